Background: an optimization exercise with open tools, aiming at small area. Do not read the settings as production practice. Where RTL was checked, it was by simulation tests only, not by an equivalence proof against the original. Runs are listed by start time; runs that overlapped did not see each other's results, and the first one shown may already differ from the original design. Not every run is shown, and edits may drop behaviour that the tests do not exercise. Function not checked in run 3: the RTL went through the layout flow alone.

==> flow/design.v <==
module axi_timer #(
  parameter AXI_ADDR_BW_p = 12     
) (
  input logic  clk,
  input logic  rst_n,
  input logic [AXI_ADDR_BW_p-1:0] i_axi_awaddr,
  input logic  i_axi_awvalid,
  input logic [31:0] i_axi_wdata,
  input logic i_axi_wvalid,
  input logic i_axi_bready,
  input logic [AXI_ADDR_BW_p-1:0] i_axi_araddr,
  input logic i_axi_arvalid,
  input logic i_axi_rready,
  output logic o_axi_awready,
  output logic o_axi_wready,
  output logic [1:0] o_axi_bresp,
  output logic o_axi_bvalid,
  output logic o_axi_arready,
  output logic [31:0] o_axi_rdata,
  output logic [1:0] o_axi_rresp,
  output logic o_axi_rvalid,
  output logic o_cnt0_en,
  output logic o_cnt0_reload,
  output logic o_cnt0_count_up,
  output logic [31:0] o_cnt0_load_value,
  output logic [31:0] o_cnt0_compare_value,
  input  logic [31:0] i_cnt0_value,
  output logic o_cnt1_en,
  output logic o_cnt1_reload,
  output logic o_cnt1_count_up,
  output logic o_cnt1_src,
  output logic [31:0] o_cnt1_load_value,
  output logic [31:0] o_cnt1_compare_value,
  input  logic [31:0] i_cnt1_value
);
  localparam logic [1:0] RESP_OKAY   = 2'b00;
  localparam logic [1:0] RESP_EXOKAY = 2'b01;
  localparam logic [1:0] RESP_SLVERR = 2'b10;
  localparam logic [1:0] RESP_DECERR = 2'b11;
  logic s_cnt0_en;
  logic s_cnt0_reload;
  logic s_cnt0_count_up;
  logic [31:0] s_cnt0_load_value;
  logic [31:0] s_cnt0_compare_value;
  logic s_cnt1_en;
  logic s_cnt1_reload;
  logic s_cnt1_count_up;
  logic s_cnt1_src;
  logic [31:0] s_cnt1_load_value;
  logic [31:0] s_cnt1_compare_value;
  assign o_cnt0_en = s_cnt0_en;
  assign o_cnt0_reload = s_cnt0_reload;
  assign o_cnt0_count_up = s_cnt0_count_up;
  assign o_cnt0_load_value = s_cnt0_load_value;
  assign o_cnt0_compare_value = s_cnt0_compare_value;
  assign o_cnt1_en = s_cnt1_en;
  assign o_cnt1_reload = s_cnt1_reload;
  assign o_cnt1_count_up = s_cnt1_count_up;
  assign o_cnt1_src = s_cnt1_src;
  assign o_cnt1_load_value = s_cnt1_load_value;
  assign o_cnt1_compare_value = s_cnt1_compare_value;
  logic [1:0]  c_axi_wresp;
  logic [3:0]  c_axi_wstrb;
  logic [31:0] c_axi_wdata;
  logic s_axi_wdata_buf_used;
  logic [31:0] s_axi_wdata_buf;
  logic [3:0]  s_axi_wstrb_buf;
  logic [1:0]  s_axi_bresp;
  logic [AXI_ADDR_BW_p-1:0] s_axi_awaddr_buf;
  logic [AXI_ADDR_BW_p-1:0] c_axi_awaddr;
  logic s_axi_awaddr_buf_used;
  logic s_axi_awvalid;
  logic s_axi_wvalid;
  logic s_axi_bvalid;
  logic s_axi_awready;
  logic s_axi_wready;
  logic s_awaddr_done;
  logic [AXI_ADDR_BW_p-1:0] s_axi_awaddr;
  assign o_axi_awready = !s_axi_awaddr_buf_used & s_axi_awvalid;
  assign o_axi_wready  = !s_axi_wdata_buf_used & s_axi_wvalid;
  logic write_response_stalled;
  logic valid_write_address;
  logic valid_write_data;
  assign write_response_stalled = o_axi_bvalid & ~i_axi_bready;
  assign valid_write_address = s_axi_awaddr_buf_used | (i_axi_awvalid & o_axi_awready);
  assign valid_write_data = s_axi_wdata_buf_used | (i_axi_wvalid & o_axi_wready);
  always_ff @(posedge clk) begin
    if (!rst_n) begin
      s_axi_awvalid <= 1'b0;
      s_axi_awaddr_buf_used <= 1'b0;
    end else begin
      s_axi_awvalid <= 1'b1;
      if (i_axi_awvalid && o_axi_awready && (write_response_stalled || !valid_write_data)) begin
        s_axi_awaddr_buf <= i_axi_awaddr;
        s_axi_awaddr_buf_used <= 1'b1;
      end else if (s_axi_awaddr_buf_used && valid_write_data && (!o_axi_bvalid || i_axi_bready)) begin
        s_axi_awaddr_buf_used <= 1'b0;
      end
    end
  end
  always_ff @(posedge clk) begin
    if (!rst_n) begin
      s_axi_wdata_buf_used <= 1'b0;
      s_axi_wvalid <= 1'b0;
    end else begin
      s_axi_wvalid <= 1'b1;
      if (i_axi_wvalid && o_axi_wready && (write_response_stalled || !valid_write_address)) begin
        s_axi_wdata_buf <= i_axi_wdata;
        s_axi_wdata_buf_used <= 1'b1;
      end else if (s_axi_wdata_buf_used && valid_write_address && (!o_axi_bvalid || i_axi_bready)) begin
        s_axi_wdata_buf_used <= 1'b0;
      end
    end
  end
  assign c_axi_awaddr = s_axi_awaddr_buf_used ? s_axi_awaddr_buf : i_axi_awaddr;
  assign c_axi_wdata  = s_axi_wdata_buf_used  ? s_axi_wdata_buf : i_axi_wdata;
  always_ff @(posedge clk) begin
    if (!rst_n) begin
      s_axi_bvalid <= 1'b0;
      s_cnt0_en <= 1'b0;
      s_cnt0_reload <= 1'b0;
      s_cnt0_count_up <= 1'b0;
      s_cnt0_load_value <= '0;
      s_cnt0_compare_value <= '0;
      s_cnt1_en <= 1'b0;
      s_cnt1_reload <= 1'b0;
      s_cnt1_count_up <= 1'b0;
      s_cnt1_src <= 1'b0;
      s_cnt1_load_value <= '0;
      s_cnt1_compare_value <= '0;
    end else begin
      if (valid_write_address && valid_write_data && (!o_axi_bvalid || i_axi_bready)) begin
        s_axi_bresp <= RESP_OKAY;
        s_axi_bvalid <= 1'b1;
        case (c_axi_awaddr[AXI_ADDR_BW_p-1:2])
          'd0 : begin
            s_cnt0_en <= c_axi_wdata[0];
            s_cnt0_reload <= c_axi_wdata[1];
            s_cnt0_count_up <= c_axi_wdata[2];
          end
          'd1 : begin
            s_cnt0_load_value <= c_axi_wdata;
          end
          'd2 : begin
            s_cnt0_compare_value <= c_axi_wdata;
          end
          'd4 : begin
            s_cnt1_en <= c_axi_wdata[0];
            s_cnt1_reload <= c_axi_wdata[1];
            s_cnt1_count_up <= c_axi_wdata[2];
            s_cnt1_src <= c_axi_wdata[3]; 
          end
          'd5 : begin
            s_cnt1_load_value <= c_axi_wdata;
          end
          'd6 : begin
            s_cnt1_compare_value <= c_axi_wdata;
          end
          default: begin
            s_axi_bresp <= RESP_SLVERR;
          end
        endcase
      end else if (o_axi_bvalid && i_axi_bready && !(valid_write_address && valid_write_data)) begin
        s_axi_bvalid <= 1'b0;
      end
    end
  end
  assign o_axi_bresp = s_axi_bresp;
  assign o_axi_bvalid = s_axi_bvalid;
  logic s_axi_rvalid;
  logic [31:0] s_axi_rdata;
  logic [1:0] s_axi_rresp;
  logic s_axi_arready;
  logic [AXI_ADDR_BW_p-1:0] s_araddr_buf;
  logic s_araddr_buf_used;
  logic [AXI_ADDR_BW_p-1:0] c_axi_araddr;
  always_ff @(posedge clk) begin
    if (!rst_n) begin
      s_araddr_buf_used <= 1'b0;
      s_axi_arready <= 1'b0;
    end else begin
      s_axi_arready <= 1'b1;
      if (i_axi_arvalid && o_axi_arready && o_axi_rvalid && !i_axi_rready) begin
        s_araddr_buf <= i_axi_araddr;
        s_araddr_buf_used <= 1'b1;
      end 
      else if (s_araddr_buf_used && (!o_axi_rvalid || i_axi_rready)) begin
        s_araddr_buf_used <= 1'b0;
      end
    end
  end
  assign c_axi_araddr = s_araddr_buf_used ? s_araddr_buf : i_axi_araddr;
  assign o_axi_arready = !s_araddr_buf_used & s_axi_arready;
  always_ff @(posedge clk) begin
    if (!rst_n) begin
      s_axi_rvalid <= 1'b0;
    end else begin
      if ((s_araddr_buf_used || (i_axi_arvalid && o_axi_arready)) && (!o_axi_rvalid || i_axi_rready)) begin
        s_axi_rresp <= RESP_OKAY;
        s_axi_rvalid <= 1'b1;
        s_axi_rdata <= '0;
        case (c_axi_araddr[AXI_ADDR_BW_p-1:2])
          'd0 : begin
            s_axi_rdata[0] <= s_cnt0_en;
            s_axi_rdata[1] <= s_cnt0_reload;
            s_axi_rdata[2] <= s_cnt0_count_up;
          end
          'd1 : begin
            s_axi_rdata <= s_cnt0_load_value;
          end
          'd2 : begin
            s_axi_rdata <= s_cnt0_compare_value;
          end
          'd3 : begin
            s_axi_rdata <= i_cnt0_value;
          end
          'd4 : begin
            s_axi_rdata[0] <= s_cnt1_en;
            s_axi_rdata[1] <= s_cnt1_reload; 
            s_axi_rdata[2] <= s_cnt1_count_up;
            s_axi_rdata[3] <= s_cnt1_src; 
          end
          'd5 : begin
            s_axi_rdata <= s_cnt1_load_value;
          end
          'd6 : begin
            s_axi_rdata <= s_cnt1_compare_value;
          end
          'd7 : begin
            s_axi_rdata <= i_cnt1_value;
          end
          default: begin
            s_axi_rdata <= 32'hdeaddead;
            s_axi_rresp <= RESP_SLVERR;
          end
        endcase
      end else if (o_axi_rvalid && i_axi_rready && !s_araddr_buf_used && !(i_axi_arvalid && o_axi_arready)) begin
        s_axi_rvalid <= 1'b0;
      end
    end
  end
  assign o_axi_rdata = s_axi_rdata;
  assign o_axi_rresp = s_axi_rresp;
  assign o_axi_rvalid = s_axi_rvalid;
endmodule
module timer_counter (
  input logic clk,
  input logic rst_n,
  input logic i_cnt0_en,
  input logic i_cnt0_reload,
  input logic i_cnt0_count_up,
  input logic [31:0] i_cnt0_load_value,
  input logic [31:0] i_cnt0_compare_value,
  input logic i_cnt1_en,
  input logic i_cnt1_reload,
  input logic i_cnt1_count_up,
  input logic i_cnt1_src,
  input logic [31:0] i_cnt1_load_value,
  input logic [31:0] i_cnt1_compare_value,
  output logic [31:0] o_cnt0_value,
  output logic [31:0] o_cnt1_value,
  output logic o_cnt0_done,
  output logic o_cnt1_done
);
  logic [31:0] s_cnt0_value;
  logic s_cnt0_done;
  logic [31:0] s_cnt1_value;
  logic s_cnt1_done;
  assign o_cnt0_done = s_cnt0_done & i_cnt0_en;
  assign o_cnt1_done = s_cnt1_done & i_cnt1_en; 
  assign o_cnt0_value = s_cnt0_value;
  assign o_cnt1_value = s_cnt1_value;
  always_ff @(posedge clk) begin
    if (!rst_n) begin
      s_cnt0_done <= 1'b0;
      s_cnt0_value <= '0;
    end else begin
      s_cnt0_done <= 1'b0;
      if (i_cnt0_en) begin
        if (i_cnt0_count_up) begin
          s_cnt0_value <= s_cnt0_value + 1;
        end else begin
          s_cnt0_value <= s_cnt0_value - 1;
        end
        if (s_cnt0_value == i_cnt0_compare_value) begin
          s_cnt0_done <= 1'b1;
          if (i_cnt0_reload) begin
            s_cnt0_value <= i_cnt0_load_value;
          end
        end
      end else begin
        s_cnt0_value <= i_cnt0_load_value;
      end
    end
  end
  always_ff @(posedge clk) begin
    if (!rst_n) begin
      s_cnt1_done <= 1'b0;
      s_cnt1_value <= '0;
    end else begin
      s_cnt1_done <= 1'b0;
      if (i_cnt1_en) begin
        if (!i_cnt1_src || (i_cnt1_src && s_cnt0_done)) begin
          if (i_cnt1_count_up) begin
            s_cnt1_value <= s_cnt1_value + 1;
          end else begin
            s_cnt1_value <= s_cnt1_value - 1;
          end
        end
        if (s_cnt1_value == i_cnt1_compare_value) begin
          s_cnt1_done <= 1'b1;
          if (i_cnt1_reload) begin
            s_cnt1_value <= i_cnt1_load_value;
          end
        end
      end else begin
        s_cnt1_value <= i_cnt1_load_value;
      end
    end
  end
endmodule
module axi_timer_counter_top #(
  parameter AXI_ADDR_BW_p = 12     
) (
  input logic  clk,
  input logic  rst_n,
  input logic [AXI_ADDR_BW_p-1:0] i_axi_awaddr,
  input logic  i_axi_awvalid,
  input logic [31:0] i_axi_wdata,
  input logic i_axi_wvalid,
  input logic i_axi_bready,
  input logic [AXI_ADDR_BW_p-1:0] i_axi_araddr,
  input logic i_axi_arvalid,
  input logic i_axi_rready,
  output logic o_axi_awready,
  output logic o_axi_wready,
  output logic [1:0] o_axi_bresp,
  output logic o_axi_bvalid,
  output logic o_axi_arready,
  output logic [31:0] o_axi_rdata,
  output logic [1:0] o_axi_rresp,
  output logic o_axi_rvalid,
  output logic o_cnt0_done,
  output logic o_cnt1_done
);
  logic s_cnt0_en;
  logic s_cnt0_reload;
  logic s_cnt0_count_up;
  logic [31:0] s_cnt0_load_value;
  logic [31:0] s_cnt0_compare_value;
  logic [31:0] s_cnt0_value;
  logic s_cnt1_en;
  logic s_cnt1_reload;
  logic s_cnt1_count_up;
  logic s_cnt1_src;
  logic [31:0] s_cnt1_load_value;
  logic [31:0] s_cnt1_compare_value;
  logic [31:0] s_cnt1_value;
  axi_timer #(
    .AXI_ADDR_BW_p ( AXI_ADDR_BW_p )
  ) axi_timer_inst (
    .clk                  ( clk                   ),
    .rst_n                ( rst_n                 ),
    .i_axi_awaddr         ( i_axi_awaddr          ),
    .i_axi_awvalid        ( i_axi_awvalid         ),
    .i_axi_wdata          ( i_axi_wdata           ),
    .i_axi_wvalid         ( i_axi_wvalid          ),
    .i_axi_bready         ( i_axi_bready          ),
    .i_axi_araddr         ( i_axi_araddr          ),
    .i_axi_arvalid        ( i_axi_arvalid         ),
    .i_axi_rready         ( i_axi_rready          ),
    .o_axi_awready        ( o_axi_awready         ),
    .o_axi_wready         ( o_axi_wready          ),
    .o_axi_bresp          ( o_axi_bresp           ),
    .o_axi_bvalid         ( o_axi_bvalid          ),
    .o_axi_arready        ( o_axi_arready         ),
    .o_axi_rdata          ( o_axi_rdata           ),
    .o_axi_rresp          ( o_axi_rresp           ),
    .o_axi_rvalid         ( o_axi_rvalid          ),
    .o_cnt0_en            ( s_cnt0_en             ),
    .o_cnt0_reload        ( s_cnt0_reload         ),
    .o_cnt0_count_up      ( s_cnt0_count_up       ),
    .o_cnt0_load_value    ( s_cnt0_load_value     ),
    .o_cnt0_compare_value ( s_cnt0_compare_value  ),
    .i_cnt0_value         ( s_cnt0_value          ),
    .o_cnt1_en            ( s_cnt1_en             ),
    .o_cnt1_reload        ( s_cnt1_reload         ),
    .o_cnt1_count_up      ( s_cnt1_count_up       ),
    .o_cnt1_src           ( s_cnt1_src            ),
    .o_cnt1_load_value    ( s_cnt1_load_value     ),
    .o_cnt1_compare_value ( s_cnt1_compare_value  ),
    .i_cnt1_value         ( s_cnt1_value          )
  );
  timer_counter timer_counter_inst (
    .clk                  ( clk                   ),
    .rst_n                ( rst_n                 ),
    .i_cnt0_en            ( s_cnt0_en             ),
    .i_cnt0_reload        ( s_cnt0_reload         ),
    .i_cnt0_count_up      ( s_cnt0_count_up       ),
    .i_cnt0_load_value    ( s_cnt0_load_value     ),
    .i_cnt0_compare_value ( s_cnt0_compare_value  ),
    .o_cnt0_value         ( s_cnt0_value          ),
    .i_cnt1_en            ( s_cnt1_en             ),
    .i_cnt1_reload        ( s_cnt1_reload         ),
    .i_cnt1_count_up      ( s_cnt1_count_up       ),
    .i_cnt1_src           ( s_cnt1_src            ),
    .i_cnt1_load_value    ( s_cnt1_load_value     ),
    .i_cnt1_compare_value ( s_cnt1_compare_value  ),
    .o_cnt1_value         ( s_cnt1_value          ),
    .o_cnt0_done          ( o_cnt0_done           ),
    .o_cnt1_done          ( o_cnt1_done           )
  );
endmodule
==> flow/run.sh <==
#!/bin/bash
# synth_recipe.tcl (not shown) runs the flow's synth.tcl, then flattens the netlist and writes it again
# the make line also repeats each setting of config.mk as NAME=value (left out here)
make -C /OpenROAD-flow-scripts/flow DESIGN_CONFIG=/design/flow/config.mk WORK_HOME=/design/flow/orfs CLKGATE_MAP_FILE= SYNTH_SCRIPT=/design/flow/synth_recipe.tcl finish
==> flow/config.mk <==
export PLATFORM = sky130hd
export DESIGN_NAME = axi_timer_counter_top
export DESIGN_NICKNAME = axi_timer_counter_top
export VERILOG_FILES = /design/flow/design.v
export SDC_FILE = /design/flow/constraint.sdc
export NUM_CORES = 4
export LEC_CHECK = 0
export CAP_MARGIN = 20
export CORE_MARGIN = 2
export CORE_UTILIZATION = 40
export SLEW_MARGIN = 20
==> flow/constraint.sdc <==
create_clock -name core_clock -period 5.0 [get_ports {clk}]
set_input_delay 1.0000 -clock core_clock [delete_from_list [all_inputs] [get_ports {clk}]]
set_output_delay 1.0000 -clock core_clock [all_outputs]
set_load 0.01 [all_outputs]
==> results of run 1 <==
-- metrics by stage --
| step | utilization, % | cells | hold slack, ns | setup WS [ns] |
|---|---|---|---|---|
| after floorplan | - | 1628 | 0.448 | 0.807 |
| after detailed placement | 44.7 | 2161 | 0.490 | 0.956 |
| after global placement | 44.7 | 2161 | 0.483 | 1.02 |
| after CTS | 47.6 | 2219 | 0.499 | 0.914 |
| after global routing | 47.6 | 2219 | 0.534 | 0.714 |
| final | 47.6 | 2219 | 0.493 | 0.787 |
-- worst register-to-register path, cell delays in order, from the launching register on --
cell	delay, ns
dfxtp_1	0.39
inv_1	0.64
ha_1	0.41
nor2b_1	0.17
o31a_1	0.31
o31ai_1	0.46
o211ai_1	0.21
a211oi_1	0.60
o31ai_1	0.23
o21ai_0	0.32
mux2i_1	0.25
o211ai_1	0.10
-- how the worst min path moves through the flow --
stage	start	end	slack [ns]	cells past startpoint
final	axi_timer_inst.s_cnt0_load_value[26]	timer_counter_inst.s_cnt0_value[26]	0.49	2
after CTS	axi_timer_inst.s_cnt0_load_value[26]	timer_counter_inst.s_cnt0_value[26]	0.50	2
after floorplan	axi_timer_inst.s_cnt0_load_value[21]	timer_counter_inst.s_cnt0_value[21]	0.45	2
after global routing	axi_timer_inst.s_cnt1_load_value[1]	axi_timer_inst.s_cnt1_load_value[1]	0.53	2
after detailed placement	axi_timer_inst.s_cnt0_load_value[26]	timer_counter_inst.s_cnt0_value[26]	0.49	2
after global placement	axi_timer_inst.s_cnt0_load_value[26]	timer_counter_inst.s_cnt0_value[26]	0.48	2
-- area by class of cell --
cell class / count / area [um^2] / area share (%)
Clock buffer: 42 / 877 / 4.88
Clock inverter: 16 / 188 / 1.04
Inverter: 21 / 81.3 / 0.453
Multi-Input combinational cell: 1211 / 8260 / 46.0
Sequential cell: 293 / 6730 / 37.4
Tap cell: 511 / 639 / 3.56
Timing Repair Buffer: 125 / 1200 / 6.67
-- routing by layer --
layer / track usage (%) / part of all wire, %
met2: 37.9 / 44
met1: 34.4 / 46
met5: 0 / 0
met3: 3.09 / 6.1
met4: 8.92 / 3.7
-- cell usage after synthesis, types with 15 or more instances --
library cell | n | area (um^2)
a211oi_1 | 142 | 1070
a21o_1 | 38 | 285
a21oi_1 | 86 | 430
a222oi_1 | 21 | 210
a22oi_1 | 50 | 375
a31oi_1 | 20 | 125
clkbuf_1 | 81 | 304
dfxtp_1 | 207 | 4140
edfxtp_1 | 86 | 2580
ha_1 | 60 | 751
inv_1 | 20 | 75.1
mux2i_1 | 58 | 581
nand2_1 | 77 | 289
nand3_1 | 46 | 230
nor2_1 | 219 | 822
nor3_1 | 21 | 105
nor4_1 | 20 | 125
o21a_1 | 15 | 113
o21ai_0 | 52 | 260
xnor2_1 | 30 | 263
xor2_1 | 79 | 692
-- registers in the layout, indices dropped and copies added (netlist names), 10 cells and up --
signal	cells
axi_timer_inst.s_araddr_buf	10
axi_timer_inst.s_axi_awaddr_buf	10
axi_timer_inst.s_axi_rdata	32
axi_timer_inst.s_axi_wdata_buf	32
axi_timer_inst.s_cnt0_compare_value	32
axi_timer_inst.s_cnt0_load_value	32
axi_timer_inst.s_cnt1_compare_value	32
axi_timer_inst.s_cnt1_load_value	32
timer_counter_inst.s_cnt0_value	32
timer_counter_inst.s_cnt1_value	32
-- cell families (layout without fill, tap and decap cells) --
group           Yosys count  count (layout)  synth area share (%)
mux                      61              61                  4.00
fa+ha+maj                62              62                  5.15
flops                   293             293                  43.8
simple gates            465             465                  13.7
compound gates          512             512                  23.9
xor+xnor                109             109                  6.21
buf+inv                 124             204                  3.19
other cells               1               2                0.0244
-- placed cells by master (no fill, tap or decap), types with 7 or more instances in the layout --
cell / Yosys / layout
nor2b_1: 12 / 11
inv_1: 20 / 20
mux2i_1: 58 / 58
nor3_1: 21 / 17
xor2_1: 79 / 79
a21oi_1: 86 / 86
nand2b_1: 14 / 14
nor4_1: 20 / 19
o21bai_1: 9 / 9
nand4_1: 14 / 14
a21o_1: 38 / 38
a211oi_1: 142 / 142
ha_1: 60 / 60
o211ai_1: 9 / 9
nand2_1: 77 / 77
o21ai_0: 52 / 52
buf_4: 2 / 25
o31a_1: 7 / 7
edfxtp_1: 86 / 86
nand3_1: 46 / 46
a22oi_1: 50 / 50
a222oi_1: 21 / 21
and3_1: 10 / 10
clkbuf_16: 0 / 31
clkdlybuf4s50_1: 0 / 99
a31oi_1: 20 / 20
nor2_1: 219 / 217
xnor2_1: 30 / 30
dfxtp_1: 207 / 206
o21a_1: 15 / 15
==> impl_metrics.env, run 1 <==
export IMPL_status="finished clean"
export IMPL_h_tree_depth=1
export IMPL_syn_area_um2=15400
export IMPL_tns_ns=0
export IMPL_clock_sinks=293
export IMPL_cp_end_kind="flip-flop"
export IMPL_grt_setup_unrepaired="false"
export IMPL_crit_slowest_cell="inv_1"
export IMPL_final_layout_size_suffix_gt1_share_pct=6.62
export IMPL_drc=0
export IMPL_nFillCells=3542
export IMPL_synthArstFlopShare_pct=0
export IMPL_ctsResizeCount=0
export IMPL_tritoncts="built"
export IMPL_post_route_min_period_ns=4.21
export IMPL_cap_violations=0
export IMPL_rows=71
export IMPL_critPathBufInv=1
export IMPL_finalSetupViolations=0
export IMPL_grt_max_degree=68
export IMPL_final_cell_area_um2=18000
export IMPL_cp_startpoint="axi_timer_inst.s_cnt0_count_up"
export IMPL_portBuffers=99
export IMPL_numCtsBuffers=31
export IMPL_yosysUniqueCellTypes=78
export IMPL_ys_flop_type="dfxtp_1"
export IMPL_r2r_cells=11
export IMPL_hold_path_class="reg -> reg"
export IMPL_drt_iter0_drc=1202
export IMPL_tightest_slew_ns=1.02
export IMPL_dieArea_um2=40000
export IMPL_overflow=0
export IMPL_dr_total_vias=13100
export IMPL_core_area_um2=37800
export IMPL_dp_hpwl_mm=33.7
export IMPL_dieWidth_um=200
export IMPL_hold_viol=0
export IMPL_cts_path_max_buffers=3
export IMPL_grt_pass1_wl_mm=74.5
export IMPL_crit_family="compound AO/OA/AOI/OAI gates"
export IMPL_detail_route_antenna_nets=0
export IMPL_wire_per_inst_um=21.7
export IMPL_crit_type="reg -> reg"
export IMPL_max_freq_ghz=0.237
export IMPL_dr_pass1_iters=6
export IMPL_finClkSkew_ns=0.0177
export IMPL_relSlewSlack_pct=31.2
export IMPL_critical_path_max_stage_delay_ns=0.64
export IMPL_via_per_inst=5.91
export IMPL_reg2reg_to="timer_counter_inst.s_cnt0_value[30]"
export IMPL_cp_arrival_ns=4.68
export IMPL_yosys_warnings=2
export IMPL_required_ns=5.47
export IMPL_clkSlewWorstSetupHoldPaths_ns=0.06
export IMPL_wl_mm=48.1
export IMPL_grt_antenna_before_repair=1
export IMPL_drv_slew=0
export IMPL_postPlaceCellArea_um2=16900
export IMPL_grt_pass1_vias=12600
export IMPL_rrSetupSlack_ns=0.79
export IMPL_yosysSeqAreaShare_pct=43.8
export IMPL_reg2reg_from="axi_timer_inst.s_cnt0_count_up"
export IMPL_postCtsSetupRepairBufs=0
export IMPL_synth_edff_count=86
export IMPL_worstPathCellList="inv_1 > ha_1 > nor2b_1 > o31a_1 > o31ai_1 > o211ai_1 > a211oi_1 > o31ai_1 > o21ai_0 > mux2i_1 > o211ai_1"
export IMPL_postCtsHoldBufs=0
export IMPL_synth_seq_cells=293
export IMPL_dieHeight_um=200
export IMPL_gr_usage_all_layers_pct=24.3
export IMPL_min_period_over_period_pct=84.3
export IMPL_nets=1808
export IMPL_worstSetupEndpoint="timer_counter_inst.s_cnt0_value[30]"
export IMPL_clock_latency_ns=0.59
export IMPL_synth_avg_cell_area_um2=9.44
export IMPL_start_util_pct=40.7
export IMPL_antennaDiodeCount=0
export IMPL_syn_inst=1627
export IMPL_gp_congestion=0.906
export IMPL_critPathMaxFanout=19
export IMPL_boundaryPins=106
export IMPL_area_delta_synth_final_pct=16.9
export IMPL_cp_start_kind="flip-flop"
export IMPL_path_depth=11
export IMPL_root_buffer="clkbuf_16"
Power of run 1 is not shown: the default activity estimate is doubtful for this run.
==> inputs of run 2 (changes only) <==
==> flow/design.v (replaced) <==
module axi_timer (
  input  logic [3:0]  i_cls,
  input  logic [2:0]  i_ctrl0,
  input  logic [3:0]  i_ctrl1,
  input  logic [31:0] i_load0,
  input  logic [31:0] i_cmp0,
  input  logic [31:0] i_cnt0,
  input  logic [31:0] i_load1,
  input  logic [31:0] i_cmp1,
  input  logic [31:0] i_cnt1,
  output logic [31:0] o_rdata
);
  logic err;
  logic [7:0] sel;
  assign err = i_cls[3];
  always_comb begin
    for (int k = 0; k < 8; k++) sel[k] = !err && (i_cls[2:0] == k[2:0]);
  end
  assign o_rdata = ({32{sel[0]}} & {29'd0, i_ctrl0})
                 | ({32{sel[1]}} & i_load0)
                 | ({32{sel[2]}} & i_cmp0)
                 | ({32{sel[3]}} & i_cnt0)
                 | ({32{sel[4]}} & {28'd0, i_ctrl1})
                 | ({32{sel[5]}} & i_load1)
                 | ({32{sel[6]}} & i_cmp1)
                 | ({32{sel[7]}} & i_cnt1)
                 | ({32{err}}    & 32'hdeaddead);
endmodule
module timer_counter (
  input  logic        clk,
  input  logic        i_en,
  input  logic        i_reload,
  input  logic        i_up,
  input  logic        i_step,
  input  logic [31:0] i_load,
  input  logic [31:0] i_cmp,
  output logic [31:0] o_value,
  output logic        o_match
);
  logic [31:0] cnt;
  logic [31:0] tgl;
  logic        eq;
  assign eq = (cnt == i_cmp);
  always_comb begin
    tgl[0] = i_step;
    for (int i = 1; i < 32; i++) tgl[i] = tgl[i-1] & (cnt[i-1] ~^ i_up);
  end
  always_ff @(posedge clk) begin
    if (!i_en || (eq && i_reload)) cnt <= i_load;
    else                           cnt <= cnt ^ tgl;
    o_match <= i_en & eq;
  end
  assign o_value = cnt;
endmodule
module axi_timer_counter_top #(
  parameter AXI_ADDR_BW_p = 12     
) (
  input logic  clk,
  input logic  rst_n,
  input logic [AXI_ADDR_BW_p-1:0] i_axi_awaddr,
  input logic  i_axi_awvalid,
  input logic [31:0] i_axi_wdata,
  input logic i_axi_wvalid,
  input logic i_axi_bready,
  input logic [AXI_ADDR_BW_p-1:0] i_axi_araddr,
  input logic i_axi_arvalid,
  input logic i_axi_rready,
  output logic o_axi_awready,
  output logic o_axi_wready,
  output logic [1:0] o_axi_bresp,
  output logic o_axi_bvalid,
  output logic o_axi_arready,
  output logic [31:0] o_axi_rdata,
  output logic [1:0] o_axi_rresp,
  output logic o_axi_rvalid,
  output logic o_cnt0_done,
  output logic o_cnt1_done
);
  logic s_rdy;                    
  logic aw_used, w_used, ar_used;
  logic bvalid, rvalid;
  logic bresp_err, rresp_err;
  always_ff @(posedge clk) s_rdy <= rst_n;
  logic       aw_hi;
  logic [2:0] aw_cls_in, aw_buf, aw_cls;
  logic [31:0] w_buf, wdata, gdata;
  assign aw_hi     = |i_axi_awaddr[AXI_ADDR_BW_p-1:5];
  assign aw_cls_in = {i_axi_awaddr[4], i_axi_awaddr[3] | aw_hi, i_axi_awaddr[2] | aw_hi};
  logic hs_aw, hs_w, vwa, vwd, go;
  assign o_axi_awready = s_rdy & !aw_used;
  assign o_axi_wready  = s_rdy & !w_used;
  assign hs_aw = i_axi_awvalid & o_axi_awready;
  assign hs_w  = i_axi_wvalid & o_axi_wready;
  assign vwa   = aw_used | hs_aw;
  assign vwd   = w_used | hs_w;
  assign go    = vwa & vwd & (!bvalid | i_axi_bready);
  always_ff @(posedge clk) begin
    if (!aw_used) aw_buf <= aw_cls_in;
    if (!w_used)  w_buf  <= i_axi_wdata;
  end
  assign aw_cls = aw_used ? aw_buf : aw_cls_in;
  assign wdata  = w_used ? w_buf : i_axi_wdata;
  assign gdata  = wdata & {32{rst_n}};
  always_ff @(posedge clk) begin
    aw_used <= rst_n & vwa & !go;
    w_used  <= rst_n & vwd & !go;
    bvalid  <= rst_n & (go | (bvalid & !i_axi_bready));
    if (go) bresp_err <= aw_cls[1] & aw_cls[0];
  end
  assign o_axi_bvalid = bvalid;
  assign o_axi_bresp  = {bresp_err, 1'b0};
  logic [2:0]  ctrl0;             
  logic [3:0]  ctrl1;             
  logic [31:0] load0, cmp0, load1, cmp1;
  logic [7:0]  we;
  always_comb begin
    for (int k = 0; k < 8; k++) we[k] = !rst_n || (go && aw_cls == k[2:0]);
  end
  always_ff @(posedge clk) begin
    if (we[0]) ctrl0 <= gdata[2:0];
    if (we[1]) load0 <= gdata;
    if (we[2]) cmp0  <= gdata;
    if (we[4]) ctrl1 <= gdata[3:0];
    if (we[5]) load1 <= gdata;
    if (we[6]) cmp1  <= gdata;
  end
  logic [31:0] cnt0, cnt1;
  logic        m0, m1;
  timer_counter t0 (
    .clk      ( clk ),
    .i_en     ( ctrl0[0] ),
    .i_reload ( ctrl0[1] ),
    .i_up     ( ctrl0[2] ),
    .i_step   ( 1'b1 ),
    .i_load   ( load0 ),
    .i_cmp    ( cmp0 ),
    .o_value  ( cnt0 ),
    .o_match  ( m0 )
  );
  timer_counter t1 (
    .clk      ( clk ),
    .i_en     ( ctrl1[0] ),
    .i_reload ( ctrl1[1] ),
    .i_up     ( ctrl1[2] ),
    .i_step   ( !ctrl1[3] | m0 ),
    .i_load   ( load1 ),
    .i_cmp    ( cmp1 ),
    .o_value  ( cnt1 ),
    .o_match  ( m1 )
  );
  assign o_cnt0_done = m0 & ctrl0[0];
  assign o_cnt1_done = m1 & ctrl1[0];
  logic [3:0]  ar_cls_in, ar_buf, ar_cls;
  logic [31:0] rsel, rdata;
  logic        hs_ar, var_, cap;
  assign ar_cls_in = {|i_axi_araddr[AXI_ADDR_BW_p-1:5], i_axi_araddr[4:2]};
  assign o_axi_arready = s_rdy & !ar_used;
  assign hs_ar = i_axi_arvalid & o_axi_arready;
  assign var_  = ar_used | hs_ar;
  assign cap   = var_ & (!rvalid | i_axi_rready);
  always_ff @(posedge clk) begin
    if (!ar_used) ar_buf <= ar_cls_in;
  end
  assign ar_cls = ar_used ? ar_buf : ar_cls_in;
  axi_timer rmux (
    .i_cls   ( ar_cls ),
    .i_ctrl0 ( ctrl0 ),
    .i_ctrl1 ( ctrl1 ),
    .i_load0 ( load0 ),
    .i_cmp0  ( cmp0 ),
    .i_cnt0  ( cnt0 ),
    .i_load1 ( load1 ),
    .i_cmp1  ( cmp1 ),
    .i_cnt1  ( cnt1 ),
    .o_rdata ( rsel )
  );
  always_ff @(posedge clk) begin
    ar_used <= rst_n & var_ & !cap;
    rvalid  <= rst_n & (cap | (rvalid & !i_axi_rready));
    if (cap) begin
      rdata     <= rsel;
      rresp_err <= ar_cls[3];
    end
  end
  assign o_axi_rvalid = rvalid;
  assign o_axi_rdata  = rdata;
  assign o_axi_rresp  = {rresp_err, 1'b0};
endmodule
==> run 2 against run 1 <==
Global-route usage down 3.7 points. Critical endpoint is now rdata[17]. Sequential cell count down 13. Critical path depth down 4. First-iteration DRC count down 28%. Die area down 15%. Clock skew down 0.0089 ns.
==> impl_metrics.env, run 2 <==
export IMPL_cts_path_max_buffers=3
export IMPL_synth_top_area_share_pct=38.9
export IMPL_via_per_inst=5.45
export IMPL_dr_total_vias=8977
export IMPL_boundaryPins=106
export IMPL_drt_iter0_drc=870
export IMPL_layout_common_cells="edfxtp_1, dfxtp_1, xor2_1"
export IMPL_post_route_min_period_ns=3.23
export IMPL_postCtsHoldBufs=0
export IMPL_met3_usage_pct=3.04
export IMPL_synth_edff_count=169
export IMPL_wl_mm=34.8
export IMPL_overflow=0
export IMPL_cp_start_kind="primary input"
export IMPL_reg2reg_from="ctrl1[2]"
export IMPL_clock_latency_ns=0.56
export IMPL_gr_usage_all_layers_pct=20.5
export IMPL_tightest_slew_ns=0.926
export IMPL_busiest_layer="met2"
export IMPL_tritoncts="built"
export IMPL_yosysMostFrequentCell="edfxtp_1"
export IMPL_critPathMaxFanout=11
export IMPL_dr_pass1_iters=5
export IMPL_worstSetupEndpoint="rdata[17]"
export IMPL_hold_path_class="reg -> reg"
export IMPL_grt_max_degree=60
export IMPL_critical_path_max_stage_delay_ns=0.72
export IMPL_postPlaceCellArea_um2=14500
export IMPL_cp_end_kind="flip-flop"
export IMPL_finClkSkew_ns=0.00880
export IMPL_r2r_cells=7
export IMPL_rows=66
export IMPL_dieWidth_um=185
export IMPL_area_delta_synth_final_pct=19.4
export IMPL_drc=0
export IMPL_portBuffers=99
export IMPL_gr_usage_met2_pct=31.2
export IMPL_syn_inst=1112
export IMPL_cp_arrival_ns=3.54
export IMPL_wire_per_inst_um=21.2
export IMPL_hold_viol=0
export IMPL_path_depth=7
export IMPL_critPathBufInv=2
export IMPL_finalNonFillerCells=1646
export IMPL_numCtsBuffers=30
export IMPL_core_area_um2=32400
export IMPL_drv_slew=0
export IMPL_cp_startpoint="i_axi_araddr[2]"
export IMPL_synth_avg_cell_area_um2=11.7
export IMPL_max_freq_ghz=0.310
export IMPL_final_layout_size_suffix_gt1_share_pct=14.6
export IMPL_grt_setup_unrepaired="false"
export IMPL_rrSetupSlack_ns=1.90
export IMPL_min_period_over_period_pct=64.5
export IMPL_root_buffer="clkbuf_16"
export IMPL_yosys_warnings=3
export IMPL_clock_sinks=280
export IMPL_dp_hpwl_mm=24.5
export IMPL_yosys_top_cells_count="edfxtp_1, dfxtp_1, xor2_1"
export IMPL_ys_flop_type="edfxtp_1"
export IMPL_worstPathCellList="clkdlybuf4s50_1 > or3b_2 > nand2_1 > buf_4 > nor3b_2 > a22oi_1 > o21ai_0"
export IMPL_final_common_cell="edfxtp_1"
export IMPL_grt_util_met1_pct=31.0
export IMPL_crit_slowest_cell="nor3b_2"
export IMPL_crit_family="simple AND/OR/NAND/NOR gates"
export IMPL_nets=1241
export IMPL_dieArea_um2=34100
export IMPL_relSlewSlack_pct=38.3
export IMPL_postCtsSetupRepairBufs=0
export IMPL_h_tree_depth=1
export IMPL_clkSlewWorstSetupHoldPaths_ns=0.06
export IMPL_placedCellCount=1587
export IMPL_dieHeight_um=185
export IMPL_synthArstFlopShare_pct=0
export IMPL_status="finished clean"
export IMPL_required_ns=5.31
export IMPL_grt_antenna_before_repair=0
export IMPL_synthTopCellsByArea="edfxtp_1, dfxtp_1, xor2_1"
export IMPL_start_util_pct=40.3
export IMPL_synth_largest_area_cell="edfxtp_1"
export IMPL_syn_area_um2=13100
export IMPL_grt_pass1_wl_mm=52.5
export IMPL_yosysUniqueCellTypes=68
export IMPL_reg2reg_to="t1.cnt[29]"
export IMPL_tns_ns=0
export IMPL_ctsResizeCount=0
export IMPL_gp_congestion=0.861
export IMPL_grt_pass1_vias=8457
export IMPL_crit_type="in -> reg"
export IMPL_detail_route_antenna_nets=0
export IMPL_cap_violations=0
export IMPL_final_cell_area_um2=15600
export IMPL_finalSetupViolations=0
export IMPL_synth_seq_cells=280
export IMPL_yosysSeqAreaShare_pct=55.9
-- run 2: cell families (layout without fill, tap and decap cells) --
family / after synthesis / in the layout / share of synthesized area [%]
AO/OA/AOI/OAI: 196 / 196 / 11.1
XOR/XNOR: 150 / 150 / 10.1
buffers and inverters: 106 / 195 / 3.47
flip-flops: 280 / 280 / 55.9
multiplexers: 78 / 78 / 6.74
other: 1 / 4 / 0.0287
AND/OR/NAND/NOR: 301 / 301 / 12.7
-- run 2: through the flow --
stage	setup WS, ns	hold slack [ns]	utilization, %
global placement	1.26	0.451	44.8
finish	1.77	0.468	48.2
floorplan	0.437	0.444	-
detailed placement	1.23	0.454	44.8
global route	1.68	0.483	48.1
CTS	1.80	0.470	48.1
-- run 2: how the worst min path moves through the flow --
| stage | startpoint | to | slack, ns | cells past startpoint |
|---|---|---|---|---|
| 2_1_floorplan | w_buf[0] | w_buf[0] | 0.44 | 1 |
| 3_3_place_gp | w_buf[3] | w_buf[3] | 0.45 | 1 |
| 3_5_place_dp | w_buf[8] | w_buf[8] | 0.45 | 1 |
| 4_1_cts | w_buf[3] | w_buf[3] | 0.47 | 1 |
| 5_1_grt | w_buf[23] | w_buf[23] | 0.48 | 1 |
| 6_report | w_buf[30] | w_buf[30] | 0.47 | 1 |
-- run 2: per-layer routing --
metal	part of all wire [%]	vias to the layer above	wire (um)
met5	0	-	0
met4	1.7	0	584
met3	7.6	47	2640
met2	44	344	15200
met1	47	4373	16300
li1	-	4213	-
-- run 2: area by class of cell --
cell class	instances	area [um^2]
fillers	2961	16800
repair buffers	126	1210
inverters	13	48.8
diodes	2	5.00
well taps	442	553
flip-flops and latches	280	7300
clock inverters	12	161
multi-input cells	727	5420
clock buffers	44	885
Power of run 2 is not shown: the default activity estimate is doubtful for this run.
==> inputs of run 3 (changes only) <==
--- a/flow/design.v
+++ b/flow/design.v
@@ -85,3 +85,3 @@
   logic [2:0] aw_cls_in, aw_buf, aw_cls;
-  logic [31:0] w_buf, wdata, gdata;
+  logic [31:0] w_buf, gdata;
   assign aw_hi     = |i_axi_awaddr[AXI_ADDR_BW_p-1:5];
@@ -96,9 +96,11 @@
   assign go    = vwa & vwd & (!bvalid | i_axi_bready);
+  logic wsel_buf, wsel_bus;
+  assign wsel_buf = rst_n & w_used;
+  assign wsel_bus = rst_n & !w_used;
+  assign gdata  = ({32{wsel_buf}} & w_buf) | ({32{wsel_bus}} & i_axi_wdata);
   always_ff @(posedge clk) begin
     if (!aw_used) aw_buf <= aw_cls_in;
-    if (!w_used)  w_buf  <= i_axi_wdata;
+    w_buf <= gdata;
   end
   assign aw_cls = aw_used ? aw_buf : aw_cls_in;
-  assign wdata  = w_used ? w_buf : i_axi_wdata;
-  assign gdata  = wdata & {32{rst_n}};
   always_ff @(posedge clk) begin
--- a/flow/config.mk
+++ b/flow/config.mk
@@ -9,3 +9,6 @@
 export CORE_MARGIN = 2
-export CORE_UTILIZATION = 40
+export CORE_UTILIZATION = 60
+export CTS_BUF_LIST = sky130_fd_sc_hd__clkbuf_8
+export CTS_CLUSTER_DIAMETER = 60
+export CTS_CLUSTER_SIZE = 18
 export SLEW_MARGIN = 20
==> run 3 against run 2 <==
Critical path type is now reg -> reg. Still clean on timing, DRC and antenna. Register-to-register slack lost 0.43 ns. Worst hold slack gained 0.023 ns. Maximum frequency shrank 8.5%. Sequential cell count is the same. Setup slack lost 0.30 ns. Cell count shrank 11%. Die area shrank 34%. Synthesized cell count grew 0.63%.
==> impl_metrics.env, run 3 <==
export IMPL_status="finished clean"
export IMPL_hold_path_class="reg -> reg"
export IMPL_synth_largest_area_cell="edfxtp_1"
export IMPL_drv_slew=0
export IMPL_grt_pass1_wl_mm=47.0
export IMPL_synth_avg_cell_area_um2=11.4
export IMPL_final_common_cell="edfxtp_1"
export IMPL_postPlaceCellArea_um2=14000
export IMPL_hold_viol=0
export IMPL_dp_hpwl_mm=20.2
export IMPL_syn_inst=1119
export IMPL_dieWidth_um=150
export IMPL_postCtsHoldBufs=0
export IMPL_dieArea_um2=22500
export IMPL_overflow=0
export IMPL_antennaDiodeCount=0
export IMPL_fin_hold_ws_ns=0.492
export IMPL_cp_start_kind="flip-flop"
export IMPL_root_buffer="clkbuf_8"
export IMPL_cts_path_max_buffers=3
export IMPL_synth_seq_cells=280
export IMPL_nets=1230
export IMPL_rrSetupSlack_ns=1.47
export IMPL_tritoncts="built"
export IMPL_gp_congestion=0.845
export IMPL_ctsResizeCount=0
export IMPL_syn_area_um2=12800
export IMPL_wl_mm=30.7
export IMPL_cp_startpoint="ctrl1[2]"
export IMPL_final_layout_size_suffix_gt1_share_pct=8.12
export IMPL_synth_edff_count=169
export IMPL_finalSetupViolations=0
export IMPL_start_util_pct=60.9
export IMPL_finClkSkew_ns=0.0321
export IMPL_postLayoutCoreUtil_pct=68.6
export IMPL_yosysUniqueCellTypes=53
export IMPL_clkSlewWorstSetupHoldPaths_ns=0.11
export IMPL_yosysSeqAreaShare_pct=57.0
export IMPL_worstSetupEndpoint="t1.cnt[31]"
export IMPL_cp_end_kind="flip-flop"
export IMPL_boundaryPins=106
export IMPL_max_freq_ghz=0.283
export IMPL_grt_setup_unrepaired="false"
export IMPL_synth_compound_area_share_pct=9.37
export IMPL_post_route_min_period_ns=3.53
export IMPL_crit_type="reg -> reg"
export IMPL_synthTopCellsByArea="edfxtp_1, dfxtp_1, xor2_1"
export IMPL_gr_usage_all_layers_pct=27.4
export IMPL_portBuffers=99
export IMPL_tightest_slew_ns=0.960
export IMPL_drc=0
export IMPL_yosys_top_cells_count="edfxtp_1, dfxtp_1, xor2_1"
export IMPL_rows=53
export IMPL_wire_per_inst_um=21.1
export IMPL_reg2reg_from="ctrl1[2]"
export IMPL_clock_latency_ns=0.57
export IMPL_synth_adder_area_share_pct=0
export IMPL_cp_arrival_ns=4.00
export IMPL_tns_ns=0
export IMPL_min_period_over_period_pct=70.6
export IMPL_grt_pass1_vias=8489
export IMPL_detail_route_antenna_nets=0
export IMPL_r2r_cells=6
export IMPL_clock_sinks=280
export IMPL_dr_total_vias=8668
export IMPL_drt_iter0_drc=790
export IMPL_critPathMaxFanout=19
export IMPL_via_per_inst=5.95
export IMPL_dr_pass1_iters=7
export IMPL_synthMuxAreaShare_pct=8.42
export IMPL_ys_flop_type="edfxtp_1"
export IMPL_yosys_area_share_simple_pct=11.8
export IMPL_numCtsBuffers=21
export IMPL_yosys_warnings=3
export IMPL_cap_violations=0
export IMPL_core_area_um2=21000
export IMPL_synth_xor_area_share_pct=10.0
export IMPL_final_cell_area_um2=14400
export IMPL_grt_max_degree=59
export IMPL_synth_top_family_by_area="simple AND/OR/NAND/NOR gates"
export IMPL_layout_common_cells="edfxtp_1, dfxtp_1, clkdlybuf4s50_1"
export IMPL_area_delta_synth_final_pct=12.5
export IMPL_postCtsSetupRepairBufs=0
export IMPL_synth_top_area_share_pct=39.6
export IMPL_synthArstFlopShare_pct=0
export IMPL_dieHeight_um=150
export IMPL_reg2reg_to="t1.cnt[31]"
export IMPL_relSlewSlack_pct=35.8
export IMPL_h_tree_depth=1
export IMPL_grt_antenna_before_repair=0
export IMPL_yosysMostFrequentCell="edfxtp_1"
export IMPL_required_ns=5.47
run 3: cell types whose count changed after synthesis, sizes merged, moves of 6 or more:
cell	before	now
a21oi	58	51
nand2	71	84
buf	26	17
a22oi	7	32
mux2	69	38
nand3	21	15
a221oi	17	31
mux2i	9	65
a221o	16	0
clkbuf	67	75
a222oi	23	2
and2	39	4
nor2b	8	41
run 3: cells by family after synthesis:
kind of cell | after synthesis
buf+inv | 105
compound gates | 183
other cells | 1
simple gates | 300
mux | 103
xor+xnor | 147
flops | 280
run 3: area by class of cell:
class                   count  area, um^2
clock inverters            16         123
inverters                  13        48.8
fillers                  1574        6610
clock buffers              22         303
repair buffers            116        1120
well taps                 275         344
flip-flops and latches    280        7300
multi-input cells         735        5180
run 3: worst min-delay path by stage:
stage,start,endpoint,slack (ns),cells past startpoint
2_1_floorplan,load1[31],t1.cnt[31],0.45,1
3_3_place_gp,load1[30],t1.cnt[30],0.46,1
3_5_place_dp,load1[20],t1.cnt[20],0.47,1
4_1_cts,load1[20],t1.cnt[20],0.50,1
5_1_grt,load1[20],t1.cnt[20],0.52,1
6_report,load1[31],t1.cnt[31],0.49,1
run 3: per-layer routing:
metal  vias up  part of all wire [%]  GRT usage, %
met5         -                     0             0
met2       336                    47          44.4
met1      4155                    44          38.6
li1       4126                     -             -
met3        51                   7.1          3.82
met4         0                   2.7          8.40
run 3: stage by stage:
step                instances  worst slack, ns
finish                   1457             1.47
global route             1457             1.35
CTS                      1457             1.44
detailed placement       1419             1.16
global placement         1419             1.15
floorplan                1120            0.410
run 3: worst max-delay path, cell delays in order (launching register included):
cell      delay, ns
edfxtp_1       0.68
or4_4          0.61
a21o_1         0.23
or4_1          0.89
nor4_1         0.58
xor2_1         0.12
mux2_1         0.30
Power of run 3 is not shown: the default activity estimate is doubtful for this run.
==> inputs of run 4 (changes only) <==
--- a/flow/design.v
+++ b/flow/design.v
@@ -1,3 +1,5 @@
 module axi_timer (
+  input  logic        i_cap,
   input  logic [3:0]  i_cls,
+  input  logic [31:0] i_hold,
   input  logic [2:0]  i_ctrl0,
@@ -14,5 +16,5 @@
   logic [7:0] sel;
-  assign err = i_cls[3];
+  assign err = i_cap & i_cls[3];
   always_comb begin
-    for (int k = 0; k < 8; k++) sel[k] = !err && (i_cls[2:0] == k[2:0]);
+    for (int k = 0; k < 8; k++) sel[k] = i_cap && !i_cls[3] && (i_cls[2:0] == k[2:0]);
   end
@@ -26,3 +28,4 @@
                  | ({32{sel[7]}} & i_cnt1)
-                 | ({32{err}}    & 32'hdeaddead);
+                 | ({32{err}}    & 32'hdeaddead)
+                 | ({32{!i_cap}} & i_hold);
 endmodule
@@ -167,3 +170,5 @@
   axi_timer rmux (
+    .i_cap   ( cap ),
     .i_cls   ( ar_cls ),
+    .i_hold  ( rdata ),
     .i_ctrl0 ( ctrl0 ),
@@ -181,6 +186,4 @@
     rvalid  <= rst_n & (cap | (rvalid & !i_axi_rready));
-    if (cap) begin
-      rdata     <= rsel;
-      rresp_err <= ar_cls[3];
-    end
+    rdata     <= rsel;
+    rresp_err <= (cap & ar_cls[3]) | (!cap & rresp_err);
   end
==> flow/flow/run.sh (new file) <==
#!/bin/bash
# Layout flow: the standard synthesis, then the combinational logic between
# the registers re-mapped for area by ABC (registers, their names and cell types
# untouched), then the standard ORFS flow from the synthesised netlist on.
set -euo pipefail
W=$(pwd)
P=${FLOW_PLATFORM:-sky130hd}
R=$W/orfs/results/$P/axi_timer_counter_top/base
LIB=$FLOW_HOME/platforms/$P/lib/sky130_fd_sc_hd__tt_025C_1v80.lib

# 1. standard synthesis
bash standard.sh synth > $W/log_1_synth.log 2>&1
cp $R/1_2_yosys.v $W/std_synth.v

# 2. re-map the logic between the registers
SEQ=$(python3 - "$LIB" <<'PY'
import re, sys
t = open(sys.argv[1]).read()
out = []
for c in re.split(r'\n\s*cell\s*\(', t)[1:]:
    name = re.match(r'"?(\w+)"?\)', c).group(1)
    if re.search(r'\n\s*(ff|latch|ff_bank|statetable)\s*\(', c):
        out.append(name)
print(' '.join(out))
PY
)
DONTUSE=$(for c in $(make -s -C $FLOW_HOME DESIGN_CONFIG=$W/config.mk WORK_HOME=$W/orfs print-DONT_USE_CELLS 2>/dev/null | sed 's/^DONT_USE_CELLS: *//'); do printf -- '-dont_use %s ' "$c"; done)
B='&get -n\n&st\n&dch\n&nf -R 1000\n&put\n'
printf "&get -n\n&st\n&deepsyn -T 60\n&put\n$B$B$B$B" > $W/remap.abc
cat > $W/remap.ys <<YS
read_liberty -ignore_miss_func -ignore_miss_dir $LIB
blackbox $SEQ
read_verilog $W/std_synth.v
hierarchy -top $FLOW_TOP
flatten
opt_clean -purge
abc -liberty $LIB -script $W/remap.abc -D 5000 $DONTUSE
opt_clean -purge
hilomap -singleton -hicell sky130_fd_sc_hd__conb_1 HI -locell sky130_fd_sc_hd__conb_1 LO
insbuf -buf sky130_fd_sc_hd__buf_4 A X
splitnets
opt_clean -purge
stat -liberty $LIB
write_verilog -noattr -noexpr -nohex -nodec $W/remapped.v
YS
yosys -s $W/remap.ys > $W/log_2_remap.log 2>&1
cp $W/remapped.v $R/1_2_yosys.v
rm -f $R/1_synth.odb

# 3. the rest of the standard flow: port buffers of the smallest size, no
#    dummy loads in the clock tree
bash standard.sh finish \
  "BUFFER_PORTS_ARGS=-buffer_cell sky130_fd_sc_hd__buf_1" \
  "CTS_ARGS=-sink_clustering_enable -repair_clock_nets -sink_clustering_size 30 -sink_clustering_max_diameter 60 -buf_list sky130_fd_sc_hd__clkbuf_16 -dont_use_dummy_load" \
  > $W/log_3_layout.log 2>&1
==> flow/standard.sh (new file) <==
#!/bin/bash
# synth_recipe.tcl (not shown) runs the flow's synth.tcl, then flattens the netlist and writes it again
# the make line also repeats each setting of config.mk as NAME=value (left out here)
make -C /OpenROAD-flow-scripts/flow DESIGN_CONFIG=/design/flow/config.mk WORK_HOME=/design/flow/orfs CLKGATE_MAP_FILE= SYNTH_SCRIPT=/design/flow/synth_recipe.tcl "${@:-finish}"
--- a/flow/config.mk
+++ b/flow/config.mk
@@ -10,5 +10,2 @@
 export CORE_UTILIZATION = 60
-export CTS_BUF_LIST = sky130_fd_sc_hd__clkbuf_8
-export CTS_CLUSTER_DIAMETER = 60
-export CTS_CLUSTER_SIZE = 18
 export SLEW_MARGIN = 20
removed: flow/run.sh
==> run 4 against run 3 <==
Cell count down 1.2%. Area after synthesis down 7.7%. Largest cell class unchanged. Critical endpoint is now t0.cnt[31]. Highest routed layer unchanged. Register-to-register slack worse by 1.0 ns.
==> impl_metrics.env, run 4 <==
export IMPL_final_common_cell="dfxtp_1"
export IMPL_finalSetupViolations=0
export IMPL_critical_path_max_stage_delay_ns=0.43
export IMPL_detail_route_antenna_nets=0
export IMPL_crit_family="compound AO/OA/AOI/OAI gates"
export IMPL_postCtsHoldBufs=0
export IMPL_cts_path_max_buffers=3
export IMPL_yosys_warnings=3
export IMPL_cap_violations=0
export IMPL_dp_hpwl_mm=25.0
export IMPL_min_period_over_period_pct=90.8
export IMPL_layout_common_cells="dfxtp_1, edfxtp_1, buf_1"
export IMPL_max_freq_ghz=0.220
export IMPL_min_from="rdata[22]"
export IMPL_crit_type="reg -> reg"
export IMPL_worstPathCellList="or3_1 > or3_1 > or3_1 > o21ai_0 > o21ai_0 > a21oi_1 > nor3b_1 > buf_4 > o211ai_1 > a21oi_2 > o21ai_0 > a21oi_1 > o211ai_1 > a21oi_2 > o21ai_0 > nor2_1 > xnor2_1 > a21oi_1"
export IMPL_dr_pass1_iters=8
export IMPL_fin_hold_ws_ns=0.482
export IMPL_area_delta_synth_final_pct=11.2
export IMPL_root_buffer="clkbuf_16"
export IMPL_gr_usage_all_layers_pct=34.8
export IMPL_relSlewSlack_pct=28.6
export IMPL_portBuffers=99
export IMPL_boundaryPins=106
export IMPL_post_route_min_period_ns=4.54
export IMPL_syn_area_um2=11800
export IMPL_drc=0
export IMPL_dieHeight_um=144
export IMPL_rows=51
export IMPL_numCtsBuffers=21
export IMPL_finClkSkew_ns=0.0320
export IMPL_reg2reg_from="ctrl0[2]"
export IMPL_nets=1240
export IMPL_grt_pass1_wl_mm=53.1
export IMPL_core_area_um2=19400
export IMPL_crit_slowest_cell="or3_1"
export IMPL_wl_mm=36.2
export IMPL_drv_slew=0
export IMPL_drt_iter0_drc=1300
export IMPL_cp_arrival_ns=4.90
export IMPL_critPathBufInv=1
export IMPL_rrSetupSlack_ns=0.46
export IMPL_clkSlewWorstSetupHoldPaths_ns=0.09
export IMPL_dr_total_vias=9396
export IMPL_hold_path_class="reg -> reg"
export IMPL_grt_max_degree=39
export IMPL_status="finished clean"
export IMPL_grt_antenna_before_repair=0
export IMPL_gp_congestion=1.08
export IMPL_holdPathEnd="rdata[22]"
export IMPL_cp_start_kind="flip-flop"
export IMPL_start_util_pct=60.9
export IMPL_via_per_inst=6.53
export IMPL_tritoncts="built"
export IMPL_final_layout_size_suffix_gt1_share_pct=6.04
export IMPL_wire_per_inst_um=25.2
export IMPL_dieWidth_um=144
export IMPL_tightest_slew_ns=1.07
export IMPL_hold_depth=1
export IMPL_synth_avg_cell_area_um2=11.2
export IMPL_clock_latency_ns=0.52
export IMPL_clock_sinks=280
export IMPL_h_tree_depth=1
export IMPL_dieArea_um2=20800
export IMPL_grt_pass1_vias=8854
export IMPL_antennaDiodeCount=0
export IMPL_cp_end_kind="flip-flop"
export IMPL_critPathMaxFanout=5
export IMPL_r2r_cells=18
export IMPL_overflow=0
export IMPL_required_ns=5.37
export IMPL_path_common_cell="o21ai_0"
export IMPL_reg2reg_to="t0.cnt[31]"
export IMPL_syn_inst=1058
export IMPL_hold_viol=0
==> run 4: cell count changes in the layout (fill, tap and decap cells not counted), sizes merged, moves of 41 or more <==
cell and change:
buf +114, a222oi +43, nand2 -41, clkinv +69, mux2i -61, nor2 +48
xor2 -60, clkdlybuf4s50 -99
==> run 4: worst max path at each step <==
stage / from / to / slack (ns) / cells after the start
2_1_floorplan: ctrl0[2] / t0.cnt[31] / 0.05 / 17
3_3_place_gp: ctrl0[2] / t0.cnt[31] / 0.33 / 18
3_5_place_dp: t1.cnt[0] / t1.cnt[31] / 0.27 / 21
4_1_cts: t1.cnt[0] / t1.cnt[31] / 0.22 / 21
5_1_grt: ctrl0[2] / t0.cnt[31] / -0.002 / 18
6_report: ctrl0[2] / t0.cnt[31] / 0.46 / 18
==> run 4: layout make-up <==
class	instances	area (um^2)
timing repair buffer	131	624
inverter	73	274
multi-input combinational	670	4420
sequential	280	6980
tap	265	332
fill	1527	6250
clock buffer	21	526
==> run 4: what timing repair did <==
action / in CTS / in global routing
setup endpoints to repair: 0 / 6
gates resized for setup: 0 / 6
setup buffers: 0 / 1
==> run 4: layer usage <==
metal	wire length [um]	global-route usage, %
met2	16800	55.8
met1	15100	49.9
met3	3430	4.70
met4	943	9.91
met5	0	0
==> run 4: per-stage QoR <==
stage	std cells	area, um^2	setup TNS [ns]	utilization, %	setup WS [ns]
global placement	1418	12600	0	65.0	0.331
detailed placement	1418	12600	0	65.0	0.267
finish	1440	13200	0	67.8	0.462
CTS	1439	13100	0	67.7	0.222
floorplan	1059	11800	0	-	0.0527
global route	1440	13200	-0.00177	67.8	-0.00177
Power of run 4 is not shown: the default activity estimate is doubtful for this run.
==> inputs of run 5 (changes only) <==
--- a/flow/flow/run.sh
+++ b/flow/flow/run.sh
@@ -53,3 +53,4 @@
   "BUFFER_PORTS_ARGS=-buffer_cell sky130_fd_sc_hd__buf_1" \
-  "CTS_ARGS=-sink_clustering_enable -repair_clock_nets -sink_clustering_size 30 -sink_clustering_max_diameter 60 -buf_list sky130_fd_sc_hd__clkbuf_16 -dont_use_dummy_load" \
+  RECOVER_POWER=100 \
+  "CTS_ARGS=-sink_clustering_enable -repair_clock_nets -sink_clustering_size 30 -sink_clustering_max_diameter 150 -buf_list sky130_fd_sc_hd__clkbuf_16 -root_buf sky130_fd_sc_hd__clkbuf_8 -tree_buf sky130_fd_sc_hd__clkbuf_8 -dont_use_dummy_load" \
   > $W/log_3_layout.log 2>&1
==> run 5 against run 4 <==
Now fails the layout checks on capacitance limit, slew limit. Via count decreased by 1.0%. Final area shrank 2.7%. Cell count decreased by 0.56%. Highest routed layer unchanged. Wire length decreased by 1.4%. Worst hold slack improved by 0.0094 ns. Global-route usage is 0.39 points lower. First-iteration DRC count up 3.4%. Register-to-register slack worse by 0.06 ns. Utilization down 1.8 points. Sequential share of layout area increased by 1.5 points. Setup slack got worse by 0.15 ns. Area after synthesis unchanged.
==> impl_metrics.env, run 5 <==
export IMPL_status="failed layout checks"
export IMPL_check_failures="capacitance limit, slew limit"
export IMPL_cp_start_kind="primary input"
export IMPL_core_area_um2=19400
export IMPL_critPathMaxFanout=31
export IMPL_final_layout_size_suffix_gt1_share_pct=4.20
export IMPL_tightest_slew_ns=3.04
export IMPL_wire_per_inst_um=24.9
export IMPL_finClkSkew_ns=0.0545
export IMPL_root_buffer="clkbuf_8"
export IMPL_dp_hpwl_mm=25.0
export IMPL_detail_route_antenna_nets=0
export IMPL_gp_congestion=1.08
export IMPL_worstPathCellList="buf_1 > nand2b_1 > nand2_1 > clkbuf_1 > clkinv_1 > and2_0 > clkbuf_2 > a221oi_1 > nand3_1"
export IMPL_drv_slew=205
export IMPL_tritoncts="built"
export IMPL_final_common_cell="dfxtp_1"
export IMPL_relSlewSlack_pct=-103
export IMPL_tns_ns=0
export IMPL_nFillCells=1576
export IMPL_portBuffers=99
export IMPL_dr_total_vias=9298
export IMPL_clock_sinks=280
export IMPL_nets=1232
export IMPL_hold_viol=0
export IMPL_grt_pass1_wl_mm=52.6
export IMPL_required_ns=5.40
export IMPL_area_delta_synth_final_pct=8.24
export IMPL_wl_mm=35.7
export IMPL_grt_antenna_before_repair=0
export IMPL_dieHeight_um=144
export IMPL_synth_avg_cell_area_um2=11.2
export IMPL_yosys_warnings=3
export IMPL_dr_pass1_iters=9
export IMPL_layout_common_cells="dfxtp_1, edfxtp_1, nor2_1"
export IMPL_syn_inst=1058
export IMPL_clkSlewWorstSetupHoldPaths_ns=0.12
export IMPL_cp_arrival_ns=5.09
export IMPL_hold_path_class="reg -> reg"
export IMPL_syn_area_um2=11800
export IMPL_postCtsHoldBufs=0
export IMPL_drt_iter0_drc=1344
export IMPL_dieArea_um2=20800
export IMPL_crit_slowest_cell="clkbuf_1"
export IMPL_cts_path_max_buffers=3
export IMPL_critical_path_max_stage_delay_ns=1.57
export IMPL_dieWidth_um=144
export IMPL_fin_hold_ws_ns=0.492
export IMPL_overflow=0
export IMPL_cap_violations=9
export IMPL_start_util_pct=60.9
export IMPL_gr_usage_all_layers_pct=34.4
export IMPL_numCtsBuffers=13
export IMPL_post_route_min_period_ns=4.69
export IMPL_drc=0
export IMPL_finalSetupViolations=0
export IMPL_rows=51
export IMPL_grt_max_degree=39
export IMPL_final_cell_area_um2=12800
export IMPL_crit_type="in -> reg"
export IMPL_postPlaceCellArea_um2=12600
export IMPL_min_period_over_period_pct=93.7
export IMPL_via_per_inst=6.49
export IMPL_grt_setup_unrepaired="false"
export IMPL_boundaryPins=106
export IMPL_antennaDiodeCount=0
export IMPL_cp_end_kind="flip-flop"
export IMPL_grt_pass1_vias=8687
export IMPL_clock_latency_ns=0.54
export IMPL_h_tree_depth=1
export IMPL_max_freq_ghz=0.213
==> run 5: metrics by stage <==
step           util (%)  std cells  setup slack [ns]
2_1_floorplan         -       1059            0.0527
3_3_place_gp       65.0       1418             0.331
3_5_place_dp       65.0       1418             0.267
4_1_cts            66.5       1431             0.216
5_1_grt            66.0       1432            0.0282
6_report           66.0       1432             0.313
==> run 5: critical path: cells and delay by family <==
kind | cells | cell delay (ns)
buf+inv | 4 | 2.77
compound gates | 1 | 0.33
simple gates | 4 | 0.96
==> run 5: layout make-up <==
class / instances / area [um^2] / share of cell area, %
sequential: 280 / 6980 / 54.5
multi-input combinational: 670 / 4350 / 34.0
tap: 265 / 332 / 2.59
clock buffer: 13 / 292 / 2.28
timing repair buffer: 131 / 574 / 4.49
inverter: 73 / 274 / 2.14
==> run 5: worst paths after layout <==
path,start,end,slack [ns],cells past startpoint
worst min register to register,rdata[22],rdata[22],0.49,1
worst min-delay path,rdata[22],rdata[22],0.49,1
worst max register to register,t1.cnt[8],t1.cnt[18],0.40,10
worst max-delay path,i_axi_rready,rdata[11],0.31,9
==> run 5: layer usage <==
metal  GRT usage, %  wire length, um  vias up
li1               -                -     4201
met4           8.69              972        0
met5              0                0        -
met3           4.21             3590       72
met1           50.5            14800     4466
met2           54.8            16300      559
==> run 5: timing repair <==
item | CTS | global route
buffers inserted | 0 | 1
setup endpoints to repair | 0 | 6
gates resized for setup | 0 | 7
Power of run 5 is not shown: the default activity estimate is doubtful for this run.
==> inputs of run 6 (changes only) <==
--- a/flow/flow/run.sh
+++ b/flow/flow/run.sh
@@ -53,3 +53,2 @@
   "BUFFER_PORTS_ARGS=-buffer_cell sky130_fd_sc_hd__buf_1" \
-  RECOVER_POWER=100 \
   "CTS_ARGS=-sink_clustering_enable -repair_clock_nets -sink_clustering_size 30 -sink_clustering_max_diameter 150 -buf_list sky130_fd_sc_hd__clkbuf_16 -root_buf sky130_fd_sc_hd__clkbuf_8 -tree_buf sky130_fd_sc_hd__clkbuf_8 -dont_use_dummy_load" \
==> run 6 against run 5 <==
Now clean on timing, DRC and antenna. Clock skew up 0.0033 ns. Critical path depth increased by 9. First-iteration DRC count down 2.9%. Register-to-register slack gained 0.10 ns. Die area did not move. Utilization rose by 0.62 points. Global-route usage unchanged. Cell count unchanged. Via count up 0.33%. Setup slack improved by 0.19 ns. Largest cell class unchanged. Sequential cell count unchanged. Area after synthesis unchanged.
==> impl_metrics.env, run 6 <==
export IMPL_clock_sinks=280
export IMPL_tns_ns=0
export IMPL_rrSetupSlack_ns=0.50
export IMPL_via_per_inst=6.51
export IMPL_hold_path_class="reg -> reg"
export IMPL_synth_avg_cell_area_um2=11.2
export IMPL_reg2reg_from="ctrl0[2]"
export IMPL_layout_common_cells="dfxtp_1, edfxtp_1, buf_1"
export IMPL_grt_max_degree=39
export IMPL_numCtsBuffers=13
export IMPL_dr_pass1_iters=8
export IMPL_core_area_um2=19400
export IMPL_finalSetupViolations=0
export IMPL_tritoncts="built"
export IMPL_yosys_warnings=3
export IMPL_critPathMaxFanout=5
export IMPL_required_ns=5.39
export IMPL_final_common_cell="dfxtp_1"
export IMPL_post_route_min_period_ns=4.50
export IMPL_rows=51
export IMPL_cp_start_kind="flip-flop"
export IMPL_final_layout_size_suffix_gt1_share_pct=5.40
export IMPL_tightest_slew_ns=1.10
export IMPL_cts_path_max_buffers=3
export IMPL_dieHeight_um=144
export IMPL_h_tree_depth=1
export IMPL_grt_setup_unrepaired="false"
export IMPL_grt_pass1_vias=8687
export IMPL_root_buffer="clkbuf_8"
export IMPL_r2r_cells=18
export IMPL_syn_inst=1058
export IMPL_grt_pass1_wl_mm=52.6
export IMPL_min_period_over_period_pct=90.0
export IMPL_nFillCells=1555
export IMPL_wire_per_inst_um=25.0
export IMPL_finClkSkew_ns=0.0577
export IMPL_detail_route_antenna_nets=0
export IMPL_drc=0
export IMPL_holdPathEnd="rdata[22]"
export IMPL_area_delta_synth_final_pct=9.26
export IMPL_status="finished clean"
export IMPL_crit_type="reg -> reg"
export IMPL_cap_violations=0
export IMPL_dp_hpwl_mm=25.0
export IMPL_boundaryPins=106
export IMPL_start_util_pct=60.9
export IMPL_reg2reg_to="t0.cnt[31]"
export IMPL_antennaDiodeCount=0
export IMPL_hold_viol=0
export IMPL_dr_total_vias=9329
export IMPL_cp_end_kind="flip-flop"
export IMPL_relSlewSlack_pct=26.8
export IMPL_dieWidth_um=144
export IMPL_gp_congestion=1.08
export IMPL_clock_latency_ns=0.55
export IMPL_clkSlewWorstSetupHoldPaths_ns=0.12
export IMPL_portBuffers=99
export IMPL_drv_slew=0
export IMPL_overflow=0
export IMPL_gr_usage_all_layers_pct=34.4
export IMPL_grt_antenna_before_repair=0
export IMPL_cp_arrival_ns=4.89
export IMPL_wl_mm=35.8
export IMPL_nets=1232
export IMPL_drt_iter0_drc=1305
export IMPL_dieArea_um2=20800
export IMPL_hold_depth=1
export IMPL_max_freq_ghz=0.222
export IMPL_syn_area_um2=11800
export IMPL_min_from="rdata[22]"
## run 6: changes by cell type in the layout (fill, tap and decap cells not counted), sizes merged
cell    delta
buf       +12
clkbuf    -12
## run 6: worst max path at each step
stage | from | end | slack, ns | depth (start not counted)
global route | ctrl0[2] | t0.cnt[31] | 0.06 | 18
detailed placement | t1.cnt[0] | t1.cnt[31] | 0.27 | 21
global placement | ctrl0[2] | t0.cnt[31] | 0.33 | 18
finish | ctrl0[2] | t0.cnt[31] | 0.50 | 18
CTS | t1.cnt[0] | t1.cnt[31] | 0.22 | 21
floorplan | ctrl0[2] | t0.cnt[31] | 0.05 | 17
## run 6: routing by layer
layer	wire length [um]	GRT usage [%]	vias to the layer above
met2	16400	54.8	602
met1	14800	50.5	4458
met5	0	0	-
met3	3720	4.21	58
met4	861	8.69	0
li1	-	-	4211
## run 6: cell type report
type	count	area [um^2]	area share, %
Sequential cell	280	6980	54.0
Tap cell	265	332	2.57
Clock buffer	13	292	2.26
Timing Repair Buffer	131	624	4.83
Multi-Input combinational cell	670	4420	34.2
Inverter	73	274	2.12
## run 6: worst max-delay path, cell delays in order, from the launching register on
cell,delay [ns]
edfxtp_1,0.40
or3_1,0.42
or3_1,0.37
or3_1,0.39
o21ai_1,0.17
o21ai_0,0.16
a21oi_1,0.18
nor3b_1,0.20
buf_4,0.21
o211ai_1,0.19
a21oi_2,0.22
o21ai_0,0.21
a21oi_1,0.24
o211ai_1,0.21
a21oi_2,0.23
o21ai_0,0.18
nor2_1,0.16
xnor2_1,0.13
a21oi_1,0.08
## run 6: repair_timing
item,in CTS,in global routing
buffers inserted,0,1
gates resized for setup,0,7
endpoints found under the setup margin,0,6
hold endpoints to repair,0,0
hold buffers,0,0
## run 6: per-stage QoR
step | utilization (%) | hold slack (ns) | area [um^2] | setup WS, ns | instances
2_1_floorplan | - | 0.443 | 11800 | 0.0527 | 1059
3_3_place_gp | 65.0 | 0.468 | 12600 | 0.331 | 1418
3_5_place_dp | 65.0 | 0.467 | 12600 | 0.267 | 1418
4_1_cts | 66.5 | 0.494 | 12900 | 0.216 | 1431
5_1_grt | 66.6 | 0.518 | 12900 | 0.0606 | 1432
6_report | 66.6 | 0.488 | 12900 | 0.502 | 1432
Power of run 6 is not shown: the default activity estimate is doubtful for this run.
==> inputs of run 7 (changes only) <==
--- a/flow/flow/run.sh
+++ b/flow/flow/run.sh
@@ -27,5 +27,9 @@
 DONTUSE=$(for c in $(make -s -C $FLOW_HOME DESIGN_CONFIG=$W/config.mk WORK_HOME=$W/orfs print-DONT_USE_CELLS 2>/dev/null | sed 's/^DONT_USE_CELLS: *//'); do printf -- '-dont_use %s ' "$c"; done)
-B='&get -n\n&st\n&dch\n&nf -R 1000\n&put\n'
-printf "&get -n\n&st\n&deepsyn -T 60\n&put\n$B$B$B$B" > $W/remap.abc
-cat > $W/remap.ys <<YS
+N0='&get -n\n&st\n&dch\n&nf -R 1000\n&put\n'
+N1='&get -n\n&st\n&dch\n&nf -R 1000 -F 8 -C 32 -p\n&put\n'
+printf "$N0$N0$N0$N0" > $W/remap_a.abc
+printf "&get -n\n&st\n&deepsyn -J 50\n&put\n$N1$N1$N1$N1" > $W/remap_b.abc
+printf "&get -n\n&st\n&deepsyn -I 4 -J 50\n&put\n$N1$N1$N1$N1" > $W/remap_c.abc
+for k in a b c; do
+cat > $W/remap_$k.ys <<YS
 read_liberty -ignore_miss_func -ignore_miss_dir $LIB
@@ -36,3 +40,3 @@
 opt_clean -purge
-abc -liberty $LIB -script $W/remap.abc -D 5000 $DONTUSE
+abc -liberty $LIB -script $W/remap_$k.abc -D 5000 $DONTUSE
 opt_clean -purge
@@ -42,6 +46,41 @@
 opt_clean -purge
-stat -liberty $LIB
-write_verilog -noattr -noexpr -nohex -nodec $W/remapped.v
+tee -o $W/remap_$k.stat stat -liberty $LIB
+write_verilog -noattr -noexpr -nohex -nodec $W/remapped_$k.v
 YS
-yosys -s $W/remap.ys > $W/log_2_remap.log 2>&1
+cat > $W/equiv_$k.ys <<YS
+read_liberty -ignore_miss_func -ignore_miss_dir $LIB
+read_verilog $W/equiv_gold.v
+read_verilog $W/equiv_gate_$k.v
+setattr -mod -unset top gold
+rename -hide gold/w:_* gate/w:_* gold/c:_* gate/c:_*
+flatten gold gate
+opt_clean
+async2sync
+equiv_make gold gate equiv
+hierarchy -top equiv
+equiv_simple -seq 2
+equiv_induct
+equiv_status -assert
+YS
+done
+sed "s/^module $FLOW_TOP(/module gold(/" $W/std_synth.v > $W/equiv_gold.v
+for k in a b c; do
+  ( yosys -s $W/remap_$k.ys > $W/log_2_remap_$k.log 2>&1 \
+    && sed "s/^module $FLOW_TOP(/module gate(/" $W/remapped_$k.v > $W/equiv_gate_$k.v \
+    && yosys -s $W/equiv_$k.ys > $W/log_2_equiv_$k.log 2>&1 \
+    && echo ok > $W/remap_$k.ok ) || true &
+done
+wait
+cp $W/std_synth.v $W/remapped.v
+best=""
+bestarea=1e18
+for k in a b c; do
+  [[ -f $W/remap_$k.ok ]] || continue
+  a=$(sed -n "s/.*Chip area for module .*: \([0-9.]*\).*/\1/p" $W/remap_$k.stat | tail -1)
+  if python3 -c "import sys; sys.exit(0 if float('$a') < float('$bestarea') else 1)"; then
+    best=$k; bestarea=$a
+  fi
+done
+echo "remap: chose '${best:-none}' area $bestarea" > $W/log_2_remap_choice.log
+[[ -n "$best" ]] && cp $W/remapped_$best.v $W/remapped.v
 cp $W/remapped.v $R/1_2_yosys.v
@@ -53,2 +92,3 @@
   "BUFFER_PORTS_ARGS=-buffer_cell sky130_fd_sc_hd__buf_1" \
+  "PRE_GLOBAL_ROUTE_TCL=$W/flow/grt_hook.tcl" \
   "CTS_ARGS=-sink_clustering_enable -repair_clock_nets -sink_clustering_size 30 -sink_clustering_max_diameter 150 -buf_list sky130_fd_sc_hd__clkbuf_16 -root_buf sky130_fd_sc_hd__clkbuf_8 -tree_buf sky130_fd_sc_hd__clkbuf_8 -dont_use_dummy_load" \
==> flow/flow/grt_hook.tcl (new file) <==
# Area recovery after the global-route repairs: downsize gates off the critical
# paths, then repair any slew or capacitance violation that this causes. The
# caller re-routes the nets these steps change.
proc recover_power_helper { } {
  log_cmd repair_timing -recover_power 100 -verbose
  log_cmd estimate_parasitics -global_routing
  repair_design_helper
  log_cmd detailed_placement
}
==> run 7 against run 6 <==
Utilization shrank 0.071 points. Cell count shrank 0.77%. Critical path type unchanged. Highest routed layer unchanged. Sequential cell count is the same. Die area shrank 0.24%. Critical path depth grew 1. Critical endpoint is now t1.cnt[31]. Setup slack lost 0.16 ns.
==> impl_metrics.env, run 7 <==
export IMPL_max_freq_ghz=0.214
export IMPL_grt_pass1_vias=8500
export IMPL_required_ns=5.41
export IMPL_reg2reg_from="t1.cnt[0]"
export IMPL_nets=1221
export IMPL_gr_usage_all_layers_pct=33.4
export IMPL_wire_per_inst_um=24.6
export IMPL_cp_end_kind="flip-flop"
export IMPL_tightest_slew_ns=1.03
export IMPL_tritoncts="built"
export IMPL_dr_total_vias=9250
export IMPL_dp_hpwl_mm=23.1
export IMPL_cts_path_max_buffers=3
export IMPL_boundaryPins=106
export IMPL_antennaDiodeCount=0
export IMPL_dieArea_um2=20800
export IMPL_min_from="load1[13]"
export IMPL_seqCellArea_um2=6980
export IMPL_start_util_pct=60.8
export IMPL_drv_slew=0
export IMPL_final_common_cell="dfxtp_1"
export IMPL_path_common_cell="a21oi_1"
export IMPL_core_area_um2=19400
export IMPL_critical_path_max_stage_delay_ns=0.43
export IMPL_multiInputGateArea_um2=4390
export IMPL_synth_avg_cell_area_um2=11.3
export IMPL_via_per_inst=6.51
export IMPL_rrSetupSlack_ns=0.34
export IMPL_crit_family="compound AO/OA/AOI/OAI gates"
export IMPL_grt_pass1_wl_mm=51.3
export IMPL_postCtsHoldBufs=0
export IMPL_holdPathEnd="t1.cnt[13]"
export IMPL_r2r_cells=19
export IMPL_post_route_min_period_ns=4.66
export IMPL_clock_sinks=280
export IMPL_syn_area_um2=11800
export IMPL_nFillCells=1595
export IMPL_gp_congestion=0.970
export IMPL_relSlewSlack_pct=31.6
export IMPL_root_buffer="clkbuf_8"
export IMPL_reg2reg_to="t1.cnt[31]"
export IMPL_drc=0
export IMPL_clock_latency_ns=0.55
export IMPL_final_layout_size_suffix_gt1_share_pct=5.28
export IMPL_ctsResizeCount=0
export IMPL_status="finished clean"
export IMPL_hold_path_class="reg -> reg"
export IMPL_hold_depth=2
export IMPL_dr_pass1_iters=7
export IMPL_syn_inst=1045
export IMPL_grt_max_degree=64
export IMPL_area_delta_synth_final_pct=9.41
export IMPL_cap_violations=0
export IMPL_cp_arrival_ns=5.07
export IMPL_crit_slowest_cell="or3_1"
export IMPL_drt_iter0_drc=1216
export IMPL_layout_common_cells="dfxtp_1, edfxtp_1, buf_1"
export IMPL_hold_viol=0
export IMPL_worstPathCellList="or3_1 > a21o_1 > a21oi_1 > o21ai_0 > a21oi_1 > a21boi_0 > o211ai_1 > a21oi_1 > buf_4 > o21ai_0 > a21oi_1 > a21boi_0 > buf_4 > o211ai_1 > a21o_1 > a21o_1 > a21oi_1 > xnor2_1 > o21ai_0"
export IMPL_clkSlewWorstSetupHoldPaths_ns=0.12
export IMPL_wl_mm=34.9
export IMPL_critPathMaxFanout=5
export IMPL_critPathBufInv=2
export IMPL_rows=51
export IMPL_overflow=0
export IMPL_finClkSkew_ns=0.0586
export IMPL_h_tree_depth=1
export IMPL_dieHeight_um=144
export IMPL_grt_setup_unrepaired="false"
export IMPL_numCtsBuffers=13
export IMPL_crit_type="reg -> reg"
export IMPL_yosys_warnings=3
export IMPL_postCtsSetupRepairBufs=0
export IMPL_finalSetupViolations=0
export IMPL_cp_start_kind="flip-flop"
export IMPL_min_period_over_period_pct=93.3
export IMPL_dieWidth_um=144
export IMPL_tns_ns=0
export IMPL_portBuffers=99
export IMPL_detail_route_antenna_nets=0
export IMPL_grt_antenna_before_repair=0
==> run 7: worst min-delay path: stages (launching register included) <==
cell and delay, ns:
edfxtp_1 0.37, nand2_1 0.05, o21ai_0 0.05
==> run 7: per-layer routing <==
layer / track usage (%) / wire, um
met5: 0 / 0
met4: 11.5 / 1100
met3: 5.17 / 3340
met2: 54.1 / 16200
met1: 46.3 / 14300
==> run 7: per-stage QoR <==
step | cell area (um^2) | setup slack (ns) | instances | hold WS, ns | util, %
2_1_floorplan | 11800 | 0.188 | 1046 | 0.442 | -
3_3_place_gp | 12600 | 0.556 | 1404 | 0.457 | 64.8
3_5_place_dp | 12600 | 0.392 | 1404 | 0.464 | 64.8
4_1_cts | 12900 | 0.362 | 1417 | 0.490 | 66.3
5_1_grt | 12900 | 0.0914 | 1421 | 0.523 | 66.5
6_report | 12900 | 0.337 | 1421 | 0.482 | 66.5
==> run 7: final cells by class <==
class                      count  share of cell area (%)
timing repair buffer         133                    5.07
tap                          265                    2.57
sequential                   280                    54.1
inverter                      70                    2.04
clock buffer                  13                    2.26
multi-input combinational    660                    34.0
==> run 7: worst max-delay path by stage <==
stage / start / to / cells past startpoint
6_report: t1.cnt[0] / t1.cnt[31] / 19
4_1_cts: ctrl0[2] / t0.cnt[30] / 18
5_1_grt: ctrl0[2] / t0.cnt[30] / 19
3_3_place_gp: t1.cnt[0] / t1.cnt[31] / 19
3_5_place_dp: ctrl0[2] / t0.cnt[30] / 18
2_1_floorplan: t0.cnt[24] / t0.cnt[5] / 7
Power of run 7 is not shown: the default activity estimate is doubtful for this run.
==> inputs of run 8 (changes only) <==
--- a/flow/flow/run.sh
+++ b/flow/flow/run.sh
@@ -92,3 +92,2 @@
   "BUFFER_PORTS_ARGS=-buffer_cell sky130_fd_sc_hd__buf_1" \
-  "PRE_GLOBAL_ROUTE_TCL=$W/flow/grt_hook.tcl" \
   "CTS_ARGS=-sink_clustering_enable -repair_clock_nets -sink_clustering_size 30 -sink_clustering_max_diameter 150 -buf_list sky130_fd_sc_hd__clkbuf_16 -root_buf sky130_fd_sc_hd__clkbuf_8 -tree_buf sky130_fd_sc_hd__clkbuf_8 -dont_use_dummy_load" \
removed: flow/flow/grt_hook.tcl
==> run 8 against run 7 <==
Die area unchanged. Utilization down 0.13 points. Worst hold slack better by 0.0028 ns. Still clean on timing, DRC and antenna. Critical path depth unchanged. Via count up 0.27%. Area after synthesis unchanged. Count of clock-buffer cells in the layout unchanged. Wire length down 0.14%. Non-clock buffer count down 4. First-iteration DRC count up 2.5%. Global-route usage unchanged.
==> impl_metrics.env, run 8 <==
export IMPL_grt_util_met1_pct=46.3
export IMPL_tritoncts="built"
export IMPL_drt_iter0_drc=1247
export IMPL_cp_arrival_ns=5.10
export IMPL_dr_pass1_iters=6
export IMPL_nets=1217
export IMPL_required_ns=5.44
export IMPL_dieArea_um2=20800
export IMPL_tightest_slew_ns=1.10
export IMPL_rrSetupSlack_ns=0.33
export IMPL_gr_usage_met2_pct=54.1
export IMPL_boundaryPins=106
export IMPL_dp_hpwl_mm=23.1
export IMPL_layout_common_cells="dfxtp_1, edfxtp_1, buf_1"
export IMPL_crit_type="reg -> reg"
export IMPL_root_buffer="clkbuf_8"
export IMPL_start_util_pct=60.8
export IMPL_grt_pass1_wl_mm=51.3
export IMPL_drc=0
export IMPL_area_delta_synth_final_pct=9.20
export IMPL_rows=51
export IMPL_min_period_over_period_pct=93.3
export IMPL_r2r_cells=19
export IMPL_gp_congestion=0.970
export IMPL_numCtsBuffers=13
export IMPL_critPathMaxFanout=5
export IMPL_clkSlewWorstSetupHoldPaths_ns=0.12
export IMPL_finClkSkew_ns=0.0609
export IMPL_clock_sinks=280
export IMPL_met3_usage_pct=5.17
export IMPL_finalSetupViolations=0
export IMPL_final_layout_size_suffix_gt1_share_pct=5.30
export IMPL_holdPathEnd="t1.cnt[13]"
export IMPL_busiest_layer="met2"
export IMPL_hold_depth=2
export IMPL_clock_latency_ns=0.55
export IMPL_status="finished clean"
export IMPL_wire_per_inst_um=24.6
export IMPL_min_from="load1[13]"
export IMPL_portBuffers=99
export IMPL_tns_ns=0
export IMPL_overflow=0
export IMPL_dr_total_vias=9275
export IMPL_finalNonFillerCells=1417
export IMPL_hold_viol=0
export IMPL_grt_antenna_before_repair=0
export IMPL_postCtsSetupRepairBufs=0
export IMPL_reg2reg_to="t1.cnt[31]"
export IMPL_max_freq_ghz=0.214
export IMPL_hold_path_class="reg -> reg"
export IMPL_synth_avg_cell_area_um2=11.3
export IMPL_placedCellCount=1404
export IMPL_post_route_min_period_ns=4.67
export IMPL_cp_start_kind="flip-flop"
export IMPL_syn_area_um2=11800
export IMPL_core_area_um2=19400
export IMPL_cap_violations=0
export IMPL_syn_inst=1045
export IMPL_h_tree_depth=1
export IMPL_reg2reg_from="t1.cnt[0]"
export IMPL_antennaDiodeCount=0
export IMPL_grt_max_degree=64
export IMPL_detail_route_antenna_nets=0
export IMPL_grt_pass1_vias=8500
export IMPL_gr_usage_all_layers_pct=33.4
export IMPL_drv_slew=0
export IMPL_dieHeight_um=144
export IMPL_yosys_warnings=3
export IMPL_grt_setup_unrepaired="false"
export IMPL_wl_mm=34.9
export IMPL_final_common_cell="dfxtp_1"
export IMPL_via_per_inst=6.55
export IMPL_cts_path_max_buffers=3
export IMPL_cp_end_kind="flip-flop"
export IMPL_dieWidth_um=144
export IMPL_relSlewSlack_pct=26.6
## run 8: changes by cell type in the layout (fill, tap and decap cells not counted), sizes merged
cell    change
buf         +4
clkbuf      -8
## run 8: how the worst max path moves through the flow
| stage | start | endpoint | slack, ns | depth (start not counted) |
|---|---|---|---|---|
| final | t1.cnt[0] | t1.cnt[31] | 0.33 | 19 |
| after CTS | ctrl0[2] | t0.cnt[30] | 0.36 | 18 |
| after global placement | t1.cnt[0] | t1.cnt[31] | 0.56 | 19 |
| after global routing | ctrl0[2] | t0.cnt[30] | 0.09 | 19 |
| after floorplan | t0.cnt[24] | t0.cnt[5] | 0.19 | 7 |
| after detailed placement | ctrl0[2] | t0.cnt[30] | 0.39 | 18 |
## run 8: cell type report
class                      count  area (um^2)
sequential                   280         6980
fill                        1592         6520
multi-input combinational    660         4410
timing repair buffer         129          609
tap                          265          332
clock buffer                  13          292
inverter                      70          263
## run 8: layer usage
| layer | wire length [um] | part of all wire (%) | vias to the layer above |
|---|---|---|---|
| met5 | 0 | 0 | - |
| met4 | 1220 | 3.5 | 0 |
| met3 | 3550 | 10 | 89 |
| met2 | 16000 | 46 | 516 |
| met1 | 14100 | 40 | 4506 |
| li1 | - | - | 4164 |
## run 8: what timing repair did
item / CTS / global route
hold buffers: 0 / 0
endpoints found under the setup margin: 0 / 4
resized for setup: 0 / 3
## run 8: critical path, cell delays in order (launching register included)
cell	delay (ns)
dfxtp_1	0.38
or3_1	0.43
a21o_1	0.20
a21oi_1	0.26
o21ai_0	0.28
a21oi_1	0.23
a21boi_0	0.36
o211ai_1	0.25
a21oi_1	0.17
buf_4	0.16
o21ai_0	0.17
a21oi_1	0.29
a21boi_0	0.22
buf_4	0.16
o211ai_1	0.19
a21o_1	0.25
a21o_1	0.20
a21oi_1	0.15
xnor2_1	0.13
o21ai_0	0.08
## run 8: through the flow
| step | utilization (%) | setup slack [ns] | hold slack, ns | area (um^2) |
|---|---|---|---|---|
| after CTS | 66.3 | 0.362 | 0.490 | 12900 |
| after global placement | 64.8 | 0.556 | 0.457 | 12600 |
| after floorplan | - | 0.188 | 0.442 | 11800 |
| final | 66.4 | 0.333 | 0.485 | 12900 |
| after detailed placement | 64.8 | 0.392 | 0.464 | 12600 |
| after global routing | 66.4 | 0.0914 | 0.523 | 12900 |
Power of run 8 is not shown: the default activity estimate is doubtful for this run.
==> inputs of run 9 (changes only) <==
--- a/flow/flow/run.sh
+++ b/flow/flow/run.sh
@@ -92,3 +92,3 @@
   "BUFFER_PORTS_ARGS=-buffer_cell sky130_fd_sc_hd__buf_1" \
-  "CTS_ARGS=-sink_clustering_enable -repair_clock_nets -sink_clustering_size 30 -sink_clustering_max_diameter 150 -buf_list sky130_fd_sc_hd__clkbuf_16 -root_buf sky130_fd_sc_hd__clkbuf_8 -tree_buf sky130_fd_sc_hd__clkbuf_8 -dont_use_dummy_load" \
+  "CTS_ARGS=-sink_clustering_enable -repair_clock_nets -sink_clustering_size 30 -sink_clustering_max_diameter 100 -buf_list sky130_fd_sc_hd__clkbuf_16 -root_buf sky130_fd_sc_hd__clkbuf_4 -tree_buf sky130_fd_sc_hd__clkbuf_4 -dont_use_dummy_load" \
   > $W/log_3_layout.log 2>&1
==> run 9 against run 8 <==
Cell count about the same. Area after synthesis stayed put. Setup slack better by 0.022 ns. Worst hold slack barely moved. Clock skew is 0.0010 ns higher. Sequential cell count unchanged. Synthesized cell count unchanged. First-iteration DRC count down 6.0%. Global-route usage hardly changed. Non-clock buffer count is the same. Highest routed layer unchanged.
==> impl_metrics.env, run 9 <==
export IMPL_finalSetupViolations=0
export IMPL_drv_slew=0
export IMPL_final_cell_area_um2=12900
export IMPL_clkSlewWorstSetupHoldPaths_ns=0.12
export IMPL_grt_pass1_vias=8482
export IMPL_grt_max_degree=64
export IMPL_via_per_inst=6.53
export IMPL_critical_path_max_stage_delay_ns=0.43
export IMPL_cts_path_max_buffers=3
export IMPL_clock_sinks=280
export IMPL_grt_antenna_before_repair=1
export IMPL_portBuffers=99
export IMPL_drt_iter0_drc=1172
export IMPL_placedCellCount=1404
export IMPL_wire_per_inst_um=24.6
export IMPL_boundaryPins=106
export IMPL_overflow=0
export IMPL_area_delta_synth_final_pct=9.06
export IMPL_hold_viol=0
export IMPL_dr_total_vias=9265
export IMPL_layout_common_cells="dfxtp_1, edfxtp_1, buf_1"
export IMPL_postPlaceCellArea_um2=12600
export IMPL_yosys_warnings=3
export IMPL_h_tree_depth=1
export IMPL_relSlewSlack_pct=26.3
export IMPL_final_common_cell="dfxtp_1"
export IMPL_met3_usage_pct=4.57
export IMPL_dieHeight_um=144
export IMPL_crit_family="compound AO/OA/AOI/OAI gates"
export IMPL_holdPathEnd="t0.cnt[23]"
export IMPL_synth_avg_cell_area_um2=11.3
export IMPL_reg2reg_to="t1.cnt[31]"
export IMPL_numCtsBuffers=13
export IMPL_required_ns=5.55
export IMPL_grt_pass1_wl_mm=51.3
export IMPL_finalNonFillerCells=1418
export IMPL_busiest_layer="met2"
export IMPL_status="finished clean"
export IMPL_post_route_min_period_ns=4.65
export IMPL_dieArea_um2=20800
export IMPL_min_period_over_period_pct=92.9
export IMPL_syn_area_um2=11800
export IMPL_tightest_slew_ns=1.10
export IMPL_clock_latency_ns=0.65
export IMPL_gp_congestion=0.970
export IMPL_cp_arrival_ns=5.19
export IMPL_tritoncts="built"
export IMPL_final_layout_size_suffix_gt1_share_pct=5.30
export IMPL_hold_path_class="reg -> reg"
export IMPL_crit_type="reg -> reg"
export IMPL_rrSetupSlack_ns=0.35
export IMPL_nets=1217
export IMPL_seqCellArea_um2=6980
export IMPL_gr_usage_met2_pct=54.3
export IMPL_critPathBufInv=2
export IMPL_start_util_pct=60.8
export IMPL_syn_inst=1045
export IMPL_min_from="load0[23]"
export IMPL_critPathMaxFanout=5
export IMPL_gr_usage_all_layers_pct=33.4
export IMPL_cp_end_kind="flip-flop"
export IMPL_core_area_um2=19400
export IMPL_cp_start_kind="flip-flop"
export IMPL_finClkSkew_ns=0.0619
export IMPL_rows=51
export IMPL_r2r_cells=19
export IMPL_grt_util_met1_pct=46.8
export IMPL_worstPathCellList="or3_1 > a21o_1 > a21oi_1 > o21ai_0 > a21oi_1 > a21boi_0 > o211ai_1 > a21oi_1 > buf_4 > o21ai_0 > a21oi_1 > a21boi_0 > buf_4 > o211ai_1 > a21o_1 > a21o_1 > a21oi_1 > xnor2_1 > o21ai_0"
export IMPL_nFillCells=1592
export IMPL_dieWidth_um=144
export IMPL_max_freq_ghz=0.215
export IMPL_dp_hpwl_mm=23.1
export IMPL_grt_setup_unrepaired="false"
export IMPL_multiInputGateArea_um2=4410
export IMPL_path_common_cell="a21oi_1"
export IMPL_cap_violations=0
export IMPL_detail_route_antenna_nets=0
export IMPL_reg2reg_from="t1.cnt[0]"
export IMPL_drc=0
export IMPL_tns_ns=0
export IMPL_crit_slowest_cell="or3_1"
export IMPL_hold_depth=2
export IMPL_postCtsHoldBufs=0
export IMPL_dr_pass1_iters=7
export IMPL_root_buffer="clkbuf_4"
export IMPL_wl_mm=34.9
run 9: through the flow:
stage               setup WS [ns]  utilization [%]  hold WS [ns]
finish                      0.355             66.3         0.486
global route               0.0911             66.3         0.524
CTS                         0.362             66.2         0.490
detailed placement          0.392             64.8         0.464
global placement            0.556             64.8         0.457
floorplan                   0.188                -         0.442
run 9: worst max path at each step:
| stage | start | endpoint | slack [ns] | cells after the start |
|---|---|---|---|---|
| finish | t1.cnt[0] | t1.cnt[31] | 0.35 | 19 |
| global route | ctrl0[2] | t0.cnt[30] | 0.09 | 19 |
| CTS | ctrl0[2] | t0.cnt[30] | 0.36 | 18 |
| detailed placement | ctrl0[2] | t0.cnt[30] | 0.39 | 18 |
| global placement | t1.cnt[0] | t1.cnt[31] | 0.56 | 19 |
| floorplan | t0.cnt[24] | t0.cnt[5] | 0.19 | 7 |
run 9: layer usage:
metal	vias up	wire length (um)
li1	4170	-
met1	4486	14300
met2	519	16000
met3	90	3410
met4	0	1180
met5	-	0
run 9: final cells by class:
type	instances	area share [%]
Antenna cell	1	0.0195
Clock buffer	13	2.12
Tap cell	265	2.58
Timing Repair Buffer	129	4.74
Sequential cell	280	54.2
Multi-Input combinational cell	660	34.3
Inverter	70	2.04
run 9: what timing repair did:
| action | in CTS | in global routing |
|---|---|---|
| resized for setup | 0 | 3 |
| setup buffers | 0 | 0 |
| endpoints found under the setup margin | 0 | 4 |
| endpoints found under the hold margin | 0 | 0 |
run 9: tightest hold or removal path: stages (launching register included):
cell,delay (ns)
edfxtp_1,0.35
nor2_1,0.06
a21oi_1,0.10
Power of run 9 is not shown: the default activity estimate is doubtful for this run.
==> inputs of run 10 (changes only) <==
--- a/flow/flow/run.sh
+++ b/flow/flow/run.sh
@@ -92,3 +92,3 @@
   "BUFFER_PORTS_ARGS=-buffer_cell sky130_fd_sc_hd__buf_1" \
-  "CTS_ARGS=-sink_clustering_enable -repair_clock_nets -sink_clustering_size 30 -sink_clustering_max_diameter 100 -buf_list sky130_fd_sc_hd__clkbuf_16 -root_buf sky130_fd_sc_hd__clkbuf_4 -tree_buf sky130_fd_sc_hd__clkbuf_4 -dont_use_dummy_load" \
+  "CTS_ARGS=-sink_clustering_enable -repair_clock_nets -sink_clustering_size 30 -sink_clustering_max_diameter 150 -buf_list sky130_fd_sc_hd__clkbuf_16 -root_buf sky130_fd_sc_hd__clkbuf_4 -tree_buf sky130_fd_sc_hd__clkbuf_4 -dont_use_dummy_load" \
   > $W/log_3_layout.log 2>&1
==> run 10 against run 9 <==
Area after synthesis did not move. Critical path depth did not move. Register-to-register slack barely moved. Largest cell class unchanged. Critical endpoint unchanged. Sequential cell count did not move. Global-route usage did not move. Still clean. Clock skew did not move. Count of clock-buffer cells in the layout did not move. Sequential share of layout area did not move. Non-clock buffer count did not move.
==> impl_metrics.env, run 10 <==
export IMPL_status="finished clean"
export IMPL_dieArea_um2=20800
export IMPL_via_per_inst=6.53
export IMPL_drc=0
export IMPL_final_common_cell="dfxtp_1"
export IMPL_start_util_pct=60.8
export IMPL_cts_path_max_buffers=3
export IMPL_root_buffer="clkbuf_4"
export IMPL_nets=1217
export IMPL_dr_total_vias=9265
export IMPL_grt_setup_unrepaired="false"
export IMPL_grt_antenna_before_repair=1
export IMPL_h_tree_depth=1
export IMPL_portBuffers=99
export IMPL_area_delta_synth_final_pct=9.06
export IMPL_tightest_slew_ns=1.10
export IMPL_dieHeight_um=144
export IMPL_rrSetupSlack_ns=0.35
export IMPL_finClkSkew_ns=0.0619
export IMPL_cp_startpoint="t1.cnt[0]"
export IMPL_nFillCells=1592
export IMPL_postCtsHoldBufs=0
export IMPL_critPathMaxFanout=5
export IMPL_final_layout_size_suffix_gt1_share_pct=5.30
export IMPL_crit_family="compound AO/OA/AOI/OAI gates"
export IMPL_clock_sinks=280
export IMPL_grt_pass1_vias=8482
export IMPL_cap_violations=0
export IMPL_wl_mm=34.9
export IMPL_max_freq_ghz=0.215
export IMPL_critPathBufInv=2
export IMPL_yosys_warnings=3
export IMPL_wire_per_inst_um=24.6
export IMPL_synth_avg_cell_area_um2=11.3
export IMPL_gp_congestion=0.970
export IMPL_crit_type="reg -> reg"
export IMPL_critical_path_max_stage_delay_ns=0.43
export IMPL_clkSlewWorstSetupHoldPaths_ns=0.12
export IMPL_finalSetupViolations=0
export IMPL_dp_hpwl_mm=23.1
export IMPL_drt_iter0_drc=1172
export IMPL_cp_end_kind="flip-flop"
export IMPL_postCtsSetupRepairBufs=0
export IMPL_hold_path_class="reg -> reg"
export IMPL_rows=51
export IMPL_required_ns=5.55
export IMPL_reg2reg_from="t1.cnt[0]"
export IMPL_worstPathCellList="or3_1 > a21o_1 > a21oi_1 > o21ai_0 > a21oi_1 > a21boi_0 > o211ai_1 > a21oi_1 > buf_4 > o21ai_0 > a21oi_1 > a21boi_0 > buf_4 > o211ai_1 > a21o_1 > a21o_1 > a21oi_1 > xnor2_1 > o21ai_0"
export IMPL_tns_ns=0
export IMPL_relSlewSlack_pct=26.3
export IMPL_layout_common_cells="dfxtp_1, edfxtp_1, buf_1"
export IMPL_clock_latency_ns=0.65
export IMPL_cp_start_kind="flip-flop"
export IMPL_crit_slowest_cell="or3_1"
export IMPL_post_route_min_period_ns=4.65
export IMPL_cp_arrival_ns=5.19
export IMPL_drv_slew=0
export IMPL_gr_usage_all_layers_pct=33.4
export IMPL_overflow=0
export IMPL_boundaryPins=106
export IMPL_syn_area_um2=11800
export IMPL_numCtsBuffers=13
export IMPL_min_from="load0[23]"
export IMPL_grt_pass1_wl_mm=51.3
export IMPL_dr_pass1_iters=7
export IMPL_syn_inst=1045
export IMPL_core_area_um2=19400
export IMPL_grt_max_degree=64
export IMPL_detail_route_antenna_nets=0
export IMPL_dieWidth_um=144
export IMPL_path_common_cell="a21oi_1"
export IMPL_tritoncts="built"
export IMPL_min_period_over_period_pct=92.9
export IMPL_ctsResizeCount=0
export IMPL_hold_viol=0
## run 10: path summary, 6_finish.rpt
check / endpoint / depth (start not counted)
worst max-delay path: t1.cnt[31] / 19
worst min-delay path: t0.cnt[23] / 2
worst min register to register: t0.cnt[23] / 2
worst max register to register: t1.cnt[31] / 19
## run 10: routing by layer
metal	track usage [%]	vias up	wire length [um]
met2	54.3	519	16000
met3	4.57	90	3410
li1	-	4170	-
met4	11.0	0	1180
met5	0	-	0
met1	46.8	4486	14300
## run 10: cell type report
class	count	area (um^2)	share of cell area (%)
timing repair buffer	129	609	4.74
sequential	280	6980	54.2
clock buffer	13	273	2.12
multi-input combinational	660	4410	34.3
inverter	70	263	2.04
tap	265	332	2.58
antenna	1	2.50	0.0195
## run 10: stage by stage
step | std cells | utilization, % | cell area, um^2 | worst slack, ns | hold slack [ns]
after detailed placement | 1404 | 64.8 | 12600 | 0.392 | 0.464
after global placement | 1404 | 64.8 | 12600 | 0.556 | 0.457
after CTS | 1417 | 66.2 | 12800 | 0.362 | 0.490
final | 1418 | 66.3 | 12900 | 0.355 | 0.486
after floorplan | 1046 | - | 11800 | 0.188 | 0.442
after global routing | 1418 | 66.3 | 12900 | 0.0911 | 0.524
## run 10: worst reg2reg max path: cells and delay by family (launching register included)
| kind | cells | cell delay, ns |
|---|---|---|
| AND/OR/NAND/NOR | 1 | 0.44 |
| AO/OA/AOI/OAI | 15 | 3.28 |
| XOR/XNOR | 1 | 0.13 |
| buffers and inverters | 2 | 0.32 |
| flip-flops | 1 | 0.39 |
Power of run 10 is not shown: the default activity estimate is doubtful for this run.
==> inputs of run 11 (changes only) <==
==> flow/run.sh (new file) <==
#!/bin/bash
# synth_recipe.tcl (not shown) runs the flow's synth.tcl, then flattens the netlist and writes it again
# the make line also repeats each setting of config.mk as NAME=value (left out here)
make -C /OpenROAD-flow-scripts/flow DESIGN_CONFIG=/design/flow/config.mk WORK_HOME=/design/flow/orfs CLKGATE_MAP_FILE= SYNTH_SCRIPT=/design/flow/synth_recipe.tcl finish
--- a/flow/config.mk
+++ b/flow/config.mk
@@ -10,2 +10,5 @@
 export CORE_UTILIZATION = 60
+export CTS_BUF_LIST = sky130_fd_sc_hd__clkbuf_16
+export CTS_CLUSTER_DIAMETER = 150
+export CTS_CLUSTER_SIZE = 30
 export SLEW_MARGIN = 20
removed: flow/flow/run.sh
removed: flow/standard.sh
==> run 11 against run 10 <==
Still clean. Sequential share of layout area is 6.0 points lower. Global-route usage down 2.1 points. Clock skew down 0.031 ns. Synthesized cell count is 6.6% higher. Via count about the same. First-iteration DRC count is essentially flat. Worst hold slack worse by 0.00058 ns. Register-to-register slack better by 1.3 ns. Non-clock buffer count down 7. Final area up 13%. Cell count is 1.8% higher. Sequential cell count stayed put.
==> impl_metrics.env, run 11 <==
export IMPL_dieHeight_um=151
export IMPL_grt_antenna_before_repair=0
export IMPL_overflow=0
export IMPL_seqCellArea_um2=6980
export IMPL_synthTopCellsByArea="edfxtp_1, dfxtp_1, xor2_1"
export IMPL_yosys_top_cells_count="dfxtp_1, edfxtp_1, xor2_1"
export IMPL_ys_flop_type="dfxtp_1"
export IMPL_cp_start_kind="flip-flop"
export IMPL_max_freq_ghz=0.301
export IMPL_cap_violations=0
export IMPL_cp_end_kind="flip-flop"
export IMPL_postLayoutCoreUtil_pct=68.6
export IMPL_relSlewSlack_pct=23.0
export IMPL_yosysMostFrequentCell="dfxtp_1"
export IMPL_finClkSkew_ns=0.0313
export IMPL_min_period_over_period_pct=66.4
export IMPL_drv_slew=0
export IMPL_synth_largest_area_cell="edfxtp_1"
export IMPL_grt_max_degree=44
export IMPL_grt_setup_unrepaired="false"
export IMPL_final_layout_size_suffix_gt1_share_pct=10.9
export IMPL_crit_type="reg -> reg"
export IMPL_postCtsHoldBufs=0
export IMPL_clkSlewWorstSetupHoldPaths_ns=0.12
export IMPL_detail_route_antenna_nets=0
export IMPL_hold_viol=0
export IMPL_tritoncts="built"
export IMPL_dieArea_um2=22700
export IMPL_gr_usage_all_layers_pct=31.3
export IMPL_start_util_pct=61.1
export IMPL_numCtsBuffers=13
export IMPL_wire_per_inst_um=24.3
export IMPL_synth_seq_cells=280
export IMPL_wl_met1_mm=15.4
export IMPL_critPathMaxFanout=41
export IMPL_required_ns=5.40
export IMPL_nFillCells=1662
export IMPL_tns_ns=0
export IMPL_dieWidth_um=151
export IMPL_cts_path_max_buffers=3
export IMPL_core_area_um2=21100
export IMPL_tightest_slew_ns=1.15
export IMPL_grt_pass1_wl_mm=52.5
export IMPL_synth_top_area_share_pct=31.9
export IMPL_dr_pass1_iters=6
export IMPL_via_per_inst=6.42
export IMPL_portBuffers=99
export IMPL_dp_hpwl_mm=24.9
export IMPL_post_route_min_period_ns=3.32
export IMPL_h_tree_depth=1
export IMPL_synth_avg_cell_area_um2=11.6
export IMPL_postCtsSetupRepairBufs=0
export IMPL_ctsResizeCount=0
export IMPL_grt_pass1_vias=8495
export IMPL_cp_arrival_ns=3.72
export IMPL_yosysSeqAreaShare_pct=54.1
export IMPL_area_delta_synth_final_pct=12.3
export IMPL_root_buffer="clkbuf_16"
export IMPL_clock_sinks=280
export IMPL_wl_mm=35.1
export IMPL_final_common_cell="dfxtp_1"
export IMPL_hold_path_class="reg -> reg"
export IMPL_layout_common_cells="dfxtp_1, edfxtp_1, xor2_1"
export IMPL_finalSetupViolations=0
export IMPL_antennaDiodeCount=0
export IMPL_synth_edff_count=137
export IMPL_rows=53
export IMPL_drc=0
export IMPL_drt_iter0_drc=1171
export IMPL_multiInputGateArea_um2=5550
export IMPL_yosys_warnings=3
export IMPL_syn_area_um2=12900
export IMPL_wl_met2_mm=14.7
export IMPL_synthArstFlopShare_pct=0
export IMPL_met3WireLength_mm=4.01
export IMPL_status="finished clean"
export IMPL_syn_inst=1114
export IMPL_gp_congestion=0.925
export IMPL_nets=1224
export IMPL_boundaryPins=106
export IMPL_yosysUniqueCellTypes=65
export IMPL_highest_layer="met4"
export IMPL_clock_latency_ns=0.51
export IMPL_dr_total_vias=9260
-- run 11: cell types whose count changed in the layout (fill, tap and decap cells not counted), moves of 22 or more --
cell,before,now
o21ai_0,49,20
a21oi_1,49,18
clkdlybuf4s50_1,0,99
nand3_1,51,25
a22o_1,34,12
xnor2_1,61,28
xor2_1,36,119
buf_1,99,0
clkinv_1,70,1
mux2i_1,4,44
nor2b_1,8,38
a222oi_1,44,12
mux2_2,0,62
-- run 11: critical path: stages, from the launching register on --
cell and delay (ns):
edfxtp_1 0.37, buf_4 0.28, or4_1 0.61, mux2i_1 0.42, nand2_1 0.59, nor4_1 0.52
xor2_1 0.13, mux2_2 0.27
-- run 11: final timing paths --
| kind | start | end | slack, ns | cells past startpoint |
|---|---|---|---|---|
| setup / recovery | ctrl0[2] | t0.cnt[27] | 1.68 | 7 |
| hold / removal | load1[8] | t1.cnt[8] | 0.49 | 1 |
| setup reg to reg | ctrl0[2] | t0.cnt[27] | 1.68 | 7 |
| hold reg to reg | load1[8] | t1.cnt[8] | 0.49 | 1 |
-- run 11: area by class of cell --
cell class	instances	share of cell area, %
repair buffers	122	8.13
clock buffers	13	2.25
inverters	12	0.311
flip-flops and latches	280	48.2
well taps	275	2.38
clock inverters	9	0.380
multi-input cells	732	38.4
-- run 11: kinds of logic (layout without fill, tap and decap cells) --
group                  count (synthesis)  in the layout  synth area share [%]
AO/OA/AOI/OAI                        194            194                  11.7
multiplexers                         109            109                  9.18
flip-flops                           280            280                  54.1
other                                  1              2                0.0291
XOR/XNOR                             147            147                  9.99
buffers and inverters                103            156                  3.37
AND/OR/NAND/NOR                      280            280                  11.7
-- run 11: metal layers --
layer | track usage (%) | vias up
met2 | 43.8 | 538
met4 | 9.35 | 0
met1 | 49.0 | 4471
met3 | 5.88 | 57
li1 | - | 4194
met5 | 0 | -
-- run 11: through the flow --
| stage | setup slack (ns) | hold slack [ns] | std cells | area, um^2 |
|---|---|---|---|---|
| 6_report | 1.68 | 0.485 | 1443 | 14500 |
| 5_1_grt | 1.56 | 0.506 | 1443 | 14500 |
| 4_1_cts | 1.73 | 0.482 | 1443 | 14500 |
| 3_5_place_dp | 1.33 | 0.476 | 1421 | 14100 |
| 3_3_place_gp | 1.08 | 0.473 | 1421 | 14100 |
| 2_1_floorplan | 0.437 | 0.450 | 1115 | 12900 |
Power of run 11 is not shown: the default activity estimate is doubtful for this run.
==> inputs of run 12 (changes only) <==
==> flow/flow/run.sh: back to that of run 10 <==
==> flow/standard.sh (new file) <==
#!/bin/bash
# synth_recipe.tcl (not shown) runs the flow's synth.tcl, then flattens the netlist and writes it again
# the make line also repeats each setting of config.mk as NAME=value (left out here)
make -C /OpenROAD-flow-scripts/flow DESIGN_CONFIG=/design/flow/config.mk WORK_HOME=/design/flow/orfs CLKGATE_MAP_FILE= SYNTH_SCRIPT=/design/flow/synth_recipe.tcl "${@:-finish}"
--- a/flow/config.mk
+++ b/flow/config.mk
@@ -7,8 +7,5 @@
 export LEC_CHECK = 0
-export CAP_MARGIN = 20
+export CAP_MARGIN = 0
 export CORE_MARGIN = 2
 export CORE_UTILIZATION = 60
-export CTS_BUF_LIST = sky130_fd_sc_hd__clkbuf_16
-export CTS_CLUSTER_DIAMETER = 150
-export CTS_CLUSTER_SIZE = 30
-export SLEW_MARGIN = 20
+export SLEW_MARGIN = 0
removed: flow/run.sh
==> run 12 against run 11 <==
Still clean on timing, DRC and antenna. Area after synthesis decreased by 8.5%. Die area decreased by 8.3%. Clock skew increased by 0.037 ns. Final area decreased by 11%. Setup slack got worse by 1.3 ns. Cell count decreased by 1.7%. Utilization decreased by 2.4 points. Critical path depth increased by 12. Sequential share of layout area increased by 6.1 points.
==> impl_metrics.env, run 12 <==
export IMPL_drv_slew=0
export IMPL_hold_path_class="reg -> reg"
export IMPL_start_util_pct=60.8
export IMPL_cts_path_max_buffers=3
export IMPL_dr_total_vias=9267
export IMPL_layout_common_cells="dfxtp_1, edfxtp_1, buf_1"
export IMPL_max_freq_ghz=0.215
export IMPL_critPathMaxFanout=5
export IMPL_area_delta_synth_final_pct=9.01
export IMPL_postCtsSetupRepairBufs=0
export IMPL_grt_setup_unrepaired="false"
export IMPL_drc=0
export IMPL_core_area_um2=19400
export IMPL_crit_type="reg -> reg"
export IMPL_grt_max_degree=64
export IMPL_reg2reg_from="t1.cnt[0]"
export IMPL_crit_slowest_cell="or3_1"
export IMPL_portBuffers=99
export IMPL_grt_antenna_before_repair=1
export IMPL_cap_violations=0
export IMPL_syn_inst=1045
export IMPL_final_layout_size_suffix_gt1_share_pct=5.21
export IMPL_synth_avg_cell_area_um2=11.3
export IMPL_critical_path_max_stage_delay_ns=0.43
export IMPL_cp_startpoint="t1.cnt[0]"
export IMPL_status="finished clean"
export IMPL_min_period_over_period_pct=92.9
export IMPL_ctsResizeCount=0
export IMPL_detail_route_antenna_nets=0
export IMPL_relSlewSlack_pct=21.2
export IMPL_gp_congestion=0.970
export IMPL_h_tree_depth=1
export IMPL_wl_mm=34.9
export IMPL_grt_pass1_vias=8482
export IMPL_yosys_warnings=3
export IMPL_cp_end_kind="flip-flop"
export IMPL_rows=51
export IMPL_postCtsHoldBufs=0
export IMPL_cp_arrival_ns=5.20
export IMPL_clock_latency_ns=0.66
export IMPL_tns_ns=0
export IMPL_dieArea_um2=20800
export IMPL_dieHeight_um=144
export IMPL_nets=1217
export IMPL_hold_viol=0
export IMPL_overflow=0
export IMPL_wire_per_inst_um=24.6
export IMPL_final_common_cell="dfxtp_1"
export IMPL_dr_pass1_iters=8
export IMPL_required_ns=5.56
export IMPL_finClkSkew_ns=0.0687
export IMPL_numCtsBuffers=13
export IMPL_dp_hpwl_mm=23.1
export IMPL_min_from="load0[23]"
export IMPL_drt_iter0_drc=1180
export IMPL_cp_start_kind="flip-flop"
export IMPL_clkSlewWorstSetupHoldPaths_ns=0.12
export IMPL_via_per_inst=6.54
export IMPL_gr_usage_all_layers_pct=33.4
export IMPL_boundaryPins=106
export IMPL_root_buffer="clkbuf_4"
export IMPL_worstPathCellList="or3_1 > a21o_1 > a21oi_1 > o21ai_0 > a21oi_1 > a21boi_0 > o211ai_1 > a21oi_1 > buf_4 > o21ai_0 > a21oi_1 > a21boi_0 > buf_4 > o211ai_1 > a21o_1 > a21o_1 > a21oi_1 > xnor2_1 > o21ai_0"
export IMPL_syn_area_um2=11800
export IMPL_tritoncts="built"
export IMPL_dieWidth_um=144
export IMPL_path_common_cell="a21oi_1"
export IMPL_tightest_slew_ns=1.17
export IMPL_clock_sinks=280
export IMPL_grt_pass1_wl_mm=51.3
export IMPL_post_route_min_period_ns=4.64
export IMPL_finalSetupViolations=0
## run 12: path summary, 6_finish.rpt
| path | to | slack, ns | depth (start not counted) |
|---|---|---|---|
| max | t1.cnt[31] | 0.36 | 19 |
| min | t0.cnt[23] | 0.49 | 2 |
| max reg2reg | t1.cnt[31] | 0.36 | 19 |
| min reg2reg | t0.cnt[23] | 0.49 | 2 |
## run 12: metrics by stage
| step | hold WS (ns) | setup WS (ns) | utilization, % | instances | instance area (um^2) |
|---|---|---|---|---|---|
| 3_3_place_gp | 0.457 | 0.556 | 64.8 | 1404 | 12600 |
| 5_1_grt | 0.524 | 0.0911 | 66.3 | 1418 | 12900 |
| 2_1_floorplan | 0.442 | 0.188 | - | 1046 | 11800 |
| 6_report | 0.486 | 0.356 | 66.3 | 1418 | 12900 |
| 4_1_cts | 0.490 | 0.362 | 66.2 | 1417 | 12800 |
| 3_5_place_dp | 0.464 | 0.392 | 64.8 | 1404 | 12600 |
## run 12: area by class of cell
| class | instances | area, um^2 |
|---|---|---|
| sequential | 280 | 6980 |
| fill | 1593 | 6540 |
| multi-input combinational | 660 | 4400 |
| timing repair buffer | 129 | 609 |
| tap | 265 | 332 |
| clock buffer | 13 | 273 |
| inverter | 70 | 263 |
| antenna | 1 | 2.50 |
## run 12: critical path, delay by kind of cell, from the launching register on
family	cells	cell delay (ns)
xor+xnor	1	0.13
buf+inv	2	0.32
compound gates	15	3.27
flops	1	0.39
simple gates	1	0.43
## run 12: per-layer routing
layer	track usage, %	wire (um)	up-vias
li1	-	-	4172
met1	46.8	14300	4469
met2	54.3	15900	522
met3	4.57	3340	104
met4	11.0	1260	0
met5	0	0	-
Power of run 12 is not shown: the default activity estimate is doubtful for this run.
==> inputs of run 13 (changes only) <==
--- a/flow/config.mk
+++ b/flow/config.mk
@@ -7,5 +7,5 @@
 export LEC_CHECK = 0
-export CAP_MARGIN = 0
+export CAP_MARGIN = 10
 export CORE_MARGIN = 2
 export CORE_UTILIZATION = 60
-export SLEW_MARGIN = 0
+export SLEW_MARGIN = 10
==> run 13 against run 12 <==
Still clean. Die area did not move. Final area unchanged. Register-to-register slack is essentially flat. Count of clock-buffer cells in the layout did not move. Largest cell class unchanged.
==> impl_metrics.env, run 13 <==
export IMPL_status="finished clean"
export IMPL_tritoncts="built"
export IMPL_drc=0
export IMPL_clock_sinks=280
export IMPL_postPlaceCellArea_um2=12600
export IMPL_reg2reg_from="t1.cnt[0]"
export IMPL_grt_max_degree=64
export IMPL_h_tree_depth=1
export IMPL_cap_violations=0
export IMPL_cp_end_kind="flip-flop"
export IMPL_finalSetupViolations=0
export IMPL_relSlewSlack_pct=21.2
export IMPL_clock_latency_ns=0.66
export IMPL_overflow=0
export IMPL_postLayoutCoreUtil_pct=66.3
export IMPL_final_layout_size_suffix_gt1_share_pct=5.21
export IMPL_dieArea_um2=20800
export IMPL_gr_usage_all_layers_pct=33.4
export IMPL_numCtsBuffers=13
export IMPL_nets=1217
export IMPL_wire_per_inst_um=24.6
export IMPL_path_common_cell="a21oi_1"
export IMPL_final_cell_area_um2=12900
export IMPL_drv_slew=0
export IMPL_dieHeight_um=144
export IMPL_worstPathCellList="or3_1 > a21o_1 > a21oi_1 > o21ai_0 > a21oi_1 > a21boi_0 > o211ai_1 > a21oi_1 > buf_4 > o21ai_0 > a21oi_1 > a21boi_0 > buf_4 > o211ai_1 > a21o_1 > a21o_1 > a21oi_1 > xnor2_1 > o21ai_0"
export IMPL_required_ns=5.56
export IMPL_finClkSkew_ns=0.0687
export IMPL_r2r_cells=19
export IMPL_grt_setup_unrepaired="false"
export IMPL_boundaryPins=106
export IMPL_rrSetupSlack_ns=0.36
export IMPL_dr_total_vias=9267
export IMPL_postCtsSetupRepairBufs=0
export IMPL_start_util_pct=60.8
export IMPL_wl_mm=34.9
export IMPL_clkSlewWorstSetupHoldPaths_ns=0.12
export IMPL_detail_route_antenna_nets=0
export IMPL_critPathMaxFanout=5
export IMPL_grt_pass1_wl_mm=51.3
export IMPL_crit_slowest_cell="or3_1"
export IMPL_tightest_slew_ns=1.17
export IMPL_post_route_min_period_ns=4.64
export IMPL_tns_ns=0
export IMPL_cts_path_max_buffers=3
export IMPL_synth_avg_cell_area_um2=11.3
export IMPL_max_freq_ghz=0.215
export IMPL_yosys_warnings=3
export IMPL_gp_congestion=0.970
export IMPL_holdPathEnd="t0.cnt[23]"
export IMPL_hold_path_class="reg -> reg"
export IMPL_grt_pass1_vias=8482
export IMPL_cp_start_kind="flip-flop"
export IMPL_syn_inst=1045
export IMPL_dieWidth_um=144
export IMPL_layout_common_cells="dfxtp_1, edfxtp_1, buf_1"
export IMPL_hold_depth=2
export IMPL_syn_area_um2=11800
export IMPL_dp_hpwl_mm=23.1
export IMPL_via_per_inst=6.54
export IMPL_dr_pass1_iters=8
export IMPL_portBuffers=99
export IMPL_area_delta_synth_final_pct=9.01
export IMPL_crit_type="reg -> reg"
export IMPL_critPathBufInv=2
export IMPL_final_common_cell="dfxtp_1"
export IMPL_min_from="load0[23]"
export IMPL_core_area_um2=19400
export IMPL_cp_arrival_ns=5.20
export IMPL_grt_antenna_before_repair=1
export IMPL_reg2reg_to="t1.cnt[31]"
export IMPL_min_period_over_period_pct=92.9
export IMPL_root_buffer="clkbuf_4"
export IMPL_hold_viol=0
export IMPL_critical_path_max_stage_delay_ns=0.43
export IMPL_drt_iter0_drc=1180
export IMPL_crit_family="compound AO/OA/AOI/OAI gates"
export IMPL_rows=51
run 13: per-stage QoR:
stage                     setup slack (ns)  instances  hold slack [ns]
final                                0.356       1418            0.486
after global routing                0.0911       1418            0.524
after CTS                            0.362       1417            0.490
after detailed placement             0.392       1404            0.464
after global placement               0.556       1404            0.457
after floorplan                      0.188       1046            0.442
run 13: what timing repair did:
item                                    4_1_cts  5_1_grt
endpoints found under the setup margin        0        4
hold buffers                                  0        0
gates resized for setup                       0        3
run 13: worst max path at each step:
stage	cells after the start	slack, ns	from	endpoint
after floorplan	7	0.19	t0.cnt[24]	t0.cnt[5]
after global placement	19	0.56	t1.cnt[0]	t1.cnt[31]
after detailed placement	18	0.39	ctrl0[2]	t0.cnt[30]
after CTS	18	0.36	ctrl0[2]	t0.cnt[30]
after global routing	19	0.09	ctrl0[2]	t0.cnt[30]
final	19	0.36	t1.cnt[0]	t1.cnt[31]
run 13: metal layers:
metal / vias up / GRT usage [%] / wire (um)
met2: 522 / 54.3 / 15900
met4: 0 / 11.0 / 1260
met5: - / 0 / 0
met1: 4469 / 46.8 / 14300
li1: 4172 / - / -
met3: 104 / 4.57 / 3340
run 13: tightest hold or removal path: cells and delay by family, from the launching register on:
kind,cells,cell delay (ns)
AND/OR/NAND/NOR,1,0.06
AO/OA/AOI/OAI,1,0.10
flip-flops,1,0.35
run 13: cell type report:
class | count | area, um^2
flip-flops and latches | 280 | 6980
diodes | 1 | 2.50
repair buffers | 129 | 609
well taps | 265 | 332
multi-input cells | 660 | 4400
clock buffers | 13 | 273
inverters | 70 | 263
fillers | 1593 | 6540
Power of run 13 is not shown: the default activity estimate is doubtful for this run.

==> afterwards: timing with drivers on the ports <==
Ports are ideal in the flow. The routed layouts listed here were re-timed in OpenROAD.
Step 1 assumes that a clkbuf_16 drives the clock port and a buf_2 every other input.
Step 2, shift: input delay + t, output delay - t, t = (earliest + latest rising clock arrival at the registers) / 2. This alone moves slack from input paths to output paths.
Slacks: no drivers / after step 1 / after step 2; pairs: no drivers / after step 1.
run	t (ns)	setup slack, ns	latest minus earliest clock arrival (ns)	worst register clock-pin slew, ns	worst slew at a driven data input, ns
run 1	0.635	0.787 / 0.787 / 0.787	0.018 / 0.019	0.06 / 0.06	0.05
run 2	0.605	1.773 / 1.799 / 1.194	0.009 / 0.009	0.06 / 0.06	0.05
run 3	0.597	1.472 / 1.472 / 1.099	0.032 / 0.032	0.12 / 0.12	0.05
run 4	0.554	0.462 / 0.462 / 0.462	0.033 / 0.033	0.09 / 0.09	0.03
run 5	0.557	0.313 / 0.336 / -0.221	0.054 / 0.054	0.12 / 0.12	0.03
run 6	0.564	0.502 / 0.502 / 0.502	0.058 / 0.058	0.12 / 0.12	0.03
run 7	0.562	0.337 / 0.337 / 0.337	0.058 / 0.059	0.12 / 0.12	0.03
run 8	0.565	0.333 / 0.333 / 0.333	0.060 / 0.061	0.12 / 0.12	0.03
run 9	0.663	0.355 / 0.355 / 0.355	0.062 / 0.062	0.12 / 0.12	0.03
run 10	0.663	0.355 / 0.355 / 0.355	0.062 / 0.062	0.12 / 0.12	0.03
run 11	0.541	1.682 / 1.682 / 1.311	0.033 / 0.032	0.12 / 0.12	0.04
run 12	0.667	0.356 / 0.356 / 0.356	0.069 / 0.069	0.12 / 0.12	0.03
run 13	0.667	0.356 / 0.356 / 0.356	0.069 / 0.069	0.12 / 0.12	0.03
For run 2, which loses most, drivers alone change the setup slack by +0.026 ns; drivers and shift together by -0.579 ns.
